What follows belongs to an exercise in optimizing a design on an open flow for small area; a production flow would make more cautious choices. Only simulation tests tie the RTL to the original design; equivalence was not proved. The runs stand in the order in which they began. Some may have run side by side, so a run need not build on the results above it, and the first need not be the original design. Not every run is shown, and edits may drop behaviour that the tests do not exercise. The clock cells of runs 6 to 13 come from the design's own scripts or RTL, not from TritonCTS. The clock port is modelled as an ideal driver, which makes a skipped or thinned clock tree look cheaper than it is; a real chip needs a root buffer or a tree. Power is estimated from default activity; no workload was simulated.

## run.sh

```bash
#!/bin/bash
# synth_recipe.tcl (not shown) runs the flow's synth.tcl, then flattens the netlist and writes it again
# the make line also repeats each setting of config.mk as NAME=value (left out here)
make -C /OpenROAD-flow-scripts/flow DESIGN_CONFIG=/design/flow/config.mk WORK_HOME=/design/flow/orfs CLKGATE_MAP_FILE= SYNTH_SCRIPT=/design/flow/synth_recipe.tcl finish
```

## config.mk

```make
export PLATFORM = sky130hd
export DESIGN_NAME = Simon_Game
export DESIGN_NICKNAME = Simon_Game
export VERILOG_FILES = /design/flow/design.v
export SDC_FILE = /design/flow/constraint.sdc
export NUM_CORES = 4
export LEC_CHECK = 0
export CAP_MARGIN = 20
export CORE_MARGIN = 2
export CORE_UTILIZATION = 40
export PLACE_DENSITY = 0.6
export SLEW_MARGIN = 20
```

## constraint.sdc

```tcl
create_clock -name core_clock -period 6.0 [get_ports {clk}]
set_input_delay 1.2000 -clock core_clock [delete_from_list [all_inputs] [get_ports {clk}]]
set_output_delay 1.2000 -clock core_clock [all_outputs]
set_load 0.01 [all_outputs]
```

## design.v

```verilog
module Simon_Game(
    input logic clk,  
    input logic rst,  
    input logic [7:0] SW,  
    output logic [7:0] LED,  
    output logic [6:0] seg0  
);
    localparam sequence_length = 7;  
    localparam one_sec = 5_000;  
    logic [2:0] rand_num;  
    logic [3*sequence_length-1:0] led_sequence;  
    logic [3*sequence_length-1:0] sw_sequence;  
    logic [2:0] gen_led_index, inp_sw_index;  
    logic [3:0] disp_led_index;  
    logic [7:0] sw_prev;  
    logic [7:0] sw_sync1, sw_sync2;  
    logic sw_change_detected;  
    logic [7:0] sw_changed;  
    logic [11:0] debounce_cnt;  
    logic [2:0] sw_index;  
    logic [25:0] count;  
LFSR lfsr(
    .clk(clk),
    .rst(rst),
    .rand_num(rand_num)
);
        typedef enum logic [2:0] {
            START,
            GENERATE_LED,
            DISPLAY,
            INPUT,
            CHECK,
            DONE
        } state_t;
        state_t state, next_state;
    always_ff @(posedge clk or posedge rst) begin  
        if (rst) begin
            state <= START;
        end 
        else begin
            state <= next_state;
        end
    end
    always_comb begin
        next_state = state;  
        unique case (state)
            START: begin
                next_state = GENERATE_LED;
            end
            GENERATE_LED: begin
                if (gen_led_index == sequence_length) begin
                    next_state = DISPLAY;
                end
            end
            DISPLAY: begin
                if (disp_led_index == sequence_length + 1) begin
                    next_state = INPUT;
                end
            end
            INPUT: begin
                if (inp_sw_index == sequence_length) begin
                    next_state = CHECK;
                end
            end
            CHECK: begin
                next_state = DONE;
            end
            DONE: begin
                if (rst) begin
                    next_state = START;
                end
            end
        endcase
    end
    always_comb begin
        sw_index = 3'd0;
        for (int i = 0; i < 8; i++) begin  
            if (sw_changed[i])  
                sw_index = i[2:0];  
        end
    end
    always_ff @(posedge clk or posedge rst) begin  
        if (rst) begin
            led_sequence <= 0;
            sw_sequence <= 0;
            gen_led_index <= 0; 
            disp_led_index <= 0;
            inp_sw_index <= 0;
            sw_prev <= 0;  
            sw_sync1 <= 0;
            sw_sync2 <= 0;
            sw_change_detected <= 0;
            sw_changed <= 0;
            debounce_cnt <= 0;
            count <= 0;
            LED <= 8'b00000000;  
            seg0 <= 7'b0111111;  
        end 
        else begin
            case (state)
                START: begin
                end
                GENERATE_LED: begin
                    if (gen_led_index == 0) begin
                        led_sequence[3*sequence_length-1 -: 3] <= 3'b101;  
                        gen_led_index <= gen_led_index + 1;
                    end 
                    else if (gen_led_index < sequence_length) begin
                        led_sequence[3*sequence_length-1 - gen_led_index*3 -: 3] <= rand_num;  
                        gen_led_index <= gen_led_index + 1;
                    end 
                end
                DISPLAY: begin
                    if (count == one_sec) begin
                        count <= 0;
                        LED <= 8'b00000000;  
                        if (disp_led_index < sequence_length) begin
                            case (led_sequence[3*sequence_length-1 - disp_led_index*3 -: 3])
                                3'd0: LED[0] <= 1;
                                3'd1: LED[1] <= 1;
                                3'd2: LED[2] <= 1;
                                3'd3: LED[3] <= 1;
                                3'd4: LED[4] <= 1;
                                3'd5: LED[5] <= 1;
                                3'd6: LED[6] <= 1;
                                3'd7: LED[7] <= 1;
                            endcase
                            disp_led_index <= disp_led_index + 1;
                        end
                        else begin
                            LED <= 8'b00000000;  
                            disp_led_index <= disp_led_index + 1;
                        end
                    end
                    else begin
                        count <= count + 1;
                    end
                end
                INPUT: begin
                    sw_sync1 <= SW;  
                    sw_sync2 <= sw_sync1;  
                    sw_change_detected <= 1'b0;
                    sw_changed <= 8'b0;
                    if (sw_sync2 != sw_prev) begin  
                        debounce_cnt <= debounce_cnt + 1;
                        if (&(debounce_cnt)) begin  
                            sw_changed <= sw_prev ^ sw_sync2;  
                            sw_prev <= sw_sync2;  
                            sw_change_detected <= 1'b1;  
                            debounce_cnt <= 0;  
                        end
                    end 
                    else begin
                        debounce_cnt <= 0;  
                    end
                    if (sw_change_detected) begin  
                        if (inp_sw_index < sequence_length) begin
                            sw_sequence[3*sequence_length-1 - inp_sw_index*3 -: 3] <= sw_index;  
                            inp_sw_index <= inp_sw_index + 1;
                        end
                    end
                end
                CHECK: begin
                    if (led_sequence == sw_sequence) begin
                        seg0 <= 7'b1111001;  
                    end 
                    else begin
                        seg0 <= 7'b1000000;  
                    end
                end
                DONE: begin
                end
            endcase
        end
    end
endmodule
module LFSR(  
    input logic clk,  
    input logic rst,  
    output logic [2:0] rand_num
);
    always_ff @(posedge clk or posedge rst) begin
        if (rst) begin
            rand_num <= 3'b010;
        end
        else begin
            rand_num <= {rand_num[1:0], rand_num[2]^rand_num[1]};
        end
    end
endmodule
```

==> results.cfg, run 1 <==
[grt]
grt_first_pass_wirelength_um = 37600
grt_max_degree = 113
gr-total-overflow = 0
first_global_vias = 7406
grt_usage_pct = 17.8
antenna_found_initial = 0

[yosys]
ys_ff_latch = 139
yosys_warnings = 2
synth-edff-count = 0
synth_cell_types = 93
yosys.area.top_type = dfrtp_1
synth_flop_cell = dfrtp_1
yosys-top-cells-area = dfrtp_1 (35%), ha_1 (6.7%), nand2_1 (6.1%)
synth_common_cells = nand2_1 (158), dfrtp_1 (136), o21ai_0 (77), nor2_1 (67), xnor2_1 (55)
postSynthAreaPerCell_um2 = 9.22
syn_nets = 1124
synth_most_common_cell = nand2_1
async_reset_ff_share_pct = 100
syn_area_um2 = 9750
synth_top_area_share_pct = 34.9
syn_inst = 1058
seq_area_frac_synth_pct = 35.7

[place]
io_buffers = 24
gp_congestion = 0.907
hpwl_um = 16300

[worst_hold_path]
worstHoldPathType = register to register

[cts]
hold_buffers = 0
tritoncts = yes
root_buffer = clkbuf_16
clock_path_buffers = 2
cts_sinks = 139
cts_resized = 0
clock_latency_ns = 0.43
cts_buffers = 17
htree_num_levels = 4
post-cts-setup-buffers = 0
clkSlewWorstSetupHoldPaths_ns = 0.07

[timing]
fin_setup_tns_ns = 0
worst_pin_slew_ns = 1.04
fmax_mhz = 184
drv_slew = 0
rsz0062_at_grt = false
hold_viol_final = 0
relSlewSlack_pct = 30.7
setup_viol = 0
finClkSkew_ns = 0.0177
finalCriticalPeriod_ns = 5.43
fin_crit_sh_pct = 90.5

[critical_path]
crit_slowest_cell = dfrtp_1
worst_setup_path_end_kind = register
crit_fanout = 10
crit_type = register to register
cp.required_ns = 6.28
cp-start-kind = register
crit_arrival_ns = 5.71
path_common_cell = nand2_1
path_cells = ha_1 > inv_1 > fa_1 > xnor2_1 > and2_1 > and2_1 > nand2_1 > a21oi_1 > nand2_1 > ha_1 > or4b_1 > nor4_1 > nand2_1 > or3_1 > nand3b_1 > o21ai_0 > o31ai_1
critPathMaxStageDelay_ns = 0.52

[floorplan]
die_y_um = 160
dieArea_um2 = 25700
die_w_um = 160
rows = 57
core_um2 = 24100
ios = 25
start_util_pct = 40.5

[routing]
wirelength_um = 22200
ant_nets = 0
drc = 0
drtPass1Iterations = 5
wire_per_inst_um = 15.7
drtIter0Drc = 673
avgViaCountPerCell = 5.53
num_vias = 7793

[job]
cap_violations = 0

[final_layout]
nets = 1139
syn2layout_area_growth_pct = 11.1
num-fill-cells = 2346
regArea_um2 = 3480
drive_above_1_share_pct = 9.86
multiInputGateArea_um2 = 5970
antennaDiodeCount = 0

[outcome]
outcome = no timing/DRC/antenna violations
-- metal layers --
layer	global-route usage, %	share of wire, %	vias up	routed length [um]
li1	-	-	3876	-
met1	25.3	49	3742	10900
met2	27.9	46	149	10100
met3	3.35	4.1	26	917
met4	4.87	1.1	0	254
met5	0	0	-	0
-- final timing paths --
path	cells past startpoint	to	startpoint	slack, ns
max in group asynchronous	3	sw_prev[2]	rst	3.70
min	0	lfsr.rand_num[2]	lfsr.rand_num[1]	0.43
min in group asynchronous	2	sw_sync1[1]	rst	1.45
max	17	led_sequence[7]	gen_led_index[1]	0.57
max reg2reg	17	led_sequence[7]	gen_led_index[1]	0.57
min reg2reg	0	lfsr.rand_num[2]	lfsr.rand_num[1]	0.43
-- worst max-delay path: cells and delay by family, from the launching register on --
family	cells	cell delay [ns]
buffers and inverters	1	0.06
DFF	1	0.52
and+or+nand+nor	9	2.46
adders and majority gates	3	1.04
AOI/OAI and AO/OA	3	0.84
xor gates and xnor gates	1	0.36
-- metrics by stage --
step | setup WS (ns) | hold slack, ns | instance area, um^2 | utilization (%) | std cells
after detailed placement | 0.610 | 0.429 | 10300 | 42.7 | 1378
after global routing | 0.0591 | 0.446 | 10800 | 45.0 | 1409
after global placement | 0.798 | 0.427 | 10300 | 42.7 | 1378
final | 0.572 | 0.435 | 10800 | 45.0 | 1409
after CTS | 0.598 | 0.437 | 10800 | 45.0 | 1409
after floorplan | 0.924 | 0.406 | 9750 | - | 1058
-- kinds of logic after synthesis --
family | after synthesis | synth area share, %
xor gates and xnor gates | 88 | 8.57
muxes | 50 | 7.05
DFF | 139 | 35.7
and+or+nand+nor | 428 | 22.3
adders and majority gates | 57 | 7.59
buffers and inverters | 70 | 3.13
AOI/OAI and AO/OA | 226 | 15.6
-- cells in the final DEF, fill, tap and decap left out, types with 17 or more instances in the layout --
cell / instances
nand4_1: 22
xnor2_1: 55
mux2_2: 17
nand3_1: 37
xor2_1: 26
clkbuf_16: 17
nor2_1: 67
clkdlybuf4s50_1: 24
a21oi_1: 19
nand2_1: 158
o31ai_1: 23
o21ai_0: 77
dfrtp_1: 136
mux2i_1: 19
inv_1: 30
ha_1: 52
-- state kept, by name, indices dropped and copies added (netlist names) --
register and flops:
lfsr.rand_num 3, sw_change_detected 1, seg0 3, debounce_cnt 12, sw_sequence 21, sw_prev 8
state 3, disp_led_index 4, inp_sw_index 3, sw_sync2 8, count 26, sw_changed 7
sw_sync1 8, LED 8, gen_led_index 3, led_sequence 21
-- final cells by class --
type	instances	share of cell area, %
Multi-Input combinational cell	849	55.1
Sequential cell	139	32.1
Inverter	35	1.28
Timing Repair Buffer	31	2.70
Tap cell	324	3.74
Clock buffer	17	3.92
Clock inverter	14	1.18
Power of run 1 is not shown: the default activity estimate is doubtful for this run.
==> inputs of run 2 (changes only) <==
==> design.v (replaced) <==
module Simon_Game(
    input  logic       clk,
    input  logic       rst,
    input  logic [7:0] SW,
    output logic [7:0] LED,
    output logic [6:0] seg0
);
    localparam logic [4:0] P_W0 = 5'd8, P_I0 = 5'd11, P_T0 = 5'd18, P_DONE = 5'd21;
    logic [4:0]  phase;
    logic [12:0] ctr;
    logic [7:0]  sw_sync1, sw_sync2, sw_prev;
    logic        fail;
    wire disp  = (phase < P_W0);
    wire inp   = (phase >= P_I0) && (phase < P_T0);
    wire done  = (phase == P_DONE);
    wire [12:0] inc    = ctr + 13'd1;
    wire        term13 = &ctr;
    wire        term12 = &ctr[11:0];
    wire [7:0]  diff   = sw_sync2 ^ sw_prev;
    wire        differ = |diff;
    wire        det    = inp & differ & term12;
    logic [2:0] hi;
    always_comb begin
        hi = 3'd0;
        for (int i = 0; i < 8; i++)
            if (diff[i]) hi = i[2:0];
    end
    logic [2:0] expect_sw;
    always_comb begin
        case (phase)
            5'd11: expect_sw = 3'd5;
            5'd12: expect_sw = 3'd3;
            5'd13: expect_sw = 3'd7;
            5'd14: expect_sw = 3'd6;
            5'd15: expect_sw = 3'd4;
            5'd16: expect_sw = 3'd1;
            default: expect_sw = 3'd2;
        endcase
    end
    wire adv = (disp & term13) | (!disp & !inp & !done) | det;
    always_ff @(posedge clk or posedge rst) begin
        if (rst) begin
            phase   <= 5'd0;
            ctr     <= 13'd3182;
            sw_prev <= 8'd0;
            fail    <= 1'b0;
        end else begin
            if (adv) phase <= phase + 5'd1;
            if (disp)
                ctr <= term13 ? 13'd3191 : inc;
            else if (inp & differ & !term12)
                ctr <= inc;
            else
                ctr <= 13'd0;
            if (det) begin
                sw_prev <= sw_sync2;
                if (hi != expect_sw) fail <= 1'b1;
            end
        end
    end
    always_ff @(posedge clk) begin
        sw_sync1 <= SW;
        sw_sync2 <= sw_sync1;
    end
    always_comb begin
        LED = 8'd0;
        case (phase)
            5'd1: LED[5] = 1'b1;
            5'd2: LED[3] = 1'b1;
            5'd3: LED[7] = 1'b1;
            5'd4: LED[6] = 1'b1;
            5'd5: LED[4] = 1'b1;
            5'd6: LED[1] = 1'b1;
            5'd7: LED[2] = 1'b1;
            default: ;
        endcase
    end
    assign seg0 = done ? (fail ? 7'b1000000 : 7'b1111001) : 7'b0111111;
endmodule
==> run 2 against run 1 <==
Still clean. Flip-flop and latch count down 96. Register-to-register slack better by 2.8 ns. Clock skew shrank 0.012 ns. Non-clock buffer count down 7. Count of clock-buffer cells in the layout is 12 lower. First-iteration DRC count decreased by 94%. Critical path type is now register to output port.
==> results.cfg, run 2 <==
[outcome]
outcome = no timing/DRC/antenna violations

[timing]
relSlewSlack_pct = 59.2
setup_viol = 0
rsz0062_at_grt = false
fin_setup_tns_ns = 0
hold_viol_final = 0
finClkSkew_ns = 0.00553
drv_slew = 0
finalCriticalPeriod_ns = 3.26
fmax_mhz = 306
worst_pin_slew_ns = 0.610
fin_crit_sh_pct = 54.4
worst_slack_ns = 2.74

[yosys]
yosys-top-cells-area = dfrtp_1 (24%), dfxtp_1 (15%), dfstp_2 (8.9%)
yosys.area.top_type = dfrtp_1
muxShareOfSynthArea_pct = 4.83
syn_inst = 192
synth-edff-count = 0
synth_top_family_by_area = simple AND/OR/NAND/NOR gates
postSynthAreaPerCell_um2 = 10.8
seq_area_frac_synth_pct = 48.5
synthXorXnorAreaFrac_pct = 10.5
synth-adder-area-share_pct = 4.23
async_reset_ff_share_pct = 62.8
synth_cell_types = 47
syn_area_um2 = 2070
syn_nets = 209
synth_flop_cell = dfrtp_1
yosys_warnings = 1
synth_top_area_share_pct = 24.2
synth-compound-area-share_pct = 10.5
synth-simple-area-share_pct = 16.3
ys_ff_latch = 43
synth_most_common_cell = dfrtp_1
synth_common_cells = dfrtp_1 (20), nor2_1 (17), dfxtp_1 (16), xnor2_1 (13), nand2_1 (10)

[job]
cap_violations = 0

[final_layout]
mostFrequentLayoutCell = clkdlybuf4s50_1
largest_reg_flops = 13
num-fill-cells = 477
regMostFlops = ctr
nets = 229
antennaDiodeCount = 0
final_cell_area_um2 = 2400
layout_common_cells = clkdlybuf4s50_1 (23), dfrtp_1 (20), nor2_1 (17), dfxtp_1 (16), xnor2_1 (13)
drive_above_1_share_pct = 15.5
syn2layout_area_growth_pct = 16.1
final_cells = 283

[floorplan]
rows = 26
ios = 25
start_util_pct = 41.1
dieArea_um2 = 5770
die_y_um = 76.0
core_um2 = 5040
die_w_um = 76.0

[critical_path]
cp_num_buf_inv = 2
path_delay_family = buffers and inverters
rr_worst_depth = 8
path_cells = inv_1 > ha_1 > nand2_1 > nor2_1 > nand2_1 > clkdlybuf4s50_1
worst_setup_path_end_kind = output port
crit_slowest_cell = clkdlybuf4s50_1
crit_fanout = 7
cp.required_ns = 4.80
crit_type = register to output port
path_depth = 6
critPathMaxStageDelay_ns = 0.49
cp-start-kind = register
path_common_cell = nand2_1
crit_arrival_ns = 2.06

[cts]
cts_buffers = 5
clock_latency_ns = 0.29
tritoncts = yes
cts_resized = 0
root_buffer = clkbuf_8
post-cts-setup-buffers = 0
hold_buffers = 0
clkSlewWorstSetupHoldPaths_ns = 0.08
clock_path_buffers = 2
cts_sinks = 43
htree_num_levels = 2

[grt]
met2_usage_pct = 19.5
top_usage_layer = met2
grt_usage_pct = 12.8
first_global_vias = 1240
met3_usage_pct = 3.93
antenna_found_initial = 0
gr-usage-met1_pct = 16.5
grt_first_pass_wirelength_um = 5860
gr-total-overflow = 0
grt_max_degree = 28

[routing]
drtIter0Drc = 43
drc = 0
num_vias = 1352
ant_nets = 0
wirelength_um = 3340
avgViaCountPerCell = 4.78
drtPass1Iterations = 4
wire_per_inst_um = 11.8

[place]
placed_area_um2 = 2320
gp_congestion = 0.790
io_buffers = 23
dp.cells = 275
hpwl_um = 2360
dpl_worst_slack_ns = 3.05

[worst_hold_path]
worstHoldPathType = register to register
hold_path_depth = 0

[power_and_ir_drop]
p_per_area_nw_per_um2 = 203
p_total_uw = 489
vdd_ir_drop_max_mv = 0.131
leakage_uw = 0.00105
[run 2: cell types whose count changed in the layout (fill, tap and decap cells not counted), sizes merged, moves of 22 or more]
| cell | change |
|---|---|
| ha | -45 |
| nand3 | -33 |
| nand2 | -148 |
| dfrtp | -116 |
| o21ai | -89 |
| nor2 | -52 |
| xnor2 | -43 |
| o31ai | -22 |
| inv | -37 |
[run 2: cell families after synthesis]
logic type,count (synthesis)
multiplexers,9
buffers and inverters,18
AND/OR/NAND/NOR,60
XOR/XNOR,23
AO/OA/AOI/OAI,31
flip-flops,43
adder cells (fa/ha/maj),7
other,1
[run 2: cell type report]
type / count / area (um^2) / area share (%)
clock buffer: 5 / 68.8 / 2.86
clock inverter: 3 / 15.0 / 0.625
inverter: 7 / 26.3 / 1.09
multi-input combinational: 131 / 963 / 40.1
sequential: 43 / 1000 / 41.8
tap: 70 / 87.6 / 3.64
timing repair buffer: 24 / 238 / 9.89
[run 2: path summary, 6_finish.rpt]
path                        startpoint     endpoint  slack (ns)
min                        sw_sync1[3]  sw_sync2[3]        0.33
min in group asynchronous          rst       ctr[7]        1.26
max reg2reg                   phase[0]         fail        3.42
min reg2reg                sw_sync1[3]  sw_sync2[3]        0.33
max                           phase[1]      seg0[3]        2.74
max in group asynchronous          rst       ctr[2]        4.44
[run 2: layer usage]
layer | vias up | share of wire, %
met2 | 31 | 44
met5 | - | 0
met1 | 612 | 50
met3 | 5 | 4.3
li1 | 704 | -
met4 | 0 | 2.0
[run 2: through the flow]
step           utilization (%)  hold slack (ns)
3_5_place_dp              46.0            0.312
4_1_cts                   47.7            0.331
6_report                  47.7            0.331
3_3_place_gp              46.0            0.310
2_1_floorplan                -            0.310
5_1_grt                   47.7            0.339
[run 2: report_power, final]
group	switching [uW]	leakage, uW	total, uW	internal, uW
registers	2.57	0.000478	296	294
logic	7.59	0.000528	16.8	9.17
clock network	96.1	0.0000477	176	79.6
total	106	0.00105	489	383
==> inputs of run 3 (changes only) <==
==> design.v (replaced) <==
module Simon_Game(
    input  logic       clk,
    input  logic       rst,
    input  logic [7:0] SW,
    output logic [7:0] LED,
    output logic [6:0] seg0
);
    logic [2:0]  mode;
    logic [2:0]  sub;
    logic [12:0] y;
    logic [7:0]  sw_sync1, sw_sync2, sw_prev;
    logic        good;
    wire [2:0]  mode_d, sub_d;
    wire [12:0] y_d;
    wire [7:0]  prev_d;
    wire        good_d;
    always_ff @(posedge clk or posedge rst) begin
        if (rst) begin
            mode <= 3'b000;
            sub  <= 3'b010;
            y    <= 13'h07f0 ^ 13'h0aaa;
        end else begin
            mode <= mode_d;
            sub  <= sub_d;
            y    <= y_d;
        end
    end
    always_ff @(posedge clk) begin
        sw_sync1 <= SW;
        sw_sync2 <= sw_sync1;
        sw_prev  <= prev_d;
        good     <= good_d;
    end
    wire [7:0] d;                        
    for (genvar i = 0; i < 8; i++) begin : g_diff
        sg_xor2 u_x (.a(sw_sync2[i]), .b(sw_prev[i]), .y(d[i]));
    end
    wire eq_lo, eq_hi, differ;
    sg_nor4  u_eql (.a(d[0]), .b(d[1]), .c(d[2]), .d(d[3]), .y(eq_lo));
    sg_nor4  u_eqh (.a(d[4]), .b(d[5]), .c(d[6]), .d(d[7]), .y(eq_hi));
    sg_nand2 u_dif (.a(eq_lo), .b(eq_hi), .y(differ));
    wire inp_n, aux_n, m_wait, disp_n, done_n, m2_n;
    sg_nand2  u_inp  (.a(mode[0]), .b(mode[2]), .y(inp_n));           
    sg_nand2  u_aux  (.a(mode[1]), .b(inp_n), .y(aux_n));             
    sg_nor2b  u_wait (.a(aux_n), .b_n(mode[0]), .y(m_wait));          
    sg_nand2b u_disp (.a_n(mode[1]), .b(mode[0]), .y(disp_n));        
    sg_nand2b u_done (.a_n(mode[1]), .b(mode[2]), .y(done_n));        
    sg_inv    u_m2n  (.a(mode[2]), .y(m2_n));
    wire dgrp, a1, a2, o1, e_disp;
    sg_nor2  u_dg (.a(mode[1]), .b(mode[2]), .y(dgrp));
    sg_nand4 u_a1 (.a(y[10]), .b(y[9]), .c(y[7]), .d(y[4]), .y(a1));
    sg_nand3 u_a2 (.a(y[3]), .b(y[1]), .c(dgrp), .y(a2));
    sg_or4   u_o1 (.a(y[12]), .b(y[11]), .c(y[2]), .d(y[0]), .y(o1));
    sg_nor3  u_ed (.a(a1), .b(a2), .c(o1), .y(e_disp));
    wire b1, b2, o3, t_deb;
    sg_nand4 u_b1 (.a(y[12]), .b(y[10]), .c(y[9]), .d(y[7]), .y(b1));
    sg_nand4 u_b2 (.a(y[5]), .b(y[4]), .c(mode[0]), .d(mode[2]), .y(b2));
    sg_or4   u_o3 (.a(y[11]), .b(y[6]), .c(y[3]), .d(y[2]), .y(o3));
    sg_nor3  u_tb (.a(b1), .b(b2), .c(o3), .y(t_deb));
    wire det;                                    
    sg_and2  u_det (.a(t_deb), .b(differ), .y(det));
    wire e_aux;
    sg_nor2  u_ea (.a(aux_n), .b(y[1]), .y(e_aux));
    wire inp_eq;
    sg_nor2  u_ie (.a(inp_n), .b(differ), .y(inp_eq));
    wire load_n, load, fb;
    sg_nor4  u_ln (.a(e_disp), .b(e_aux), .c(inp_eq), .d(t_deb), .y(load_n));
    sg_inv   u_ld (.a(load_n), .y(load));
    sg_xnor2 u_fb (.a(y[12]), .b(y[5]), .y(fb));
    sg_nor2  u_y0 (.a(load), .b(fb), .y(y_d[0]));
    for (genvar i = 1; i < 13; i++) begin : g_ctr
        if (i % 2) begin : g_odd
            sg_nand2 u_n (.a(load_n), .b(y[i-1]), .y(y_d[i]));
        end else begin : g_even
            sg_nor2  u_n (.a(load), .b(y[i-1]), .y(y_d[i]));
        end
    end
    wire step_n, sfb, ls, adv_n;
    sg_nor2  u_st (.a(e_disp), .b(det), .y(step_n));
    sg_xor2  u_sf (.a(sub[2]), .b(sub[1]), .y(sfb));
    sg_mux2  u_s2 (.s(step_n), .a0(sub[1]), .a1(sub[2]), .y(sub_d[2]));
    sg_mux2  u_s1 (.s(step_n), .a0(sub[0]), .a1(sub[1]), .y(sub_d[1]));
    sg_mux2  u_s0 (.s(step_n), .a0(sfb),    .a1(sub[0]), .y(sub_d[0]));
    sg_nor3  u_ls (.a(sub[2]), .b(sub[0]), .c(step_n), .y(ls));
    sg_nor2  u_av (.a(ls), .b(e_aux), .y(adv_n));
    sg_mux2  u_m0 (.s(adv_n), .a0(m2_n),    .a1(mode[0]), .y(mode_d[0]));
    sg_mux2  u_m1 (.s(adv_n), .a0(mode[0]), .a1(mode[1]), .y(mode_d[1]));
    sg_mux2  u_m2 (.s(adv_n), .a0(mode[1]), .a1(mode[2]), .y(mode_d[2]));
    wire hold;
    sg_nor2 u_hold (.a(det), .b(m_wait), .y(hold));
    for (genvar i = 0; i < 8; i++) begin : g_prev
        sg_a22o u_p (.a1(det), .a2(sw_sync2[i]), .b1(hold), .b2(sw_prev[i]), .y(prev_d[i]));
    end
    wire u76, u54, u32, q1, hi1;
    sg_nor2   u_u76 (.a(d[7]), .b(d[6]), .y(u76));
    sg_nor2   u_u54 (.a(d[5]), .b(d[4]), .y(u54));
    sg_nor2   u_u32 (.a(d[3]), .b(d[2]), .y(u32));
    sg_nand2b u_q1  (.a_n(u32), .b(u54), .y(q1));
    sg_nand2  u_hi1 (.a(u76), .b(q1), .y(hi1));
    wire g1, g2n, g3, g4n, g5, hi0_n;
    sg_nor2b u_g1 (.a(d[2]), .b_n(d[1]), .y(g1));
    sg_nor2  u_g2 (.a(d[3]), .b(g1),  .y(g2n));
    sg_nor2  u_g3 (.a(d[4]), .b(g2n), .y(g3));
    sg_nor2  u_g4 (.a(d[5]), .b(g3),  .y(g4n));
    sg_nor2  u_g5 (.a(d[6]), .b(g4n), .y(g5));
    sg_nor2  u_h0 (.a(d[7]), .b(g5),  .y(hi0_n));
    wire x2, x1, x0, match, keep;
    sg_xnor2 u_x2 (.a(eq_hi), .b(sub[2]), .y(x2));
    sg_xor2  u_x1 (.a(hi1),   .b(sub[1]), .y(x1));
    sg_xnor2 u_x0 (.a(hi0_n), .b(sub[0]), .y(x0));
    sg_nor3  u_mt (.a(x2), .b(x1), .c(x0), .y(match));
    sg_nand2b u_kp (.a_n(match), .b(det), .y(keep));
    sg_a21o  u_gd (.a1(good), .a2(keep), .b1(m_wait), .y(good_d));
    wire s2_n, s1_n, s0_n;
    sg_inv u_s2n (.a(sub[2]), .y(s2_n));
    sg_inv u_s1n (.a(sub[1]), .y(s1_n));
    sg_inv u_s0n (.a(sub[0]), .y(s0_n));
    assign LED[0] = 1'b0;
    sg_nor3 u_l1 (.a(disp_n), .b(sub[2]), .c(sub[1]), .y(LED[1]));
    sg_nor3 u_l2 (.a(disp_n), .b(sub[2]), .c(sub[0]), .y(LED[2]));
    sg_nor4 u_l3 (.a(disp_n), .b(sub[2]), .c(s1_n), .d(s0_n), .y(LED[3]));
    sg_nor3 u_l4 (.a(disp_n), .b(sub[1]), .c(sub[0]), .y(LED[4]));
    sg_nor4 u_l5 (.a(disp_n), .b(s2_n), .c(sub[1]), .d(s0_n), .y(LED[5]));
    sg_nor4 u_l6 (.a(disp_n), .b(s2_n), .c(s1_n), .d(sub[0]), .y(LED[6]));
    sg_nor4 u_l7 (.a(disp_n), .b(s2_n), .c(s1_n), .d(s0_n), .y(LED[7]));
    wire seg_ok;
    sg_or2  u_sg (.a(done_n), .b(good), .y(seg_ok));
    wire done;
    sg_inv  u_dn (.a(done_n), .y(done));
    assign seg0 = {done, seg_ok, seg_ok, seg_ok, done_n, done_n, seg_ok};
endmodule
module sg_inv  (input logic a, output logic y);                   assign y = ~a;                 endmodule
module sg_and2 (input logic a, b, output logic y);                assign y = a & b;              endmodule
module sg_or2  (input logic a, b, output logic y);                assign y = a | b;              endmodule
module sg_nand2(input logic a, b, output logic y);                assign y = ~(a & b);           endmodule
module sg_nor2 (input logic a, b, output logic y);                assign y = ~(a | b);           endmodule
module sg_nand2b(input logic a_n, b, output logic y);             assign y = ~(~a_n & b);        endmodule
module sg_nor2b(input logic a, b_n, output logic y);              assign y = ~a & b_n;           endmodule
module sg_nand3(input logic a, b, c, output logic y);             assign y = ~(a & b & c);       endmodule
module sg_nor3 (input logic a, b, c, output logic y);             assign y = ~(a | b | c);       endmodule
module sg_nand4(input logic a, b, c, d, output logic y);          assign y = ~(a & b & c & d);   endmodule
module sg_nor4 (input logic a, b, c, d, output logic y);          assign y = ~(a | b | c | d);   endmodule
module sg_or4  (input logic a, b, c, d, output logic y);          assign y = a | b | c | d;      endmodule
module sg_xor2 (input logic a, b, output logic y);                assign y = a ^ b;              endmodule
module sg_xnor2(input logic a, b, output logic y);                assign y = ~(a ^ b);           endmodule
module sg_mux2 (input logic s, a0, a1, output logic y);           assign y = s ? a1 : a0;        endmodule
module sg_a21o (input logic a1, a2, b1, output logic y);          assign y = (a1 & a2) | b1;     endmodule
module sg_a22o (input logic a1, a2, b1, b2, output logic y);      assign y = (a1 & a2) | (b1 & b2); endmodule
==> flow/run.sh (new file) <==
#!/bin/bash
# Standard synthesis, then every combinational cell at its smallest size, then
# the standard layout with the smallest buffer on each port and a small clock
# tree without dummy loads. Each tool's output goes to its own log here.
set -euo pipefail
bash standard.sh synth > synth.log 2>&1
python3 flow/downsize.py orfs/results/sky130hd/Simon_Game/base/1_2_yosys.v \
  "$FLOW_HOME/platforms/sky130hd/lef/sky130_fd_sc_hd_merged.lef" > downsize.log 2>&1
bash standard.sh BUFFER_PORTS_ARGS="-buffer_cell sky130_fd_sc_hd__buf_1" \
  CTS_ARGS="-sink_clustering_enable -repair_clock_nets -dont_use_dummy_load -root_buf sky130_fd_sc_hd__clkbuf_4 -buf_list sky130_fd_sc_hd__clkbuf_4" \
  RECOVER_POWER=100 finish > layout.log 2>&1
==> flow/downsize.py (new file) <==
#!/usr/bin/env python3
"""Give every combinational cell of a synthesized netlist the smallest drive
strength of its family (the strongest among equal sizes) (same cell name without the _N suffix), using the cell
sizes in the platform LEF. Registers keep their cell. Rewrites the netlist in
place and prints each change."""
import re
import sys

netlist, lef = sys.argv[1], sys.argv[2]
area = {}
text = open(lef).read()
for m in re.finditer(r"MACRO\s+(\S+)(.*?)END\s+\1", text, re.S):
    s = re.search(r"SIZE\s+([\d.]+)\s+BY\s+([\d.]+)", m.group(2))
    if s:
        area[m.group(1)] = float(s.group(1)) * float(s.group(2))

families = {}
for name in area:
    m = re.fullmatch(r"(sky130_fd_sc_hd__[a-z0-9]+)_(\d+)", name)
    if m:
        families.setdefault(m.group(1), []).append(name)

def smallest(cell):
    m = re.fullmatch(r"(sky130_fd_sc_hd__([a-z0-9]+))_(\d+)", cell)
    if not m or m.group(2).startswith(("df", "sdf", "edf", "dl", "conb")):
        return cell
    best = min(families.get(m.group(1), [cell]), key=lambda c: (area[c], -int(c.rsplit("_", 1)[1])))
    return best if area[best] < area[cell] else cell

src = open(netlist).read()
count = {}
lines = []
for line in src.split("\n"):
    m = re.match(r"^(\s*)(sky130_fd_sc_hd__\w+)(\s.*)$", line)
    if m:
        new = smallest(m.group(2))
        if new != m.group(2):
            count[(m.group(2), new)] = count.get((m.group(2), new), 0) + 1
            line = m.group(1) + new + m.group(3)
    lines.append(line)
open(netlist, "w").write("\n".join(lines))
for (a, b), n in sorted(count.items()):
    print(f"{n:4d} {a} -> {b}")
==> standard.sh (new file) <==
#!/bin/bash
# synth_recipe.tcl (not shown) runs the flow's synth.tcl, then flattens the netlist and writes it again
# the make line also repeats each setting of config.mk as NAME=value (left out here)
make -C /OpenROAD-flow-scripts/flow DESIGN_CONFIG=/design/flow/config.mk WORK_HOME=/design/flow/orfs CLKGATE_MAP_FILE= SYNTH_SCRIPT=/design/flow/synth_recipe.tcl "${@:-finish}"
--- a/config.mk
+++ b/config.mk
@@ -7,6 +7,8 @@
 export LEC_CHECK = 0
 export CAP_MARGIN = 20
 export CORE_MARGIN = 2
-export CORE_UTILIZATION = 40
-export PLACE_DENSITY = 0.6
+export CORE_UTILIZATION = 60
+export PLACE_DENSITY = 0.8
 export SLEW_MARGIN = 20
+export SYNTH_HIERARCHICAL = 1
+export SYNTH_MINIMUM_KEEP_SIZE = 0
removed: run.sh
==> run 3 against run 2 <==
Critical path depth down 3. Total power down 12%. Core utilization up 21 points. Combinational power down 35%. Area after synthesis down 23%. Sequential power up 2%. Global-route usage up 5.6 points. Register-to-register slack better by 0.02 ns. First-iteration DRC count unchanged. Via count down 23%. Cell count down 30%. Flip-flop and latch count up 1. Critical path type unchanged. Highest routed layer unchanged.
==> results.cfg, run 3 <==
[outcome]
outcome = no timing/DRC/antenna violations

[worst_hold_path]
worstHoldPathType = register to register
hold_path_depth = 0

[timing]
hold_viol_final = 0
fin_crit_sh_pct = 45.6
finClkSkew_ns = 0.0272
setup_viol = 0
worst_pin_slew_ns = 1.00
fmax_mhz = 365
rsz0062_at_grt = false
drv_slew = 0
fin_setup_tns_ns = 0
finalCriticalPeriod_ns = 2.74
relSlewSlack_pct = 32.7

[final_layout]
syn2layout_area_growth_pct = 8.27
nets = 179
antennaDiodeCount = 0
layout_common_cells = dfxtp_1 (25), buf_1 (23), nor2_1 (21), dfrtp_1 (11)
drive_above_1_share_pct = 11.4
largest_reg_flops = 13
regMostFlops = y
final_cell_area_um2 = 1720
mostFrequentLayoutCell = dfxtp_1

[grt]
gr-usage-met1_pct = 25.6
met3_usage_pct = 5.62
gr-total-overflow = 0
first_global_vias = 999
met2_usage_pct = 26.9
grt_usage_pct = 18.4
antenna_found_initial = 0
top_usage_layer = met2
grt_max_degree = 20
grt_first_pass_wirelength_um = 4400

[routing]
drtPass1Iterations = 4
drc = 0
ant_nets = 0
wire_per_inst_um = 12.7
wirelength_um = 2500
num_vias = 1038
drtIter0Drc = 43
avgViaCountPerCell = 5.27

[power_and_ir_drop]
p_total_uw = 431
vdd_ir_drop_max_mv = 0.221
p_per_area_nw_per_um2 = 250
leakage_uw = 0.000739

[critical_path]
crit_fanout = 7
cp-start-kind = register
worst_setup_path_end_kind = output port
critPathMaxStageDelay_ns = 0.44
crit_arrival_ns = 1.54
cp.required_ns = 4.80
path_cells = nand2b_1 > nor4_1 > buf_1
crit_slowest_cell = dfrtp_1
crit_type = register to output port
rr_worst_depth = 8

[floorplan]
die_w_um = 55.5
start_util_pct = 63.6
rows = 18
die_y_um = 55.5
ios = 25
core_um2 = 2500
dieArea_um2 = 3080

[cts]
cts_buffers = 5
clock_latency_ns = 0.34
clkSlewWorstSetupHoldPaths_ns = 0.12
hold_buffers = 0
post-cts-setup-buffers = 0
htree_num_levels = 2
clock_path_buffers = 2
tritoncts = yes
cts_resized = 0
cts_sinks = 44
root_buffer = clkbuf_4

[place]
io_buffers = 23
placed_area_um2 = 1680
gp_congestion = 0.821
hpwl_um = 1790

[yosys]
syn_area_um2 = 1590
yosys_warnings = 7
postSynthAreaPerCell_um2 = 10.8
syn_nets = 157
syn_inst = 147

[job]
cap_violations = 0
run 3: final timing paths:
| check | end | slack (ns) | from |
|---|---|---|---|
| worst max-delay path | LED[5] | 3.26 | mode[1] |
| worst min-delay path | sw_sync2[6] | 0.33 | sw_sync1[6] |
| worst max register to register | mode[0] | 3.44 | sw_prev[4] |
| worst min register to register | sw_sync2[6] | 0.33 | sw_sync1[6] |
| max in group asynchronous | sub[0] | 4.63 | rst |
| min in group asynchronous | y[0] | 0.92 | rst |
run 3: power by group:
group / switching [uW] / internal, uW / leakage [uW] / total [uW]
logic: 6.70 / 4.20 / 0.000290 / 10.9
registers: 2.64 / 300 / 0.000426 / 303
clock network: 77.7 / 39.3 / 0.0000230 / 117
total: 87.1 / 343 / 0.000739 / 431
run 3: per-stage QoR:
step,setup WS (ns),util [%],cells,hold WS (ns)
2_1_floorplan,3.73,-,147,0.310
3_3_place_gp,3.67,67.3,192,0.310
3_5_place_dp,3.54,67.3,192,0.312
4_1_cts,3.25,68.8,197,0.341
5_1_grt,3.12,68.8,197,0.333
6_report,3.26,68.8,197,0.334
run 3: critical path: cells and delay by family, from the launching register on:
family / cells / cell delay (ns)
simple gates: 2 / 0.58
buf+inv: 1 / 0.19
flops: 1 / 0.44
run 3: area by class of cell:
class | count | area (um^2)
Sequential cell | 44 | 986
Fill cell | 201 | 779
Multi-Input combinational cell | 88 | 547
Timing Repair Buffer | 23 | 86.3
Clock buffer | 5 | 37.5
Tap cell | 30 | 37.5
Inverter | 7 | 26.3
run 3: routing by layer:
metal	vias up	share of wire (%)
met5	-	0
met4	0	1.0
met3	4	5.4
met2	34	45
met1	472	49
li1	528	-
==> inputs of run 4 (changes only) <==
--- a/flow/run.sh
+++ b/flow/run.sh
@@ -7,5 +7,5 @@
 python3 flow/downsize.py orfs/results/sky130hd/Simon_Game/base/1_2_yosys.v \
   "$FLOW_HOME/platforms/sky130hd/lef/sky130_fd_sc_hd_merged.lef" > downsize.log 2>&1
 bash standard.sh BUFFER_PORTS_ARGS="-buffer_cell sky130_fd_sc_hd__buf_1" \
-  CTS_ARGS="-sink_clustering_enable -repair_clock_nets -dont_use_dummy_load -root_buf sky130_fd_sc_hd__clkbuf_4 -buf_list sky130_fd_sc_hd__clkbuf_4" \
+  CTS_ARGS="-sink_clustering_enable -repair_clock_nets -dont_use_dummy_load -root_buf sky130_fd_sc_hd__clkbuf_8 -buf_list sky130_fd_sc_hd__clkbuf_8" \
   RECOVER_POWER=100 finish > layout.log 2>&1
--- a/config.mk
+++ b/config.mk
@@ -6,8 +6,8 @@
 export NUM_CORES = 4
 export LEC_CHECK = 0
 export CAP_MARGIN = 20
-export CORE_MARGIN = 2
-export CORE_UTILIZATION = 60
+export CORE_AREA = 2.5 2.5 58.5 58.5
+export DIE_AREA = 0 0 61 61
 export PLACE_DENSITY = 0.8
 export SLEW_MARGIN = 20
 export SYNTH_HIERARCHICAL = 1
==> run 4 against run 3 <==
Flip-flop and latch count is the same. Critical endpoint is now LED[6]. Sequential power is essentially flat. Clock power grew 33%. Combinational power is essentially flat. Area after synthesis is the same. Cell count grew 7.1%.
==> results.cfg, run 4 <==
[routing]
drc = 0
num_vias = 1043
highest_layer = met4
avgViaCountPerCell = 4.94
drtIter0Drc = 29
ant_nets = 0
met2_length_um = 1210
drtPass1Iterations = 4
route.layer.met1.wl_um = 1180
wirelength_um = 2550
wire_per_inst_um = 12.1
dr_wl_met3_um = 118

[place]
io_buffers = 23
dpl_worst_slack_ns = 3.60
hpwl_um = 1840
gp_congestion = 0.825

[final_layout]
mostFrequentLayoutCell = dfxtp_1
antennaDiodeCount = 0
regArea_um2 = 986
syn2layout_area_growth_pct = 11.3
layout_common_cells = dfxtp_1 (25), buf_1 (23), nor2_1 (21), dfrtp_1 (11)
nets = 179
multiInputGateArea_um2 = 547
num-fill-cells = 255
largest_reg_flops = 13
regMostFlops = y
drive_above_1_share_pct = 10.8

[floorplan]
die_y_um = 61
core_um2 = 3030
start_util_pct = 52.5
ios = 25
rows = 20
die_w_um = 61
dieArea_um2 = 3720

[critical_path]
timing.rr.start = y[11]
critPathMaxStageDelay_ns = 0.42
crit_fanout = 7
path_cells = nand2b_1 > nor4_1 > buf_1
crit_slowest_cell = dfrtp_1
worst_setup_path_end_kind = output port
rr_worst_depth = 7
cp-start-kind = register
crit_arrival_ns = 1.50
crit_type = register to output port
cp.required_ns = 4.80
reg2reg_to = mode[0]
ff2ff_setup_slack_ns = 3.43

[worst_hold_path]
min_from = sw_sync1[0]
hold_path_depth = 0
holdPathEnd = sw_sync2[0]
worstHoldPathType = register to register

[cts]
post-cts-setup-buffers = 0
tritoncts = yes
hold_buffers = 0
htree_num_levels = 2
root_buffer = clkbuf_8
clkSlewWorstSetupHoldPaths_ns = 0.07
clock_latency_ns = 0.29
clock_path_buffers = 2
cts_buffers = 5
cts_sinks = 44
cts_resized = 0

[outcome]
outcome = no timing/DRC/antenna violations

[timing]
worst_pin_slew_ns = 1.09
rsz0062_at_grt = false
drv_slew = 0
relSlewSlack_pct = 26.5
finalCriticalPeriod_ns = 2.70
setup_viol = 0
fin_setup_tns_ns = 0
fin_crit_sh_pct = 44.9
fmax_mhz = 371
worst_slack_ns = 3.30
finClkSkew_ns = 0.0204
hold_viol_final = 0

[grt]
grt_usage_pct = 16.2
grt_max_degree = 20
antenna_found_initial = 0
gr-total-overflow = 0
first_global_vias = 965
grt_first_pass_wirelength_um = 4220

[yosys]
syn_area_um2 = 1590
yosys_warnings = 7
postSynthAreaPerCell_um2 = 10.8
syn_nets = 157
syn_inst = 147

[job]
cap_violations = 0

[power_and_ir_drop]
leakage_uw = 0.000753
p_per_area_nw_per_um2 = 265
vdd_ir_drop_max_mv = 0.183
-- run 4: changes by cell type in the layout (fill, tap and decap cells not counted) --
cell | previous run | this run
clkbuf_8 | 0 | 5
mux2_1 | 0 | 1
clkbuf_4 | 5 | 0
mux2_2 | 6 | 5
-- run 4: through the flow --
| stage | power (uW) | hold WS [ns] | cells | area [um^2] | utilization, % |
|---|---|---|---|---|---|
| after floorplan | 316 | 0.310 | 147 | 1590 | - |
| after global placement | 319 | 0.310 | 206 | 1700 | 56.2 |
| after detailed placement | 319 | 0.312 | 206 | 1700 | 56.2 |
| after CTS | 476 | 0.323 | 211 | 1770 | 58.4 |
| after global routing | 493 | 0.335 | 211 | 1770 | 58.4 |
| final | 469 | 0.321 | 211 | 1770 | 58.4 |
-- run 4: per-layer routing --
layer,GRT usage [%],up-vias
met1,19.8,489
met5,0,-
met3,6.40,4
met2,25.2,25
li1,-,525
met4,7.45,0
-- run 4: final cells by class --
type                       instances  area share, %
inverter                           7           1.49
timing repair buffer              23           4.88
tap                               44           3.11
sequential                        44           55.7
clock buffer                       5           3.89
multi-input combinational         88           30.9
-- run 4: worst max path at each step --
| stage | start | end | depth (start not counted) |
|---|---|---|---|
| after detailed placement | sw_prev[5] | mode[0] | 8 |
| after global routing | sw_prev[5] | mode[0] | 8 |
| after global placement | sw_prev[5] | mode[2] | 8 |
| after CTS | mode[1] | LED[6] | 3 |
| final | mode[1] | LED[6] | 3 |
| after floorplan | mode[1] | LED[3] | 2 |
-- run 4: power breakdown --
part | leakage [uW] | switching [uW] | internal [uW] | total [uW]
registers | 0.000426 | 2.40 | 300 | 302
logic | 0.000291 | 6.64 | 4.20 | 10.8
clock network | 0.0000359 | 80.7 | 74.9 | 156
-- run 4: critical path: cells and delay by family, from the launching register on --
| kind | cells | cell delay (ns) |
|---|---|---|
| and+or+nand+nor | 2 | 0.61 |
| DFF | 1 | 0.42 |
| buffers and inverters | 1 | 0.19 |
==> inputs of run 5 (changes only) <==
--- a/flow/run.sh
+++ b/flow/run.sh
@@ -7,5 +7,5 @@
 python3 flow/downsize.py orfs/results/sky130hd/Simon_Game/base/1_2_yosys.v \
   "$FLOW_HOME/platforms/sky130hd/lef/sky130_fd_sc_hd_merged.lef" > downsize.log 2>&1
 bash standard.sh BUFFER_PORTS_ARGS="-buffer_cell sky130_fd_sc_hd__buf_1" \
-  CTS_ARGS="-sink_clustering_enable -repair_clock_nets -dont_use_dummy_load -root_buf sky130_fd_sc_hd__clkbuf_8 -buf_list sky130_fd_sc_hd__clkbuf_8" \
+  CTS_ARGS="-sink_clustering_enable -repair_clock_nets -dont_use_dummy_load -root_buf sky130_fd_sc_hd__clkbuf_4 -buf_list sky130_fd_sc_hd__clkbuf_4" \
   RECOVER_POWER=100 finish > layout.log 2>&1
==> run 5 against run 4 <==
Area after synthesis did not move. Core utilization fell by 1.0 points. Largest cell class unchanged. Non-clock buffer count did not move. Still clean on timing, DRC and antenna. Worst hold slack got worse by 0.0016 ns. Combinational power barely moved. Fmax fell by 2.3%.
==> results.cfg, run 5 <==
[timing]
relSlewSlack_pct = 29.3
rsz0062_at_grt = false
finalCriticalPeriod_ns = 2.76
hold_slack_ns = 0.319
fmax_mhz = 362
finClkSkew_ns = 0.0274
fin_crit_sh_pct = 46.0
setup_viol = 0
worst_pin_slew_ns = 1.05
fin_setup_tns_ns = 0
drv_slew = 0
hold_viol_final = 0

[cts]
htree_num_levels = 2
cts_resized = 0
clock_latency_ns = 0.34
root_buffer = clkbuf_4
clkSlewWorstSetupHoldPaths_ns = 0.11
tritoncts = yes
cts_buffers = 5
cts_sinks = 44
hold_buffers = 0
post-cts-setup-buffers = 0
clock_path_buffers = 2

[floorplan]
die_w_um = 61
core_um2 = 3030
ios = 25
rows = 20
dieArea_um2 = 3720
start_util_pct = 52.5
die_y_um = 61

[power_and_ir_drop]
leakage_uw = 0.000740
clockPowerShare_pct = 26.8
p_sw_uw = 84.0
p_per_area_nw_per_um2 = 246
seq_power_share_pct = 70.7
vdd_ir_drop_max_mv = 0.157
internal_power_uw = 343
combinationalPowerShare_pct = 2.5
p_sw_share_pct = 19.7

[worst_hold_path]
worstHoldPathType = register to register
min_from = sw_sync1[0]
hold_path_depth = 0
holdPathEnd = sw_sync2[0]

[critical_path]
reg2reg_to = mode[0]
rr_worst_depth = 7
crit_type = register to output port
cp.required_ns = 4.80
ff2ff_setup_slack_ns = 3.44
worst_setup_path_end_kind = output port
cp-start-kind = register
crit_arrival_ns = 1.56
crit_fanout = 7
timing.rr.start = y[11]

[routing]
drtIter0Drc = 25
num_vias = 1036
drc = 0
avgViaCountPerCell = 4.91
wirelength_um = 2490
ant_nets = 0
wire_per_inst_um = 11.8
drtPass1Iterations = 4

[final_layout]
mostFrequentLayoutCell = dfxtp_1
final_util_pct = 57.4
drive_above_1_share_pct = 10.2
layout_common_cells = dfxtp_1 (25), buf_1 (23), nor2_1 (21), dfrtp_1 (11)
syn2layout_area_growth_pct = 9.37
nets = 179
final_cell_area_um2 = 1740
antennaDiodeCount = 0
largest_reg_flops = 13
regMostFlops = y

[grt]
first_global_vias = 953
antenna_found_initial = 0
grt_first_pass_wirelength_um = 4150
grt_max_degree = 20
gr-total-overflow = 0
grt_usage_pct = 15.9

[yosys]
syn_nets = 157
yosys_warnings = 7
postSynthAreaPerCell_um2 = 10.8
syn_inst = 147
syn_area_um2 = 1590

[outcome]
outcome = no timing/DRC/antenna violations

[place]
io_buffers = 23
gp_congestion = 0.825
placed_area_um2 = 1700
hpwl_um = 1840

[job]
cap_violations = 0
-- run 5: worst max-delay path by stage --
stage / start / end / cells after the start
finish: mode[1] / LED[6] / 3
global route: mode[1] / LED[6] / 3
CTS: mode[1] / LED[6] / 3
detailed placement: sw_prev[5] / mode[0] / 8
global placement: sw_prev[5] / mode[2] / 8
floorplan: mode[1] / LED[3] / 2
-- run 5: critical path, cell delays in order (launching register included) --
cell      delay [ns]
dfrtp_1         0.44
nand2b_1        0.25
nor4_1          0.35
buf_1           0.19
-- run 5: final cells by class --
type | instances | area (um^2)
clock buffers | 5 | 37.5
inverters | 7 | 26.3
repair buffers | 23 | 86.3
fillers | 260 | 1290
well taps | 44 | 55.1
multi-input cells | 88 | 547
flip-flops and latches | 44 | 986
-- run 5: metal layers --
layer / global-route usage, % / vias up / part of all wire [%]
met1: 19.2 / 480 / 47
met2: 25.2 / 28 / 47
met5: 0 / - / 0
li1: - / 526 / -
met4: 6.52 / 0 / 0.76
met3: 6.40 / 2 / 5.2
-- run 5: stage by stage --
step	std cells	power (uW)	setup WS, ns
2_1_floorplan	147	316	3.73
3_3_place_gp	206	319	3.68
3_5_place_dp	206	319	3.60
4_1_cts	211	435	3.22
5_1_grt	211	452	3.12
6_report	211	427	3.24
-- run 5: power groups by stage --
stage	Clock [uW]	Sequential, uW	Combinational [uW]
CTS	122	302	10.9
detailed placement	0	309	10.7
global route	137	303	12.6
global placement	0	308	10.5
finish	114	302	10.6
floorplan	0	308	7.89
==> inputs of run 6 (changes only) <==
==> flow/run.sh (replaced) <==
#!/bin/bash
# Standard synthesis, then every combinational cell at its smallest size, then
# the standard layout with the smallest buffer on each port and a clock tree of
# four buffers fed by the clock port. Each tool's output goes to its own log.
set -euo pipefail
bash standard.sh synth > synth.log 2>&1
python3 flow/downsize.py orfs/results/sky130hd/Simon_Game/base/1_2_yosys.v \
  "$FLOW_HOME/platforms/sky130hd/lef/sky130_fd_sc_hd_merged.lef" > downsize.log 2>&1
bash standard.sh BUFFER_PORTS_ARGS="-buffer_cell sky130_fd_sc_hd__buf_1" \
  PRE_CTS_TCL="$PWD/flow/cts_quad.tcl" CLOCK_LEAF_BUF=sky130_fd_sc_hd__clkbuf_4 \
  RECOVER_POWER=100 finish > layout.log 2>&1
==> flow/cts_quad.tcl (new file) <==
# Clock tree: the clock port drives four clock buffers directly, each at the
# centre of one quarter of the clock pins (split at the median x, then at the
# median y of each half), and each buffer drives the clock pins of its quarter.
# It replaces clock_tree_synthesis in ORFS's cts step, which then legalizes
# and repairs as usual. The buffer cell is CLOCK_LEAF_BUF.
rename clock_tree_synthesis orfs_clock_tree_synthesis
proc split_half {items key} {
  set sorted [lsort -integer -index $key $items]
  set h [expr {[llength $sorted] / 2}]
  return [list [lrange $sorted 0 [expr {$h - 1}]] [lrange $sorted $h end]]
}
proc clock_tree_synthesis {args} {
  set block [ord::get_db_block]
  set clk_net [$block findNet clk]
  $clk_net setSigType CLOCK
  set master [[ord::get_db] findMaster $::env(CLOCK_LEAF_BUF)]
  set sinks {}
  foreach it [$clk_net getITerms] {
    set loc [[$it getInst] getLocation]
    lappend sinks [list $it [lindex $loc 0] [lindex $loc 1]]
  }
  set groups {}
  foreach half [split_half $sinks 1] {
    foreach quarter [split_half $half 2] {
      lappend groups $quarter
    }
  }
  set k 0
  foreach group $groups {
    if {[llength $group] == 0} { continue }
    set buf [odb::dbInst_create $block $master clkbuf_leaf_$k]
    set leaf [odb::dbNet_create $block clknet_leaf_$k]
    $leaf setSigType CLOCK
    set xs 0
    set ys 0
    foreach s $group {
      set it [lindex $s 0]
      incr xs [lindex $s 1]
      incr ys [lindex $s 2]
      $it disconnect
      $it connect $leaf
    }
    [$buf findITerm A] connect $clk_net
    [$buf findITerm X] connect $leaf
    set n [llength $group]
    $buf setLocation [expr {$xs / $n}] [expr {$ys / $n}]
    $buf setPlacementStatus PLACED
    puts "clock buffer $k ($::env(CLOCK_LEAF_BUF)) drives $n clock pins"
    incr k
  }
  set_propagated_clock [all_clocks]
}
==> run 6 against run 5 <==
Worst hold slack improved by 0.011 ns. Register-to-register slack improved by 0.02 ns. Flip-flop and latch count did not move. Clock skew fell by 0.016 ns. Critical endpoint unchanged. Wire length fell by 1.9%. Synthesized cell count did not move.
==> results.cfg, run 6 <==
[outcome]
outcome = no timing/DRC/antenna violations

[timing]
finalCriticalPeriod_ns = 2.62
fin_setup_tns_ns = 0
relSlewSlack_pct = 28.1
worst_pin_slew_ns = 1.07
hold_viol_final = 0
fmax_mhz = 382
finClkSkew_ns = 0.0112
rsz0062_at_grt = false
fin_crit_sh_pct = 43.6
setup_viol = 0
drv_slew = 0

[floorplan]
core_um2 = 3030
die_y_um = 61
ios = 25
start_util_pct = 52.5
rows = 20
dieArea_um2 = 3720
die_w_um = 61

[critical_path]
cp-start-kind = register
critPathMaxStageDelay_ns = 0.44
cp_num_buf_inv = 1
crit_arrival_ns = 1.42
timing.rr.start = y[6]
reg2reg_to = mode[0]
ff2ff_setup_slack_ns = 3.46
crit_fanout = 7
rr_worst_depth = 7
crit_slowest_cell = dfrtp_1
crit_type = register to output port
path_delay_family = simple AND/OR/NAND/NOR gates
cp.required_ns = 4.80
path_cells = nand2b_1 > nor4_1 > buf_1
worst_setup_path_end_kind = output port

[routing]
num_vias = 1043
ant_nets = 0
drtPass1Iterations = 4
avgViaCountPerCell = 4.97
drc = 0
drtIter0Drc = 41
wirelength_um = 2440
wire_per_inst_um = 11.6

[cts]
post-cts-setup-buffers = 0
cts_resized = 0
clkSlewWorstSetupHoldPaths_ns = 0.11
clock_latency_ns = 0.16
hold_buffers = 0

[worst_hold_path]
min_from = sw_sync1[5]
hold_path_depth = 0
worstHoldPathType = register to register
holdPathEnd = sw_sync2[5]

[final_layout]
antennaDiodeCount = 0
syn2layout_area_growth_pct = 8.90
final_util_pct = 57.1
mostFrequentLayoutCell = dfxtp_1
nets = 178
largest_reg_flops = 13
drive_above_1_share_pct = 10.2
regMostFlops = y
layout_common_cells = dfxtp_1 (25), buf_1 (23), nor2_1 (21), dfrtp_1 (11)

[grt]
gr-total-overflow = 0
grt_usage_pct = 13.9
grt_max_degree = 20
first_global_vias = 956
antenna_found_initial = 0
grt_first_pass_wirelength_um = 4070

[place]
io_buffers = 23
hpwl_um = 1840
gp_congestion = 0.825

[job]
cap_violations = 0

[yosys]
postSynthAreaPerCell_um2 = 10.8
yosys_warnings = 7
syn_nets = 157
syn_inst = 147
syn_area_um2 = 1590

[power_and_ir_drop]
p_per_area_nw_per_um2 = 236
leakage_uw = 0.000736
vdd_ir_drop_max_mv = 0.139
==> run 6: changes by cell type in the layout (fill, tap and decap cells not counted), sizes merged <==
cell | before | now
clkbuf | 5 | 4
==> run 6: per-layer routing <==
metal | up-vias | global-route usage (%) | part of all wire (%)
met2 | 28 | 24.6 | 48
met5 | - | 0 | 0
met3 | 5 | 1.28 | 4.4
met4 | 0 | 3.11 | 2.0
met1 | 484 | 18.5 | 46
li1 | 526 | - | -
==> run 6: where the power goes <==
group / switching (uW) / leakage [uW] / internal (uW)
combinational: 6.39 / 0.000291 / 4.20
sequential: 2.38 / 0.000426 / 300
clock: 64.4 / 0.0000184 / 32.0
==> run 6: metrics by stage <==
step | area, um^2 | hold WS [ns] | setup slack (ns) | power (uW) | cells
after floorplan | 1590 | 0.310 | 3.73 | 316 | 147
after global placement | 1700 | 0.310 | 3.68 | 319 | 206
after detailed placement | 1700 | 0.312 | 3.60 | 319 | 206
after CTS | 1730 | 0.336 | 3.40 | 413 | 210
after global routing | 1730 | 0.345 | 3.18 | 428 | 210
final | 1730 | 0.330 | 3.38 | 409 | 210
==> run 6: worst reg2reg max path, delay by kind of cell (launching register included) <==
family,cells,cell delay (ns)
multiplexers,1,0.28
flip-flops,1,0.38
AND/OR/NAND/NOR,6,1.79
==> run 6: worst max-delay path by stage <==
stage	start	endpoint	slack, ns	cells past startpoint
finish	mode[1]	LED[6]	3.38	3
global route	sw_prev[5]	mode[0]	3.18	8
CTS	mode[1]	LED[6]	3.40	3
detailed placement	sw_prev[5]	mode[0]	3.60	8
global placement	sw_prev[5]	mode[2]	3.68	8
floorplan	mode[1]	LED[3]	3.73	2
==> run 6: cell type report <==
class | count | area (um^2)
Sequential cell | 44 | 986
Fill cell | 261 | 1300
Multi-Input combinational cell | 88 | 547
Tap cell | 44 | 55.1
Timing Repair Buffer | 23 | 86.3
Inverter | 7 | 26.3
Buffer | 4 | 30.0
==> inputs of run 7 (changes only) <==
--- a/design.v
+++ b/design.v
@@ -8,6 +8,7 @@
     logic [2:0]  mode;
     logic [2:0]  sub;
     logic [12:0] y;
+    logic        run;
     logic [7:0]  sw_sync1, sw_sync2, sw_prev;
     logic        good;
     wire [2:0]  mode_d, sub_d;
@@ -18,14 +19,15 @@
         if (rst) begin
             mode <= 3'b000;
             sub  <= 3'b010;
-            y    <= 13'h07f0 ^ 13'h0aaa;
+            run  <= 1'b0;
         end else begin
             mode <= mode_d;
             sub  <= sub_d;
-            y    <= y_d;
+            run  <= 1'b1;
         end
     end
     always_ff @(posedge clk) begin
+        y        <= y_d;
         sw_sync1 <= SW;
         sw_sync2 <= sw_sync1;
         sw_prev  <= prev_d;
@@ -63,13 +65,19 @@
     sg_nor2  u_ea (.a(aux_n), .b(y[1]), .y(e_aux));
     wire inp_eq;
     sg_nor2  u_ie (.a(inp_n), .b(differ), .y(inp_eq));
-    wire load_n, load, fb;
-    sg_nor4  u_ln (.a(e_disp), .b(e_aux), .c(inp_eq), .d(t_deb), .y(load_n));
-    sg_inv   u_ld (.a(load_n), .y(load));
+    wire load_n0, load, load_n, first, fb;
+    sg_nor4  u_ln (.a(e_disp), .b(e_aux), .c(inp_eq), .d(t_deb), .y(load_n0));
+    sg_nand2 u_ld (.a(load_n0), .b(run), .y(load));
+    sg_inv   u_lb (.a(load), .y(load_n));
+    sg_inv   u_fi (.a(run), .y(first));
     sg_xnor2 u_fb (.a(y[12]), .b(y[5]), .y(fb));
     sg_nor2  u_y0 (.a(load), .b(fb), .y(y_d[0]));
     for (genvar i = 1; i < 13; i++) begin : g_ctr
-        if (i % 2) begin : g_odd
+        if (i >= 5 && i <= 11 && i % 2) begin : g_odd_first
+            sg_a21oi u_n (.a1(load_n), .a2(y[i-1]), .b1(first), .y(y_d[i]));
+        end else if (i >= 5 && i <= 11) begin : g_even_first
+            sg_o21ai u_n (.a1(load), .a2(y[i-1]), .b1(run), .y(y_d[i]));
+        end else if (i % 2) begin : g_odd
             sg_nand2 u_n (.a(load_n), .b(y[i-1]), .y(y_d[i]));
         end else begin : g_even
             sg_nor2  u_n (.a(load), .b(y[i-1]), .y(y_d[i]));
@@ -85,7 +93,7 @@
     sg_nor2  u_av (.a(ls), .b(e_aux), .y(adv_n));
     sg_mux2  u_m0 (.s(adv_n), .a0(m2_n),    .a1(mode[0]), .y(mode_d[0]));
     sg_mux2  u_m1 (.s(adv_n), .a0(mode[0]), .a1(mode[1]), .y(mode_d[1]));
-    sg_mux2  u_m2 (.s(adv_n), .a0(mode[1]), .a1(mode[2]), .y(mode_d[2]));
+    sg_a21o  u_m2 (.a1(e_aux), .a2(mode[0]), .b1(mode[2]), .y(mode_d[2]));
     wire hold;
     sg_nor2 u_hold (.a(det), .b(m_wait), .y(hold));
     for (genvar i = 0; i < 8; i++) begin : g_prev
@@ -144,5 +152,7 @@
 module sg_xor2 (input logic a, b, output logic y);                assign y = a ^ b;              endmodule
 module sg_xnor2(input logic a, b, output logic y);                assign y = ~(a ^ b);           endmodule
 module sg_mux2 (input logic s, a0, a1, output logic y);           assign y = s ? a1 : a0;        endmodule
+module sg_a21oi(input logic a1, a2, b1, output logic y);          assign y = ~((a1 & a2) | b1);  endmodule
+module sg_o21ai(input logic a1, a2, b1, output logic y);          assign y = ~((a1 | a2) & b1);  endmodule
 module sg_a21o (input logic a1, a2, b1, output logic y);          assign y = (a1 & a2) | b1;     endmodule
 module sg_a22o (input logic a1, a2, b1, b2, output logic y);      assign y = (a1 & a2) | (b1 & b2); endmodule
==> run 7 against run 6 <==
Critical path depth did not move. Worst hold slack gained 0.0066 ns. Sequential power grew 5%. Total power grew 5.3%. Fmax grew 2.8%. Critical endpoint is now LED[5]. Largest cell class unchanged. Highest routed layer is now met3.
==> results.cfg, run 7 <==
[power_and_ir_drop]
p_per_area_nw_per_um2 = 254
leakage_uw = 0.000709
vdd_ir_drop_max_mv = 0.136
p_total_uw = 431

[final_layout]
largest_reg_flops = 13
layout_common_cells = dfxtp_1 (38), buf_1 (23), nor2_1 (18), xor2_1 (10)
syn2layout_area_growth_pct = 9.08
mostFrequentLayoutCell = dfxtp_1
nets = 182
regMostFlops = y
antennaDiodeCount = 0
drive_above_1_share_pct = 5.88

[cts]
clkSlewWorstSetupHoldPaths_ns = 0.11
post-cts-setup-buffers = 0
clock_latency_ns = 0.17
cts_resized = 0
hold_buffers = 0

[grt]
grt_first_pass_wirelength_um = 3970
gr-total-overflow = 0
grt_usage_pct = 13.5
antenna_found_initial = 0
first_global_vias = 998
grt_max_degree = 13

[floorplan]
dieArea_um2 = 3720
die_w_um = 61
die_y_um = 61
ios = 25
rows = 20
core_um2 = 3030
start_util_pct = 51.4

[timing]
finClkSkew_ns = 0.0115
worst_pin_slew_ns = 0.572
fin_crit_sh_pct = 42.5
drv_slew = 0
fmax_mhz = 392
fin_setup_tns_ns = 0
relSlewSlack_pct = 61.8
rsz0062_at_grt = false
finalCriticalPeriod_ns = 2.55
worst_slack_ns = 3.45
setup_viol = 0
hold_viol_final = 0

[routing]
wirelength_um = 2410
avgViaCountPerCell = 4.89
drtIter0Drc = 29
num_vias = 1046
drc = 0
drtPass1Iterations = 4
ant_nets = 0
wire_per_inst_um = 11.3

[critical_path]
crit_type = register to output port
cp-start-kind = register
crit_fanout = 7
cp.required_ns = 4.80
critPathMaxStageDelay_ns = 0.43
path_cells = nand2b_1 > nor4_1 > buf_1
rr_worst_depth = 8
crit_slowest_cell = dfrtp_1
crit_arrival_ns = 1.35
worst_setup_path_end_kind = output port

[yosys]
syn_inst = 151
syn_area_um2 = 1560
syn_nets = 161
postSynthAreaPerCell_um2 = 10.3
yosys_warnings = 7

[job]
cap_violations = 0

[place]
dpl_worst_slack_ns = 3.64
gp_congestion = 0.873
hpwl_um = 1880
io_buffers = 23

[outcome]
outcome = no timing/DRC/antenna violations

[worst_hold_path]
hold_path_depth = 0
worstHoldPathType = register to register
## run 7: metal layers
metal	wire length, um	vias up	global-route usage [%]
li1	-	540	-
met1	1100	477	16.0
met2	1210	29	26.7
met3	102	0	1.28
met4	0	0	1.86
met5	0	-	0
## run 7: final timing paths
path / startpoint / slack, ns / to
setup / recovery: mode[1] / 3.45 / LED[5]
hold / removal: sw_sync1[5] / 0.34 / sw_sync2[5]
setup reg to reg: sw_prev[5] / 3.49 / mode[0]
hold reg to reg: sw_sync1[5] / 0.34 / sw_sync2[5]
max in group asynchronous: rst / 4.82 / sub[1]
min in group asynchronous: rst / 0.91 / mode[2]
## run 7: final cells by class
type,count,area [um^2]
plain buffers,4,30.0
repair buffers,23,86.3
well taps,44,55.1
inverters,8,30.0
fillers,273,1330
flip-flops and latches,45,937
multi-input cells,90,559
## run 7: worst max-delay path, delay by kind of cell (launching register included)
kind,cells,cell delay (ns)
buffers and inverters,1,0.19
and+or+nand+nor,2,0.56
DFF,1,0.43
## run 7: stage by stage
stage,area (um^2),utilization [%],std cells,hold WS (ns)
detailed placement,1670,55.1,210,0.312
global route,1700,56.1,214,0.348
global placement,1670,55.1,210,0.310
floorplan,1560,-,151,0.310
finish,1700,56.1,214,0.337
CTS,1700,56.1,214,0.338
## run 7: where the power goes
part / internal, uW / switching (uW)
sequential: 311 / 6.64
combinational: 7.39 / 9.84
clock: 32.0 / 64.4
total: 350 / 80.9
==> inputs of run 8 (changes only) <==
--- a/design.v
+++ b/design.v
@@ -5,20 +5,21 @@
     output logic [7:0] LED,
     output logic [6:0] seg0
 );
-    logic [2:0]  mode;
+    logic [1:0]  mode;
     logic [2:0]  sub;
     logic [12:0] y;
     logic        run;
     logic [7:0]  sw_sync1, sw_sync2, sw_prev;
     logic        good;
-    wire [2:0]  mode_d, sub_d;
+    wire [1:0]  mode_d;
+    wire [2:0]  sub_d;
     wire [12:0] y_d;
     wire [7:0]  prev_d;
     wire        good_d;
     always_ff @(posedge clk or posedge rst) begin
         if (rst) begin
-            mode <= 3'b000;
-            sub  <= 3'b010;
+            mode <= 2'b00;
+            sub  <= 3'b000;
             run  <= 1'b0;
         end else begin
             mode <= mode_d;
@@ -41,22 +42,21 @@
     sg_nor4  u_eql (.a(d[0]), .b(d[1]), .c(d[2]), .d(d[3]), .y(eq_lo));
     sg_nor4  u_eqh (.a(d[4]), .b(d[5]), .c(d[6]), .d(d[7]), .y(eq_hi));
     sg_nand2 u_dif (.a(eq_lo), .b(eq_hi), .y(differ));
-    wire inp_n, aux_n, m_wait, disp_n, done_n, m2_n;
-    sg_nand2  u_inp  (.a(mode[0]), .b(mode[2]), .y(inp_n));           
-    sg_nand2  u_aux  (.a(mode[1]), .b(inp_n), .y(aux_n));             
-    sg_nor2b  u_wait (.a(aux_n), .b_n(mode[0]), .y(m_wait));          
-    sg_nand2b u_disp (.a_n(mode[1]), .b(mode[0]), .y(disp_n));        
-    sg_nand2b u_done (.a_n(mode[1]), .b(mode[2]), .y(done_n));        
-    sg_inv    u_m2n  (.a(mode[2]), .y(m2_n));
-    wire dgrp, a1, a2, o1, e_disp;
-    sg_nor2  u_dg (.a(mode[1]), .b(mode[2]), .y(dgrp));
+    wire inp_n, aux_n, m_wait, dgrp, disp_n, done_n;
+    sg_nand2  u_inp  (.a(mode[0]), .b(mode[1]), .y(inp_n));           
+    sg_nand2b u_aux  (.a_n(mode[1]), .b(mode[0]), .y(aux_n));         
+    sg_nor2b  u_wait (.a(aux_n), .b_n(sub[0]), .y(m_wait));           
+    sg_nor2   u_dg   (.a(mode[1]), .b(mode[0]), .y(dgrp));            
+    sg_inv    u_disp (.a(dgrp), .y(disp_n));
+    sg_nand2b u_done (.a_n(mode[0]), .b(mode[1]), .y(done_n));        
+    wire a1, a2, o1, e_disp;
     sg_nand4 u_a1 (.a(y[10]), .b(y[9]), .c(y[7]), .d(y[4]), .y(a1));
     sg_nand3 u_a2 (.a(y[3]), .b(y[1]), .c(dgrp), .y(a2));
     sg_or4   u_o1 (.a(y[12]), .b(y[11]), .c(y[2]), .d(y[0]), .y(o1));
     sg_nor3  u_ed (.a(a1), .b(a2), .c(o1), .y(e_disp));
     wire b1, b2, o3, t_deb;
     sg_nand4 u_b1 (.a(y[12]), .b(y[10]), .c(y[9]), .d(y[7]), .y(b1));
-    sg_nand4 u_b2 (.a(y[5]), .b(y[4]), .c(mode[0]), .d(mode[2]), .y(b2));
+    sg_nand4 u_b2 (.a(y[5]), .b(y[4]), .c(mode[0]), .d(mode[1]), .y(b2));
     sg_or4   u_o3 (.a(y[11]), .b(y[6]), .c(y[3]), .d(y[2]), .y(o3));
     sg_nor3  u_tb (.a(b1), .b(b2), .c(o3), .y(t_deb));
     wire det;                                    
@@ -83,17 +83,25 @@
             sg_nor2  u_n (.a(load), .b(y[i-1]), .y(y_d[i]));
         end
     end
-    wire step_n, sfb, ls, adv_n;
+    wire step_n, sfb, zero, last, k_n, s2_st, s0_st;
+    wire s2_n, s1_n, s0_n;
+    sg_inv   u_s2n (.a(sub[2]), .y(s2_n));
+    sg_inv   u_s1n (.a(sub[1]), .y(s1_n));
+    sg_inv   u_s0n (.a(sub[0]), .y(s0_n));
     sg_nor2  u_st (.a(e_disp), .b(det), .y(step_n));
     sg_xor2  u_sf (.a(sub[2]), .b(sub[1]), .y(sfb));
-    sg_mux2  u_s2 (.s(step_n), .a0(sub[1]), .a1(sub[2]), .y(sub_d[2]));
+    sg_nor3  u_z  (.a(sub[2]), .b(sub[1]), .c(sub[0]), .y(zero));     
+    sg_nor3  u_la (.a(sub[2]), .b(s1_n), .c(sub[0]), .y(last));       
+    sg_nand2 u_k  (.a(det), .b(last), .y(k_n));                       
+    sg_o21a  u_s2a (.a1(sub[1]), .a2(zero), .b1(k_n), .y(s2_st));
+    sg_o21a  u_s0a (.a1(sfb), .a2(zero), .b1(k_n), .y(s0_st));
+    sg_mux2  u_s2 (.s(step_n), .a0(s2_st),  .a1(sub[2]), .y(sub_d[2]));
     sg_mux2  u_s1 (.s(step_n), .a0(sub[0]), .a1(sub[1]), .y(sub_d[1]));
-    sg_mux2  u_s0 (.s(step_n), .a0(sfb),    .a1(sub[0]), .y(sub_d[0]));
-    sg_nor3  u_ls (.a(sub[2]), .b(sub[0]), .c(step_n), .y(ls));
-    sg_nor2  u_av (.a(ls), .b(e_aux), .y(adv_n));
-    sg_mux2  u_m0 (.s(adv_n), .a0(m2_n),    .a1(mode[0]), .y(mode_d[0]));
-    sg_mux2  u_m1 (.s(adv_n), .a0(mode[0]), .a1(mode[1]), .y(mode_d[1]));
-    sg_a21o  u_m2 (.a1(e_aux), .a2(mode[0]), .b1(mode[2]), .y(mode_d[2]));
+    sg_mux2  u_s0 (.s(step_n), .a0(s0_st),  .a1(sub[0]), .y(sub_d[0]));
+    wire m0_keep;
+    sg_nand2b u_m0k (.a_n(sub[0]), .b(e_aux), .y(m0_keep));
+    sg_a22o   u_m0  (.a1(mode[0]), .a2(m0_keep), .b1(e_disp), .b2(last), .y(mode_d[0]));
+    sg_a21o   u_m1  (.a1(mode[1]), .a2(k_n), .b1(e_aux), .y(mode_d[1]));
     wire hold;
     sg_nor2 u_hold (.a(det), .b(m_wait), .y(hold));
     for (genvar i = 0; i < 8; i++) begin : g_prev
@@ -119,15 +127,11 @@
     sg_nor3  u_mt (.a(x2), .b(x1), .c(x0), .y(match));
     sg_nand2b u_kp (.a_n(match), .b(det), .y(keep));
     sg_a21o  u_gd (.a1(good), .a2(keep), .b1(m_wait), .y(good_d));
-    wire s2_n, s1_n, s0_n;
-    sg_inv u_s2n (.a(sub[2]), .y(s2_n));
-    sg_inv u_s1n (.a(sub[1]), .y(s1_n));
-    sg_inv u_s0n (.a(sub[0]), .y(s0_n));
     assign LED[0] = 1'b0;
-    sg_nor3 u_l1 (.a(disp_n), .b(sub[2]), .c(sub[1]), .y(LED[1]));
-    sg_nor3 u_l2 (.a(disp_n), .b(sub[2]), .c(sub[0]), .y(LED[2]));
+    sg_nor4 u_l1 (.a(disp_n), .b(sub[2]), .c(sub[1]), .d(s0_n), .y(LED[1]));
+    sg_nor4 u_l2 (.a(disp_n), .b(sub[2]), .c(s1_n), .d(sub[0]), .y(LED[2]));
     sg_nor4 u_l3 (.a(disp_n), .b(sub[2]), .c(s1_n), .d(s0_n), .y(LED[3]));
-    sg_nor3 u_l4 (.a(disp_n), .b(sub[1]), .c(sub[0]), .y(LED[4]));
+    sg_nor4 u_l4 (.a(disp_n), .b(s2_n), .c(sub[1]), .d(sub[0]), .y(LED[4]));
     sg_nor4 u_l5 (.a(disp_n), .b(s2_n), .c(sub[1]), .d(s0_n), .y(LED[5]));
     sg_nor4 u_l6 (.a(disp_n), .b(s2_n), .c(s1_n), .d(sub[0]), .y(LED[6]));
     sg_nor4 u_l7 (.a(disp_n), .b(s2_n), .c(s1_n), .d(s0_n), .y(LED[7]));
@@ -154,5 +158,6 @@
 module sg_mux2 (input logic s, a0, a1, output logic y);           assign y = s ? a1 : a0;        endmodule
 module sg_a21oi(input logic a1, a2, b1, output logic y);          assign y = ~((a1 & a2) | b1);  endmodule
 module sg_o21ai(input logic a1, a2, b1, output logic y);          assign y = ~((a1 | a2) & b1);  endmodule
+module sg_o21a (input logic a1, a2, b1, output logic y);          assign y = (a1 | a2) & b1;     endmodule
 module sg_a21o (input logic a1, a2, b1, output logic y);          assign y = (a1 & a2) | b1;     endmodule
 module sg_a22o (input logic a1, a2, b1, b2, output logic y);      assign y = (a1 & a2) | (b1 & b2); endmodule
==> run 8 against run 7 <==
Still clean on timing, DRC and antenna. Die area is the same. Worst setup slack lost 0.061 ns. Area after synthesis down 0.88%.
==> results.cfg, run 8 <==
[outcome]
outcome = no timing/DRC/antenna violations

[final_layout]
drive_above_1_share_pct = 4.09
nets = 183
num-fill-cells = 270
multiInputGateArea_um2 = 572
mostFrequentLayoutCell = dfxtp_1
largest_reg_flops = 13
layout_common_cells = dfxtp_1 (38), buf_1 (23), nor2_1 (17), xor2_1 (10), nor4_1 (10)
syn2layout_area_growth_pct = 9.16
final_util_pct = 55.6
regMostFlops = y
regArea_um2 = 911
antennaDiodeCount = 0

[routing]
met2_length_um = 1290
avgViaCountPerCell = 5.09
highest_layer = met4
drtPass1Iterations = 4
route.layer.met1.wl_um = 1120
drtIter0Drc = 44
drc = 0
wire_per_inst_um = 12.0
wirelength_um = 2570
dr_wl_met3_um = 115
num_vias = 1094
ant_nets = 0

[timing]
setup_viol = 0
rsz0062_at_grt = false
hold_viol_final = 0
fin_crit_sh_pct = 43.5
fin_setup_tns_ns = 0
worst_pin_slew_ns = 0.611
relSlewSlack_pct = 59.3
drv_slew = 0
finClkSkew_ns = 0.00910
finalCriticalPeriod_ns = 2.61
hold_slack_ns = 0.330
fmax_mhz = 383

[cts]
hold_buffers = 0
clkSlewWorstSetupHoldPaths_ns = 0.10
clock_latency_ns = 0.16
post-cts-setup-buffers = 0
cts_resized = 0

[grt]
grt_first_pass_wirelength_um = 4160
antenna_found_initial = 0
gr-total-overflow = 0
first_global_vias = 1008
grt_usage_pct = 14.0
grt_max_degree = 13

[critical_path]
worst_setup_path_end_kind = output port
crit_fanout = 7
crit_arrival_ns = 1.41
crit_type = register to output port
cp-start-kind = register
cp.required_ns = 4.80

[floorplan]
ios = 25
start_util_pct = 51.0
dieArea_um2 = 3720
core_um2 = 3030
die_w_um = 61
rows = 20
die_y_um = 61

[yosys]
syn_nets = 162
syn_area_um2 = 1540
syn_inst = 152
postSynthAreaPerCell_um2 = 10.1
yosys_warnings = 7

[place]
gp_congestion = 0.879
io_buffers = 23
hpwl_um = 1980

[power_and_ir_drop]
p_total_uw = 428
leakage_uw = 0.000707
p_per_area_nw_per_um2 = 254
vdd_ir_drop_max_mv = 0.165

[job]
cap_violations = 0

[worst_hold_path]
worstHoldPathType = register to register
## run 8: worst paths after layout
path                             startpoint           to  slack (ns)  cells after the start
worst max-delay path                mode[0]       LED[6]        3.39                      4
worst min-delay path            sw_sync1[3]  sw_sync2[3]        0.33                      0
worst max register to register         y[6]       sub[0]        3.69                      6
worst min register to register  sw_sync1[3]  sw_sync2[3]        0.33                      0
max in group asynchronous               rst          run        4.89                      2
min in group asynchronous               rst       sub[0]        0.90                      2
## run 8: per-stage QoR
stage | worst slack, ns | std cells | instance area [um^2]
global route | 3.23 | 215 | 1680
global placement | 3.70 | 211 | 1650
CTS | 3.39 | 215 | 1680
finish | 3.39 | 215 | 1680
floorplan | 3.71 | 152 | 1540
detailed placement | 3.61 | 211 | 1650
## run 8: metal layers
layer / vias to the layer above / global-route usage (%)
met2: 28 / 26.7
met4: 0 / 2.48
li1: 550 / -
met1: 511 / 17.1
met5: - / 0
met3: 5 / 1.49
## run 8: worst max-delay path, stage by stage, from the launching register on
cell     delay, ns
dfrtp_1       0.45
nor2_1        0.16
inv_1         0.13
nor4_1        0.31
buf_1         0.19
## run 8: cell type report
type | instances | area share, %
multi-input combinational | 92 | 34.0
timing repair buffer | 23 | 5.13
buffer | 4 | 1.78
inverter | 8 | 1.78
tap | 44 | 3.27
sequential | 44 | 54.1
## run 8: report_power, final
group / switching (uW) / internal (uW)
clock: 65.5 / 32.0
combinational: 10.5 / 8.49
sequential: 7.63 / 304
total: 83.6 / 345
==> inputs of run 9 (changes only) <==
--- a/design.v
+++ b/design.v
@@ -24,7 +24,7 @@
         end else begin
             mode <= mode_d;
             sub  <= sub_d;
-            run  <= 1'b1;
+            run  <= ~rst;
         end
     end
     always_ff @(posedge clk) begin
@@ -54,11 +54,10 @@
     sg_nand3 u_a2 (.a(y[3]), .b(y[1]), .c(dgrp), .y(a2));
     sg_or4   u_o1 (.a(y[12]), .b(y[11]), .c(y[2]), .d(y[0]), .y(o1));
     sg_nor3  u_ed (.a(a1), .b(a2), .c(o1), .y(e_disp));
-    wire b1, b2, o3, t_deb;
-    sg_nand4 u_b1 (.a(y[12]), .b(y[10]), .c(y[9]), .d(y[7]), .y(b1));
-    sg_nand4 u_b2 (.a(y[5]), .b(y[4]), .c(mode[0]), .d(mode[1]), .y(b2));
+    wire b2, o3, t_deb;
+    sg_nand4 u_b2 (.a(y[12]), .b(y[5]), .c(mode[0]), .d(mode[1]), .y(b2));
     sg_or4   u_o3 (.a(y[11]), .b(y[6]), .c(y[3]), .d(y[2]), .y(o3));
-    sg_nor3  u_tb (.a(b1), .b(b2), .c(o3), .y(t_deb));
+    sg_nor3  u_tb (.a(a1), .b(b2), .c(o3), .y(t_deb));
     wire det;                                    
     sg_and2  u_det (.a(t_deb), .b(differ), .y(det));
     wire e_aux;
==> run 9 against run 8 <==
Still clean on timing, DRC and antenna. Wire length fell by 0.19%. Flip-flop and latch count unchanged. Synthesized cell count shrank 1.3%. Clock skew shrank 0.0029 ns. First-iteration DRC count down 4.5%. Core utilization decreased by 0.33 points. Worst hold slack better by 0.0059 ns. Area after synthesis down 0.65%. Final area decreased by 0.59%. Sequential power is essentially flat. Critical path depth did not move.
==> results.cfg, run 9 <==
[critical_path]
cp-start-kind = register
crit_arrival_ns = 1.39
cp.required_ns = 4.80
crit_fanout = 7
crit_type = register to output port
worst_setup_path_end_kind = output port

[worst_hold_path]
worstHoldPathType = register to register

[cts]
hold_buffers = 0
cts_resized = 0
clkSlewWorstSetupHoldPaths_ns = 0.10
clock_latency_ns = 0.16
post-cts-setup-buffers = 0

[grt]
gr-usage-met1_pct = 17.8
top_usage_layer = met2
met3_usage_pct = 2.56
antenna_found_initial = 0
grt_max_degree = 13
first_global_vias = 1032
gr-total-overflow = 0
grt_first_pass_wirelength_um = 4360
met2_usage_pct = 28.3
grt_usage_pct = 14.9

[timing]
relSlewSlack_pct = 56.6
fin_crit_sh_pct = 43.1
worst_slack_ns = 3.41
fin_setup_tns_ns = 0
hold_viol_final = 0
finClkSkew_ns = 0.00623
finalCriticalPeriod_ns = 2.59
worst_pin_slew_ns = 0.651
setup_viol = 0
rsz0062_at_grt = false
drv_slew = 0
fmax_mhz = 386

[job]
cap_violations = 0

[yosys]
syn_inst = 150
postSynthAreaPerCell_um2 = 10.2
syn_nets = 160
yosys_warnings = 7
syn_area_um2 = 1530

[routing]
drtIter0Drc = 42
drtPass1Iterations = 4
num_vias = 1046
drc = 0
avgViaCountPerCell = 4.91
wirelength_um = 2570
ant_nets = 0
wire_per_inst_um = 12.0

[floorplan]
ios = 25
core_um2 = 3030
die_y_um = 61
start_util_pct = 50.6
rows = 20
die_w_um = 61
dieArea_um2 = 3720

[final_layout]
largest_reg_flops = 13
layout_common_cells = dfxtp_1 (38), buf_1 (23), nor2_1 (17), xor2_1 (10), nor4_1 (10)
drive_above_1_share_pct = 4.14
antennaDiodeCount = 0
nets = 181
mostFrequentLayoutCell = dfxtp_1
syn2layout_area_growth_pct = 9.22
regMostFlops = y

[place]
gp_congestion = 0.815
hpwl_um = 2010
dpl_worst_slack_ns = 3.62
io_buffers = 23

[outcome]
outcome = no timing/DRC/antenna violations

[power_and_ir_drop]
vdd_ir_drop_max_mv = 0.119
p_per_area_nw_per_um2 = 255
leakage_uw = 0.000704
-- run 9: worst paths after layout --
| path | startpoint | endpoint | slack [ns] | cells after the start |
|---|---|---|---|---|
| worst min register to register | sw_sync1[0] | sw_sync2[0] | 0.34 | 0 |
| max in group asynchronous | rst | run | 4.88 | 2 |
| worst max register to register | y[6] | sub[0] | 3.54 | 6 |
| worst max-delay path | mode[0] | LED[3] | 3.41 | 4 |
| worst min-delay path | sw_sync1[0] | sw_sync2[0] | 0.34 | 0 |
| min in group asynchronous | rst | mode[1] | 0.91 | 2 |
-- run 9: critical path: stages (launching register included) --
cell	delay, ns
dfrtp_1	0.44
nor2_1	0.16
inv_1	0.13
nor4_1	0.31
buf_1	0.18
-- run 9: layout make-up --
type	instances	area [um^2]
Fill cell	279	1350
Sequential cell	44	911
Multi-Input combinational cell	90	562
Timing Repair Buffer	23	86.3
Tap cell	44	55.1
Buffer	4	30.0
Inverter	8	30.0
-- run 9: per-layer routing --
| metal | up-vias | part of all wire (%) | wire length, um |
|---|---|---|---|
| met5 | - | 0 | 0 |
| met4 | 0 | 1.1 | 29 |
| met3 | 3 | 5.1 | 130 |
| met2 | 27 | 50 | 1270 |
| met1 | 474 | 44 | 1130 |
| li1 | 542 | - | - |
-- run 9: metrics by stage --
step	util (%)	total power [uW]	area (um^2)	hold slack [ns]	instances
2_1_floorplan	-	330	1530	0.310	150
3_3_place_gp	54.3	335	1640	0.311	209
3_5_place_dp	54.3	337	1640	0.313	209
4_1_cts	55.3	432	1670	0.338	213
5_1_grt	55.3	451	1670	0.346	213
6_report	55.3	427	1670	0.336	213
-- run 9: where the power goes --
| part | switching, uW | internal, uW |
|---|---|---|
| clock network | 64.9 | 32.0 |
| registers | 7.20 | 304 |
| logic | 10.3 | 8.44 |
==> inputs of run 10 (changes only) <==
--- a/design.v
+++ b/design.v
@@ -42,18 +42,17 @@
     sg_nor4  u_eql (.a(d[0]), .b(d[1]), .c(d[2]), .d(d[3]), .y(eq_lo));
     sg_nor4  u_eqh (.a(d[4]), .b(d[5]), .c(d[6]), .d(d[7]), .y(eq_hi));
     sg_nand2 u_dif (.a(eq_lo), .b(eq_hi), .y(differ));
-    wire inp_n, aux_n, m_wait, dgrp, disp_n, done_n;
+    wire inp_n, aux_n, m_wait, disp_n, done_n;
     sg_nand2  u_inp  (.a(mode[0]), .b(mode[1]), .y(inp_n));           
     sg_nand2b u_aux  (.a_n(mode[1]), .b(mode[0]), .y(aux_n));         
     sg_nor2b  u_wait (.a(aux_n), .b_n(sub[0]), .y(m_wait));           
-    sg_nor2   u_dg   (.a(mode[1]), .b(mode[0]), .y(dgrp));            
-    sg_inv    u_disp (.a(dgrp), .y(disp_n));
+    sg_or2    u_disp (.a(mode[1]), .b(mode[0]), .y(disp_n));          
     sg_nand2b u_done (.a_n(mode[0]), .b(mode[1]), .y(done_n));        
     wire a1, a2, o1, e_disp;
     sg_nand4 u_a1 (.a(y[10]), .b(y[9]), .c(y[7]), .d(y[4]), .y(a1));
-    sg_nand3 u_a2 (.a(y[3]), .b(y[1]), .c(dgrp), .y(a2));
+    sg_nand2 u_a2 (.a(y[3]), .b(y[1]), .y(a2));
     sg_or4   u_o1 (.a(y[12]), .b(y[11]), .c(y[2]), .d(y[0]), .y(o1));
-    sg_nor3  u_ed (.a(a1), .b(a2), .c(o1), .y(e_disp));
+    sg_nor4  u_ed (.a(a1), .b(a2), .c(o1), .d(disp_n), .y(e_disp));
     wire b2, o3, t_deb;
     sg_nand4 u_b2 (.a(y[12]), .b(y[5]), .c(mode[0]), .d(mode[1]), .y(b2));
     sg_or4   u_o3 (.a(y[11]), .b(y[6]), .c(y[3]), .d(y[2]), .y(o3));
@@ -94,9 +93,11 @@
     sg_nand2 u_k  (.a(det), .b(last), .y(k_n));                       
     sg_o21a  u_s2a (.a1(sub[1]), .a2(zero), .b1(k_n), .y(s2_st));
     sg_o21a  u_s0a (.a1(sfb), .a2(zero), .b1(k_n), .y(s0_st));
-    sg_mux2  u_s2 (.s(step_n), .a0(s2_st),  .a1(sub[2]), .y(sub_d[2]));
-    sg_mux2  u_s1 (.s(step_n), .a0(sub[0]), .a1(sub[1]), .y(sub_d[1]));
-    sg_mux2  u_s0 (.s(step_n), .a0(s0_st),  .a1(sub[0]), .y(sub_d[0]));
+    wire step;
+    sg_inv   u_sp (.a(step_n), .y(step));
+    sg_a22o  u_s2 (.a1(step), .a2(s2_st),  .b1(step_n), .b2(sub[2]), .y(sub_d[2]));
+    sg_a22o  u_s1 (.a1(step), .a2(sub[0]), .b1(step_n), .b2(sub[1]), .y(sub_d[1]));
+    sg_a22o  u_s0 (.a1(step), .a2(s0_st),  .b1(step_n), .b2(sub[0]), .y(sub_d[0]));
     wire m0_keep;
     sg_nand2b u_m0k (.a_n(sub[0]), .b(e_aux), .y(m0_keep));
     sg_a22o   u_m0  (.a1(mode[0]), .a2(m0_keep), .b1(e_disp), .b2(last), .y(mode_d[0]));
@@ -147,14 +148,12 @@
 module sg_nor2 (input logic a, b, output logic y);                assign y = ~(a | b);           endmodule
 module sg_nand2b(input logic a_n, b, output logic y);             assign y = ~(~a_n & b);        endmodule
 module sg_nor2b(input logic a, b_n, output logic y);              assign y = ~a & b_n;           endmodule
-module sg_nand3(input logic a, b, c, output logic y);             assign y = ~(a & b & c);       endmodule
 module sg_nor3 (input logic a, b, c, output logic y);             assign y = ~(a | b | c);       endmodule
 module sg_nand4(input logic a, b, c, d, output logic y);          assign y = ~(a & b & c & d);   endmodule
 module sg_nor4 (input logic a, b, c, d, output logic y);          assign y = ~(a | b | c | d);   endmodule
 module sg_or4  (input logic a, b, c, d, output logic y);          assign y = a | b | c | d;      endmodule
 module sg_xor2 (input logic a, b, output logic y);                assign y = a ^ b;              endmodule
 module sg_xnor2(input logic a, b, output logic y);                assign y = ~(a ^ b);           endmodule
-module sg_mux2 (input logic s, a0, a1, output logic y);           assign y = s ? a1 : a0;        endmodule
 module sg_a21oi(input logic a1, a2, b1, output logic y);          assign y = ~((a1 & a2) | b1);  endmodule
 module sg_o21ai(input logic a1, a2, b1, output logic y);          assign y = ~((a1 | a2) & b1);  endmodule
 module sg_o21a (input logic a1, a2, b1, output logic y);          assign y = (a1 | a2) & b1;     endmodule
==> run 10 against run 9 <==
Final area is 0.30% lower. Still clean. Clock skew grew 0.0031 ns. Sequential power about the same. Worst hold slack worse by 0.011 ns. First-iteration DRC count is 2.4% higher. Fmax decreased by 6.6%.
==> results.cfg, run 10 <==
[power_and_ir_drop]
vdd_ir_drop_max_mv = 0.145
leakage_uw = 0.000717
p_per_area_nw_per_um2 = 257
p_total_uw = 429

[worst_hold_path]
min_from = sw_sync1[1]
holdPathEnd = sw_sync2[1]
worstHoldPathType = register to register
hold_path_depth = 0

[timing]
finClkSkew_ns = 0.00938
fin_crit_sh_pct = 46.2
relSlewSlack_pct = 58.7
hold_viol_final = 0
fin_setup_tns_ns = 0
fmax_mhz = 361
setup_viol = 0
worst_pin_slew_ns = 0.619
finalCriticalPeriod_ns = 2.77
drv_slew = 0
hold_slack_ns = 0.325
rsz0062_at_grt = false

[floorplan]
core_um2 = 3030
ios = 25
start_util_pct = 50.5
die_w_um = 61
rows = 20
dieArea_um2 = 3720
die_y_um = 61

[critical_path]
path_delay_family = simple AND/OR/NAND/NOR gates
reg2reg_to = sub[0]
critPathMaxStageDelay_ns = 0.45
timing.rr.start = y[11]
crit_fanout = 8
worst_setup_path_end_kind = output port
path_cells = or2_0 > nor4_1 > buf_1
path_depth = 3
cp-start-kind = register
crit_slowest_cell = dfrtp_1
crit_arrival_ns = 1.57
rr_worst_depth = 6
crit_type = register to output port
ff2ff_setup_slack_ns = 3.74
cp.required_ns = 4.80
cp_num_buf_inv = 1

[routing]
drtPass1Iterations = 4
wire_per_inst_um = 11.8
num_vias = 1058
avgViaCountPerCell = 4.97
wirelength_um = 2510
ant_nets = 0
drtIter0Drc = 43
drc = 0

[cts]
hold_buffers = 0
post-cts-setup-buffers = 0
cts_resized = 0
clkSlewWorstSetupHoldPaths_ns = 0.11
clock_latency_ns = 0.17

[final_layout]
nets = 181
antennaDiodeCount = 0
syn2layout_area_growth_pct = 9.25
regMostFlops = y
num-fill-cells = 280
final_util_pct = 55.1
layout_common_cells = dfxtp_1 (38), buf_1 (23), nor2_1 (16), a22o_1 (12), nor4_1 (11)
drive_above_1_share_pct = 2.37
largest_reg_flops = 13
mostFrequentLayoutCell = dfxtp_1

[place]
io_buffers = 23
gp_congestion = 0.771
hpwl_um = 1870

[yosys]
syn_nets = 160
postSynthAreaPerCell_um2 = 10.2
syn_area_um2 = 1530
yosys_warnings = 7
syn_inst = 150

[grt]
first_global_vias = 990
grt_max_degree = 13
grt_usage_pct = 13.8
grt_first_pass_wirelength_um = 4030
antenna_found_initial = 0
gr-total-overflow = 0

[job]
cap_violations = 0

[outcome]
outcome = no timing/DRC/antenna violations
## run 10: cell count changes in the layout (fill, tap and decap cells not counted), sizes merged
cell / previous run / this run
or2: 1 / 2
a22o: 9 / 12
nand2: 7 / 8
nor2: 17 / 16
mux2: 3 / 0
nand3: 1 / 0
nor3: 5 / 4
nor4: 10 / 11
## run 10: how the worst max path moves through the flow
stage	to	slack, ns	from
floorplan	LED[1]	3.64	mode[0]
global placement	LED[7]	3.64	mode[0]
detailed placement	LED[4]	3.53	mode[0]
CTS	LED[3]	3.32	mode[0]
global route	LED[1]	3.15	mode[0]
finish	LED[4]	3.23	mode[0]
## run 10: area by class of cell
type	count	area [um^2]	area share [%]
multi-input combinational	90	557	33.4
tap	44	55.1	3.30
inverter	8	30.0	1.80
timing repair buffer	23	86.3	5.17
buffer	4	30.0	1.80
sequential	44	911	54.6
## run 10: routing by layer
| layer | share of wire (%) | up-vias | GRT usage [%] | wire (um) |
|---|---|---|---|---|
| met3 | 2.6 | 6 | 1.07 | 65 |
| met1 | 44 | 495 | 16.3 | 1100 |
| met2 | 51 | 14 | 26.4 | 1290 |
| li1 | - | 543 | - | - |
| met4 | 2.2 | 0 | 3.73 | 56 |
| met5 | 0 | - | 0 | 0 |
## run 10: where the power goes
group	internal, uW	switching [uW]
sequential	304	7.33
combinational	8.51	10.6
clock	32.0	66.1
total	345	84.0
## run 10: worst register-to-register path, stage by stage, from the launching register on
cell and delay, ns:
dfxtp_1 0.34, or4_1 0.50, nor3_1 0.21, and2_0 0.56
nand2_1 0.20, o21a_1 0.15, a22o_1 0.20
## run 10: metrics by stage
step	std cells	area (um^2)	worst slack (ns)
4_1_cts	213	1670	3.32
5_1_grt	213	1670	3.15
2_1_floorplan	150	1530	3.64
3_3_place_gp	209	1640	3.64
3_5_place_dp	209	1640	3.53
6_report	213	1670	3.23
==> inputs of run 11 (changes only) <==
--- a/design.v
+++ b/design.v
@@ -19,16 +19,15 @@
     always_ff @(posedge clk or posedge rst) begin
         if (rst) begin
             mode <= 2'b00;
-            sub  <= 3'b000;
             run  <= 1'b0;
         end else begin
             mode <= mode_d;
-            sub  <= sub_d;
-            run  <= ~rst;
+            run  <= ~rst;                
         end
     end
     always_ff @(posedge clk) begin
         y        <= y_d;
+        sub      <= sub_d;
         sw_sync1 <= SW;
         sw_sync2 <= sw_sync1;
         sw_prev  <= prev_d;
@@ -42,11 +41,12 @@
     sg_nor4  u_eql (.a(d[0]), .b(d[1]), .c(d[2]), .d(d[3]), .y(eq_lo));
     sg_nor4  u_eqh (.a(d[4]), .b(d[5]), .c(d[6]), .d(d[7]), .y(eq_hi));
     sg_nand2 u_dif (.a(eq_lo), .b(eq_hi), .y(differ));
-    wire inp_n, aux_n, m_wait, disp_n, done_n;
+    wire inp_n, aux_n, m_wait, disp_n, done_n, first;
+    sg_inv    u_fi   (.a(run), .y(first));
     sg_nand2  u_inp  (.a(mode[0]), .b(mode[1]), .y(inp_n));           
     sg_nand2b u_aux  (.a_n(mode[1]), .b(mode[0]), .y(aux_n));         
     sg_nor2b  u_wait (.a(aux_n), .b_n(sub[0]), .y(m_wait));           
-    sg_or2    u_disp (.a(mode[1]), .b(mode[0]), .y(disp_n));          
+    sg_or3    u_disp (.a(mode[1]), .b(mode[0]), .c(first), .y(disp_n));  
     sg_nand2b u_done (.a_n(mode[0]), .b(mode[1]), .y(done_n));        
     wire a1, a2, o1, e_disp;
     sg_nand4 u_a1 (.a(y[10]), .b(y[9]), .c(y[7]), .d(y[4]), .y(a1));
@@ -63,11 +63,10 @@
     sg_nor2  u_ea (.a(aux_n), .b(y[1]), .y(e_aux));
     wire inp_eq;
     sg_nor2  u_ie (.a(inp_n), .b(differ), .y(inp_eq));
-    wire load_n0, load, load_n, first, fb;
+    wire load_n0, load, load_n, fb;
     sg_nor4  u_ln (.a(e_disp), .b(e_aux), .c(inp_eq), .d(t_deb), .y(load_n0));
     sg_nand2 u_ld (.a(load_n0), .b(run), .y(load));
     sg_inv   u_lb (.a(load), .y(load_n));
-    sg_inv   u_fi (.a(run), .y(first));
     sg_xnor2 u_fb (.a(y[12]), .b(y[5]), .y(fb));
     sg_nor2  u_y0 (.a(load), .b(fb), .y(y_d[0]));
     for (genvar i = 1; i < 13; i++) begin : g_ctr
@@ -93,11 +92,12 @@
     sg_nand2 u_k  (.a(det), .b(last), .y(k_n));                       
     sg_o21a  u_s2a (.a1(sub[1]), .a2(zero), .b1(k_n), .y(s2_st));
     sg_o21a  u_s0a (.a1(sfb), .a2(zero), .b1(k_n), .y(s0_st));
-    wire step;
-    sg_inv   u_sp (.a(step_n), .y(step));
-    sg_a22o  u_s2 (.a1(step), .a2(s2_st),  .b1(step_n), .b2(sub[2]), .y(sub_d[2]));
-    sg_a22o  u_s1 (.a1(step), .a2(sub[0]), .b1(step_n), .b2(sub[1]), .y(sub_d[1]));
-    sg_a22o  u_s0 (.a1(step), .a2(s0_st),  .b1(step_n), .b2(sub[0]), .y(sub_d[0]));
+    wire step_r, hold_r;
+    sg_nor2  u_sp (.a(step_n), .b(first), .y(step_r));
+    sg_nor2b u_sh (.a(first), .b_n(step_n), .y(hold_r));
+    sg_a22o  u_s2 (.a1(step_r), .a2(s2_st),  .b1(hold_r), .b2(sub[2]), .y(sub_d[2]));
+    sg_a22o  u_s1 (.a1(step_r), .a2(sub[0]), .b1(hold_r), .b2(sub[1]), .y(sub_d[1]));
+    sg_a22o  u_s0 (.a1(step_r), .a2(s0_st),  .b1(hold_r), .b2(sub[0]), .y(sub_d[0]));
     wire m0_keep;
     sg_nand2b u_m0k (.a_n(sub[0]), .b(e_aux), .y(m0_keep));
     sg_a22o   u_m0  (.a1(mode[0]), .a2(m0_keep), .b1(e_disp), .b2(last), .y(mode_d[0]));
@@ -148,6 +148,7 @@
 module sg_nor2 (input logic a, b, output logic y);                assign y = ~(a | b);           endmodule
 module sg_nand2b(input logic a_n, b, output logic y);             assign y = ~(~a_n & b);        endmodule
 module sg_nor2b(input logic a, b_n, output logic y);              assign y = ~a & b_n;           endmodule
+module sg_or3  (input logic a, b, c, output logic y);             assign y = a | b | c;          endmodule
 module sg_nor3 (input logic a, b, c, output logic y);             assign y = ~(a | b | c);       endmodule
 module sg_nand4(input logic a, b, c, d, output logic y);          assign y = ~(a & b & c & d);   endmodule
 module sg_nor4 (input logic a, b, c, d, output logic y);          assign y = ~(a | b | c | d);   endmodule
==> run 11 against run 10 <==
Highest routed layer unchanged. Area after synthesis shrank 0.57%. Largest power group unchanged. Die area is the same. Synthesized cell count grew 0.67%. Clock power is essentially flat. Critical path depth grew 1. Total power shrank 1.1%. Final area shrank 0.52%. Critical endpoint unchanged. Still clean on timing, DRC and antenna. Largest cell class unchanged. Worst setup slack lost 0.13 ns.
==> results.cfg, run 11 <==
[critical_path]
cp-start-kind = register
worst_setup_path_end_kind = output port
ff2ff_setup_slack_ns = 3.74
crit_fanout = 8
cp.required_ns = 4.80
timing.rr.start = y[6]
rr_worst_depth = 5
reg2reg_to = sw_prev[2]
crit_type = register to output port
crit_arrival_ns = 1.70

[place]
placed_area_um2 = 1630
hpwl_um = 1860
gp_congestion = 0.855
io_buffers = 23

[timing]
fmax_mhz = 344
worst_pin_slew_ns = 0.606
finalCriticalPeriod_ns = 2.90
setup_viol = 0
hold_viol_final = 0
hold_slack_ns = 0.324
relSlewSlack_pct = 59.6
fin_crit_sh_pct = 48.4
drv_slew = 0
finClkSkew_ns = 0.0172
rsz0062_at_grt = false
fin_setup_tns_ns = 0

[floorplan]
core_um2 = 3030
rows = 20
dieArea_um2 = 3720
die_w_um = 61
start_util_pct = 50.2
die_y_um = 61
ios = 25

[worst_hold_path]
holdPathEnd = sw_sync2[0]
min_from = sw_sync1[0]
hold_path_depth = 0
worstHoldPathType = register to register

[yosys]
postSynthAreaPerCell_um2 = 10.1
syn_nets = 161
syn_inst = 151
syn_area_um2 = 1520
yosys_warnings = 7

[cts]
hold_buffers = 0
post-cts-setup-buffers = 0
clkSlewWorstSetupHoldPaths_ns = 0.11
clock_latency_ns = 0.17
cts_resized = 0

[routing]
ant_nets = 0
drtPass1Iterations = 6
drc = 0
wire_per_inst_um = 11.6
num_vias = 1066
wirelength_um = 2480
drtIter0Drc = 48
avgViaCountPerCell = 4.98

[final_layout]
antennaDiodeCount = 0
regMostFlops = y
largest_reg_flops = 13
final_util_pct = 54.8
num-fill-cells = 273
syn2layout_area_growth_pct = 9.31
layout_common_cells = dfxtp_1 (41), buf_1 (23), nor2_1 (17), a22o_1 (12), nor4_1 (11)
final_cell_area_um2 = 1660
mostFrequentLayoutCell = dfxtp_1
nets = 182
drive_above_1_share_pct = 2.35

[job]
cap_violations = 0

[grt]
antenna_found_initial = 0
met2_usage_pct = 25.7
met3_usage_pct = 1.92
grt_first_pass_wirelength_um = 3880
gr-usage-met1_pct = 16.1
grt_max_degree = 13
first_global_vias = 933
gr-total-overflow = 0
top_usage_layer = met2
grt_usage_pct = 13.3

[power_and_ir_drop]
p_total_uw = 424
leakage_uw = 0.000672
p_per_area_nw_per_um2 = 255
vdd_ir_drop_max_mv = 0.187

[outcome]
outcome = no timing/DRC/antenna violations
## run 11: area by class of cell
class / count / area, um^2 / share of cell area, %
multi-input cells: 92 / 567 / 34.1
plain buffers: 4 / 30.0 / 1.81
well taps: 44 / 55.1 / 3.32
flip-flops and latches: 44 / 896 / 54.0
inverters: 7 / 26.3 / 1.58
repair buffers: 23 / 86.3 / 5.20
## run 11: report_power, final
part | internal [uW] | switching (uW)
Sequential | 304 | 6.04
Combinational | 6.88 | 9.50
Clock | 32.0 | 66.1
Total | 342 | 81.6
## run 11: worst max-delay path by stage
stage,start,end,slack [ns],cells past startpoint
after global placement,run,LED[5],3.44,4
final,run,LED[4],3.10,4
after detailed placement,run,LED[4],3.36,4
after CTS,run,LED[4],3.09,4
after floorplan,run,LED[1],3.46,3
after global routing,run,LED[4],3.01,4
## run 11: layer usage
| layer | part of all wire (%) | vias up |
|---|---|---|
| li1 | - | 553 |
| met1 | 43 | 486 |
| met2 | 51 | 24 |
| met3 | 5.0 | 3 |
| met4 | 1.2 | 0 |
| met5 | 0 | - |
## run 11: critical path, cell delays in order, from the launching register on
cell and delay, ns:
dfrtp_1 0.41, inv_1 0.12, or3_1 0.45, nor4_1 0.36, buf_1 0.19
## run 11: metrics by stage
| step | setup WS, ns | std cells |
|---|---|---|
| 6_report | 3.10 | 214 |
| 5_1_grt | 3.01 | 214 |
| 3_3_place_gp | 3.44 | 210 |
| 4_1_cts | 3.09 | 214 |
| 3_5_place_dp | 3.36 | 210 |
| 2_1_floorplan | 3.46 | 151 |
==> inputs of run 12 (changes only) <==
--- a/design.v
+++ b/design.v
@@ -41,11 +41,10 @@
     sg_nor4  u_eql (.a(d[0]), .b(d[1]), .c(d[2]), .d(d[3]), .y(eq_lo));
     sg_nor4  u_eqh (.a(d[4]), .b(d[5]), .c(d[6]), .d(d[7]), .y(eq_hi));
     sg_nand2 u_dif (.a(eq_lo), .b(eq_hi), .y(differ));
-    wire inp_n, aux_n, m_wait, disp_n, done_n, first;
+    wire inp_n, aux_n, disp_n, done_n, first;
     sg_inv    u_fi   (.a(run), .y(first));
     sg_nand2  u_inp  (.a(mode[0]), .b(mode[1]), .y(inp_n));           
     sg_nand2b u_aux  (.a_n(mode[1]), .b(mode[0]), .y(aux_n));         
-    sg_nor2b  u_wait (.a(aux_n), .b_n(sub[0]), .y(m_wait));           
     sg_or3    u_disp (.a(mode[1]), .b(mode[0]), .c(first), .y(disp_n));  
     sg_nand2b u_done (.a_n(mode[0]), .b(mode[1]), .y(done_n));        
     wire a1, a2, o1, e_disp;
@@ -103,7 +102,7 @@
     sg_a22o   u_m0  (.a1(mode[0]), .a2(m0_keep), .b1(e_disp), .b2(last), .y(mode_d[0]));
     sg_a21o   u_m1  (.a1(mode[1]), .a2(k_n), .b1(e_aux), .y(mode_d[1]));
     wire hold;
-    sg_nor2 u_hold (.a(det), .b(m_wait), .y(hold));
+    sg_nor2 u_hold (.a(det), .b(first), .y(hold));
     for (genvar i = 0; i < 8; i++) begin : g_prev
         sg_a22o u_p (.a1(det), .a2(sw_sync2[i]), .b1(hold), .b2(sw_prev[i]), .y(prev_d[i]));
     end
@@ -126,7 +125,7 @@
     sg_xnor2 u_x0 (.a(hi0_n), .b(sub[0]), .y(x0));
     sg_nor3  u_mt (.a(x2), .b(x1), .c(x0), .y(match));
     sg_nand2b u_kp (.a_n(match), .b(det), .y(keep));
-    sg_a21o  u_gd (.a1(good), .a2(keep), .b1(m_wait), .y(good_d));
+    sg_a21o  u_gd (.a1(good), .a2(keep), .b1(first), .y(good_d));
     assign LED[0] = 1'b0;
     sg_nor4 u_l1 (.a(disp_n), .b(sub[2]), .c(sub[1]), .d(s0_n), .y(LED[1]));
     sg_nor4 u_l2 (.a(disp_n), .b(sub[2]), .c(s1_n), .d(sub[0]), .y(LED[2]));
==> run 12 against run 11 <==
Highest routed layer unchanged. Critical path type unchanged. Worst setup slack worse by 0.053 ns. Synthesized cell count fell by 0.66%. Combinational power grew 9%. Register-to-register slack got worse by 0.11 ns. Global-route usage grew 0.91 points. Sequential share of layout area grew 0.20 points. Critical path depth is the same.
==> results.cfg, run 12 <==
[floorplan]
core_um2 = 3030
start_util_pct = 50.0
rows = 20
dieArea_um2 = 3720
die_y_um = 61
ios = 25
die_w_um = 61

[place]
dp.cells = 209
io_buffers = 23
gp_congestion = 0.885
placed_area_um2 = 1620
hpwl_um = 1930

[routing]
drc = 0
drtPass1Iterations = 4
ant_nets = 0
num_vias = 1085
wire_per_inst_um = 11.7
avgViaCountPerCell = 5.09
drtIter0Drc = 58
wirelength_um = 2500

[critical_path]
crit_slowest_cell = or3_1
cp-start-kind = register
crit_fanout = 9
worst_setup_path_end_kind = output port
crit_type = register to output port
cp_num_buf_inv = 2
path_cells = inv_1 > or3_1 > nor4_1 > buf_1
crit_arrival_ns = 1.76
critPathMaxStageDelay_ns = 0.46
path_delay_family = simple AND/OR/NAND/NOR gates
cp.required_ns = 4.80

[final_layout]
regMostFlops = y
syn2layout_area_growth_pct = 9.35
mostFrequentLayoutCell = dfxtp_1
largest_reg_flops = 13
num-fill-cells = 270
layout_common_cells = dfxtp_1 (41), buf_1 (23), nor2_1 (17), a22o_1 (12), nor4_1 (11)
final_cells = 213
drive_above_1_share_pct = 2.37
antennaDiodeCount = 0
final_util_pct = 54.6
nets = 181
final_cell_area_um2 = 1650

[timing]
fin_setup_tns_ns = 0
worst_pin_slew_ns = 0.645
rsz0062_at_grt = false
hold_viol_final = 0
setup_viol = 0
fmax_mhz = 338
fin_crit_sh_pct = 49.3
finClkSkew_ns = 0.00926
drv_slew = 0
finalCriticalPeriod_ns = 2.96
relSlewSlack_pct = 57.0

[power_and_ir_drop]
leakage_uw = 0.000662
p_per_area_nw_per_um2 = 259
p_total_uw = 428
vdd_ir_drop_max_mv = 0.193

[yosys]
syn_nets = 160
postSynthAreaPerCell_um2 = 10.1
syn_inst = 150
syn_area_um2 = 1510
yosys_warnings = 7

[grt]
gr-total-overflow = 0
grt_usage_pct = 14.3
first_global_vias = 1011
grt_first_pass_wirelength_um = 4150
antenna_found_initial = 0
grt_max_degree = 13

[cts]
clock_latency_ns = 0.17
cts_resized = 0
clkSlewWorstSetupHoldPaths_ns = 0.11
post-cts-setup-buffers = 0
hold_buffers = 0

[job]
cap_violations = 0

[worst_hold_path]
worstHoldPathType = register to register

[outcome]
outcome = no timing/DRC/antenna violations
## run 12: per-layer routing
layer	wire length [um]	vias to the layer above	track usage, %
li1	-	544	-
met1	1100	507	16.1
met2	1260	32	28.6
met3	122	2	1.92
met4	16	0	2.17
met5	0	-	0
## run 12: path summary, 6_finish.rpt
check | start | end | slack (ns) | cells past startpoint
setup / recovery | run | LED[1] | 3.04 | 4
hold / removal | sw_sync1[7] | sw_sync2[7] | 0.34 | 0
setup reg to reg | sw_prev[5] | sw_prev[4] | 3.63 | 6
hold reg to reg | sw_sync1[7] | sw_sync2[7] | 0.34 | 0
max in group asynchronous | rst | mode[1] | 5.00 | 2
min in group asynchronous | rst | mode[0] | 0.86 | 2
## run 12: report_power, final
group | switching, uW | internal (uW)
combinational | 10.8 | 6.97
sequential | 5.82 | 304
clock | 68.6 | 32.0
## run 12: area by class of cell
type,count,area (um^2),area share (%)
plain buffers,4,30.0,1.82
well taps,44,55.1,3.33
flip-flops and latches,44,896,54.2
multi-input cells,91,561,33.9
repair buffers,23,86.3,5.22
inverters,7,26.3,1.59
## run 12: stage by stage
| step | setup WS, ns | hold WS, ns |
|---|---|---|
| 5_1_grt | 2.91 | 0.343 |
| 3_5_place_dp | 3.25 | 0.313 |
| 2_1_floorplan | 3.44 | 0.310 |
| 6_report | 3.04 | 0.337 |
| 4_1_cts | 3.04 | 0.338 |
| 3_3_place_gp | 3.42 | 0.311 |
==> inputs of run 13 (changes only) <==
--- a/design.v
+++ b/design.v
@@ -41,10 +41,9 @@
     sg_nor4  u_eql (.a(d[0]), .b(d[1]), .c(d[2]), .d(d[3]), .y(eq_lo));
     sg_nor4  u_eqh (.a(d[4]), .b(d[5]), .c(d[6]), .d(d[7]), .y(eq_hi));
     sg_nand2 u_dif (.a(eq_lo), .b(eq_hi), .y(differ));
-    wire inp_n, aux_n, disp_n, done_n, first;
+    wire inp_n, disp_n, done_n, first;
     sg_inv    u_fi   (.a(run), .y(first));
     sg_nand2  u_inp  (.a(mode[0]), .b(mode[1]), .y(inp_n));           
-    sg_nand2b u_aux  (.a_n(mode[1]), .b(mode[0]), .y(aux_n));         
     sg_or3    u_disp (.a(mode[1]), .b(mode[0]), .c(first), .y(disp_n));  
     sg_nand2b u_done (.a_n(mode[0]), .b(mode[1]), .y(done_n));        
     wire a1, a2, o1, e_disp;
@@ -59,7 +58,7 @@
     wire det;                                    
     sg_and2  u_det (.a(t_deb), .b(differ), .y(det));
     wire e_aux;
-    sg_nor2  u_ea (.a(aux_n), .b(y[1]), .y(e_aux));
+    sg_nor3b u_ea (.a(mode[1]), .b(y[1]), .c_n(mode[0]), .y(e_aux));
     wire inp_eq;
     sg_nor2  u_ie (.a(inp_n), .b(differ), .y(inp_eq));
     wire load_n0, load, load_n, fb;
@@ -119,12 +118,12 @@
     sg_nor2  u_g4 (.a(d[5]), .b(g3),  .y(g4n));
     sg_nor2  u_g5 (.a(d[6]), .b(g4n), .y(g5));
     sg_nor2  u_h0 (.a(d[7]), .b(g5),  .y(hi0_n));
-    wire x2, x1, x0, match, keep;
+    wire x2, x1, x0, mism, keep;
     sg_xnor2 u_x2 (.a(eq_hi), .b(sub[2]), .y(x2));
     sg_xor2  u_x1 (.a(hi1),   .b(sub[1]), .y(x1));
     sg_xnor2 u_x0 (.a(hi0_n), .b(sub[0]), .y(x0));
-    sg_nor3  u_mt (.a(x2), .b(x1), .c(x0), .y(match));
-    sg_nand2b u_kp (.a_n(match), .b(det), .y(keep));
+    sg_or3   u_mt (.a(x2), .b(x1), .c(x0), .y(mism));
+    sg_nand2 u_kp (.a(det), .b(mism), .y(keep));
     sg_a21o  u_gd (.a1(good), .a2(keep), .b1(first), .y(good_d));
     assign LED[0] = 1'b0;
     sg_nor4 u_l1 (.a(disp_n), .b(sub[2]), .c(sub[1]), .d(s0_n), .y(LED[1]));
@@ -148,6 +147,7 @@
 module sg_nand2b(input logic a_n, b, output logic y);             assign y = ~(~a_n & b);        endmodule
 module sg_nor2b(input logic a, b_n, output logic y);              assign y = ~a & b_n;           endmodule
 module sg_or3  (input logic a, b, c, output logic y);             assign y = a | b | c;          endmodule
+module sg_nor3b(input logic a, b, c_n, output logic y);           assign y = ~a & ~b & c_n;      endmodule
 module sg_nor3 (input logic a, b, c, output logic y);             assign y = ~(a | b | c);       endmodule
 module sg_nand4(input logic a, b, c, d, output logic y);          assign y = ~(a & b & c & d);   endmodule
 module sg_nor4 (input logic a, b, c, d, output logic y);          assign y = ~(a | b | c | d);   endmodule
==> run 13 against run 12 <==
Still clean. Final area shrank 0.23%. Via count grew 2.1%. Sequential power is essentially flat. Critical path depth is the same. Die area is the same. Wire length grew 1.5%. Clock skew grew 0.0023 ns. Core utilization shrank 0.12 points. Register-to-register slack gained 0.02 ns. Global-route usage grew 0.54 points. Flip-flop and latch count is the same. Sequential share of layout area grew 0.12 points. Largest cell class unchanged.
==> results.cfg, run 13 <==
[floorplan]
core_um2 = 3030
rows = 20
die_y_um = 61
ios = 25
die_w_um = 61
dieArea_um2 = 3720
start_util_pct = 49.8

[timing]
fmax_mhz = 348
rsz0062_at_grt = false
finClkSkew_ns = 0.0115
fin_setup_tns_ns = 0
fin_crit_sh_pct = 47.9
finalCriticalPeriod_ns = 2.87
setup_viol = 0
hold_slack_ns = 0.332
worst_slack_ns = 3.13
hold_viol_final = 0
relSlewSlack_pct = 58.6
worst_pin_slew_ns = 0.621
drv_slew = 0

[routing]
ant_nets = 0
drtIter0Drc = 67
avgViaCountPerCell = 5.23
drtPass1Iterations = 4
drc = 0
wirelength_um = 2540
num_vias = 1108
wire_per_inst_um = 12.0

[critical_path]
cp-startpoint = run
path_cells = inv_1 > or3_1 > nor4_1 > buf_1
crit_arrival_ns = 1.67
crit_slowest_cell = or3_1
cp.required_ns = 4.80
timing.rr.start = sw_prev[5]
rr_worst_depth = 6
ff2ff_setup_slack_ns = 3.65
crit_fanout = 9
worst_setup_path_end_kind = output port
critPathMaxStageDelay_ns = 0.46
crit_type = register to output port
cp-start-kind = register

[place]
dp.cells = 208
io_buffers = 23
hpwl_um = 1910
gp_congestion = 0.818
dpl_worst_slack_ns = 3.34
placed_area_um2 = 1620

[power_and_ir_drop]
combinationalPowerShare_pct = 4.1
p_per_area_nw_per_um2 = 258
vdd_ir_drop_max_mv = 0.142
seq_power_share_pct = 72.6
clockPowerShare_pct = 23.2
p_sw_uw = 83.7
internal_power_uw = 343
leakage_uw = 0.000661
p_sw_share_pct = 19.6

[final_layout]
syn2layout_area_growth_pct = 9.37
regMostFlops = y
largest_reg_flops = 13
drive_above_1_share_pct = 2.38
final_cell_area_um2 = 1650
layout_common_cells = dfxtp_1 (41), buf_1 (23), nor2_1 (16), a22o_1 (12), nor4_1 (11)
antennaDiodeCount = 0
final_cells = 212
mostFrequentLayoutCell = dfxtp_1
nets = 180

[grt]
grt_first_pass_wirelength_um = 4310
first_global_vias = 1027
antenna_found_initial = 0
grt_usage_pct = 14.8
gr-total-overflow = 0
grt_max_degree = 13

[cts]
post-cts-setup-buffers = 0
clkSlewWorstSetupHoldPaths_ns = 0.10
hold_buffers = 0
cts_resized = 0
clock_latency_ns = 0.17

[worst_hold_path]
min_from = sw_sync1[2]
hold_path_depth = 0
worstHoldPathType = register to register

[job]
cap_violations = 0

[yosys]
syn_area_um2 = 1510
postSynthAreaPerCell_um2 = 10.1
syn_inst = 149
syn_nets = 159
yosys_warnings = 7

[outcome]
outcome = no timing/DRC/antenna violations
-- run 13: worst max-delay path, delay by kind of cell (launching register included) --
kind | cells | cell delay [ns]
flops | 1 | 0.41
simple gates | 2 | 0.78
buf+inv | 2 | 0.32
-- run 13: layout make-up --
class	instances	area [um^2]
Buffer	4	30.0
Fill cell	270	1380
Inverter	7	26.3
Multi-Input combinational cell	90	557
Sequential cell	44	896
Tap cell	44	55.1
Timing Repair Buffer	23	86.3
-- run 13: per-stage QoR --
stage	util (%)	total power (uW)
global route	54.5	447
floorplan	-	328
detailed placement	53.5	334
CTS	54.5	430
finish	54.5	426
global placement	53.5	332
-- run 13: final timing paths --
| check | to |
|---|---|
| setup / recovery | LED[3] |
| hold / removal | sw_sync2[2] |
| setup reg to reg | sw_prev[3] |
| hold reg to reg | sw_sync2[2] |
| max in group asynchronous | run |
| min in group asynchronous | mode[1] |
-- run 13: power groups by stage --
stage | logic (uW) | clock network, uW | registers, uW
final | 17.6 | 99.1 | 310
after global routing | 20.0 | 116 | 311
after CTS | 17.8 | 102 | 310
after detailed placement | 17.7 | 0 | 316
after global placement | 16.9 | 0 | 315
after floorplan | 13.1 | 0 | 315
-- run 13: routing by layer --
metal | wire, um | global-route usage (%) | up-vias
li1 | - | - | 547
met2 | 1260 | 29.3 | 49
met5 | 0 | 0 | -
met3 | 167 | 1.71 | 4
met4 | 46 | 1.86 | 0
met1 | 1060 | 17.3 | 508

re-timing with driven ports:
The flow's constraints put no driver on any port. The routed layouts listed below were extracted and timed again, unchanged, in two steps.
Step 1 sets driving cells, clkbuf_16 on the clock port and buf_2 on the other inputs (assumed; they add their load-dependent delay and slew).
Step 2 moves the port delays by t, midway between the first and last clock arrival at a register: inputs arrive t later, outputs are due t later. That takes back most of the time a late clock gives input paths.
a / b / c = ideal ports / drivers / drivers and shift; a / b = the first two.
run | t, ns | slack for setup (ns) | worst setup path after step 2 | latest minus earliest clock arrival (ns) | worst register clock-pin slew, ns
run 1 | 0.465 | 0.572 / 0.572 / 0.572 | register to register | 0.018 / 0.018 | 0.07 / 0.07
run 2 | 0.318 | 2.736 / 2.710 / 3.028 | register to output | 0.006 / 0.006 | 0.08 / 0.08
run 3 | 0.345 | 3.263 / 3.241 / 3.437 | register to register | 0.028 / 0.028 | 0.12 / 0.12
run 4 | 0.304 | 3.305 / 3.281 / 3.432 | register to register | 0.021 / 0.020 | 0.08 / 0.08
run 5 | 0.347 | 3.241 / 3.220 / 3.436 | register to register | 0.027 / 0.028 | 0.11 / 0.11
run 6 | 0.199 | 3.381 / 3.342 / 3.455 | register to register | 0.011 / 0.011 | 0.11 / 0.11
run 7 | 0.201 | 3.452 / 3.413 / 3.495 | register to register | 0.012 / 0.011 | 0.11 / 0.11
run 8 | 0.199 | 3.392 / 3.353 / 3.551 | register to output | 0.009 / 0.009 | 0.11 / 0.11
run 9 | 0.202 | 3.412 / 3.371 / 3.541 | register to register | 0.007 / 0.006 | 0.10 / 0.10
run 10 | 0.203 | 3.230 / 3.188 / 3.391 | register to output | 0.010 / 0.009 | 0.11 / 0.11
run 11 | 0.203 | 3.097 / 3.056 / 3.259 | register to output | 0.017 / 0.017 | 0.11 / 0.11
run 12 | 0.204 | 3.045 / 3.006 / 3.209 | register to output | 0.010 / 0.009 | 0.11 / 0.11
run 13 | 0.204 | 3.129 / 3.089 / 3.292 | register to output | 0.011 / 0.011 | 0.11 / 0.11
After both steps every run listed still meets setup and hold.
